Background: an optimization exercise with open tools, aiming at small area, a short achievable clock period and few clock cycles. Do not read the settings as production practice. Only simulation tests tie the RTL to the original design; equivalence was not proved. The runs stand in the order in which they began. Some may have run side by side, so a run need not build on the results above it, and the first need not be the original design. The series may have gaps, and a smaller design here may also do less where the tests do not look. Power and IR drop assume default switching activity.

$ cat design/flow/config.mk
export PLATFORM = sky130hd
export DESIGN_NAME = rv5stage_top
export DESIGN_NICKNAME = rv5stage_top
export VERILOG_FILES = /design/flow/design.v
export SDC_FILE = /design/flow/constraint.sdc
export NUM_CORES = 8
export LEC_CHECK = 0
export CAP_MARGIN = 20
export CORE_MARGIN = 2
export CORE_UTILIZATION = 30
export SLEW_MARGIN = 20
$ cat design/flow/design.v
typedef struct packed {
  logic enable;
  logic [31:0] pc;
  logic [31:0] inst;
} FetchInfo;
typedef struct packed {
  logic enable;
  logic [31:0] pc;
  logic [6:0] opcode;
  logic [4:0] rd;
  logic [4:0] rs1;
  logic [4:0] rs2;
  logic [31:0] imm;
  logic rd_valid;
  logic rs1_valid;
  logic rs2_valid;
  logic [2:0] funct3;
  logic [6:0] funct7;
  logic reg_write;
  logic alu_src;       
  logic load_imm;      
  logic pc_rel;        
  logic branch;        
  logic uncond;        
  logic mem_read;      
  logic mem_write;     
  logic mem_to_reg;    
} DecodeInfo;
typedef struct packed {
  logic enable;
  logic [4:0] rd;
  logic [31:0] data;
} ForwardInfo;
typedef struct packed {
  logic stall_req;
  logic [3:0] flush_req;
} PipeRequest;
typedef struct packed {
  logic stall;
  logic flush;
} PipeControl;
module bram #(
  parameter WIDTH = 128,                 
  parameter DEPTH = 128,
  parameter ADDRW = $clog2(DEPTH),
  parameter MASKW = WIDTH / 8
) (
  input logic clk,
  input logic ena,
  input logic enb,
  input logic [MASKW-1:0] wea,
  input logic [ADDRW-1:0] addra,
  input logic [ADDRW-1:0] addrb,
  input logic [WIDTH-1:0] dia,
  output logic [WIDTH-1:0] dob
);
logic [WIDTH-1:0] mem [DEPTH-1:0];
always_ff @(posedge clk) begin
  if (ena) begin
    for (integer i = 0; i < MASKW; i = i + 1) begin
      if (wea[i]) begin
        mem[addra][i * 8 +: 8] <= dia[i * 8 +: 8];
      end
    end
  end
end
always_ff @(posedge clk) begin
  if (enb) begin
    dob <= mem[addrb];
  end
end
endmodule
module lutram #(
  parameter WIDTH = 128,                 
  parameter DEPTH = 128,
  parameter ADDRW = $clog2(DEPTH)
) (
  input logic clk,
  input logic we,
  input logic [ADDRW-1:0] a,
  input logic [ADDRW-1:0] dpra,
  input logic [WIDTH-1:0] di,
  output logic [WIDTH-1:0] spo,
  output logic [WIDTH-1:0] dpo
);
logic [WIDTH-1:0] mem [DEPTH-1:0];
always_ff @ (posedge clk) begin
  if (we) begin
    mem[a] <= di;
  end
end
assign spo = mem[a];
assign dpo = mem[dpra];
endmodule
module snoopy_rocache #(
  parameter WIDTH = 128,
  parameter MASKW = WIDTH / 8,
  parameter SIZE = 4 * 1024 * 8,     
  parameter DEPTH = SIZE / WIDTH,
  parameter ADDR_WIDTH = 32,
  parameter SPECULATE_BRAM_OPERATION = 1'b0
) (
  input   logic clk,
  input   logic rst,
  input   logic valid,
  output  logic ready,
  input   logic [ADDR_WIDTH-1:0] speculate_addr,
  input   logic [ADDR_WIDTH-1:0] addr,
  input   logic [MASKW-1:0] wmask,
  input   logic [WIDTH-1:0] wdata,
  output  logic [WIDTH-1:0] rdata,
  input   logic we,
  input   logic ce,
  output logic        bus_rw_valid,
  output logic [31:0] bus_rw_addr,
  output logic        bus_rw_we,
  input  logic        bus_rw_ready,
  input  logic [127:0] bus_r_data,
  output logic [15:0] bus_w_mask,
  output logic [127:0] bus_w_data,
  output logic        bus_w_ce,
  output logic        bus_inv_ready,
  input  logic        bus_inv_valid,
  input  logic [31:0] bus_inv_addr
);
parameter IDX_LSB_POS     = $clog2(WIDTH / 8);
parameter TAG_LSB_POS     = $clog2(SIZE / 8);
parameter TAG_WIDTH       = ADDR_WIDTH - TAG_LSB_POS;
parameter MEM_ADDR_WIDTH  = $clog2(DEPTH);
parameter DATA_LINE_WIDTH = WIDTH;
parameter TAG_LINE_WIDTH  = TAG_WIDTH;
logic [DEPTH-1:0]           valid_ram;
logic [MEM_ADDR_WIDTH-1:0]  valid_ram_r_addr;
logic                       valid_ram_r_data;
logic                       valid_ram_we1;
logic [MEM_ADDR_WIDTH-1:0]  valid_ram_w1_addr;
logic                       valid_ram_w1_data;
logic                       valid_ram_we2;
logic [MEM_ADDR_WIDTH-1:0]  valid_ram_w2_addr;
logic                       valid_ram_w2_data;
logic [MASKW-1:0]           data_ram_w_en;
logic data_ram_r_en;
logic [MEM_ADDR_WIDTH-1:0]  data_ram_w_addr;
logic [MEM_ADDR_WIDTH-1:0]  data_ram_r_addr;
logic [DATA_LINE_WIDTH-1:0] data_ram_w_data;
logic [DATA_LINE_WIDTH-1:0] data_ram_r_data;
logic tag_ram_rw_wen;
logic [MEM_ADDR_WIDTH-1:0]  tag_ram_rw_addr;
logic [MEM_ADDR_WIDTH-1:0]  tag_ram_r_addr;
logic [TAG_LINE_WIDTH-1:0]  tag_ram_rw_wdata;
logic [TAG_LINE_WIDTH-1:0]  tag_ram_rw_rdata;
logic [TAG_LINE_WIDTH-1:0]  tag_ram_r_data;
typedef enum {
  REFILL_IDLE = 0,
  REFILL_BUS,
  REFILL_OPER
} refill_stat_t;
refill_stat_t refill_stat, refill_stat_next;
typedef enum {
  WRITE_IDLE = 0,
  WRITE_BUS,
  WRITE_RESP
} write_stat_t;
write_stat_t write_stat, write_stat_next;
typedef enum {
  INV_IDLE = 0,
  INV_PENDING,
  INV_OPER
} inv_stat_t;
inv_stat_t inv_stat, inv_stat_next;
bram #(
  .WIDTH(DATA_LINE_WIDTH),
  .DEPTH(DEPTH)
) data_ram (
  .clk(clk),
  .ena(| data_ram_w_en),
  .enb(data_ram_r_en),
  .wea(data_ram_w_en),
  .addra(data_ram_w_addr),
  .addrb(data_ram_r_addr),
  .dia(data_ram_w_data),
  .dob(data_ram_r_data)
);
lutram #(
  .WIDTH(TAG_LINE_WIDTH),
  .DEPTH(DEPTH)
) tag_ram (
  .clk(clk),
  .we(tag_ram_rw_wen),
  .a(tag_ram_rw_addr),
  .dpra(tag_ram_r_addr),
  .di(tag_ram_rw_wdata),
  .spo(tag_ram_rw_rdata),
  .dpo(tag_ram_r_data)
);
assign valid_ram_r_data = valid_ram[valid_ram_r_addr];
always_ff @ (posedge clk) begin
  if (rst) begin
    valid_ram <= 0;
  end else begin
    if (valid_ram_we1) valid_ram[valid_ram_w1_addr] <= valid_ram_w1_data;
    if (valid_ram_we2) valid_ram[valid_ram_w2_addr] <= valid_ram_w2_data;
  end
end
logic read_hit;
logic [ADDR_WIDTH-1:0]  refill_addr;
logic [WIDTH-1:0]       refill_data;
generate
if (SPECULATE_BRAM_OPERATION == 1'b0) begin
always_comb begin
  tag_ram_rw_wen = 0;
  tag_ram_rw_addr = 0;
  tag_ram_rw_wdata = 0;
  data_ram_r_en = 0;
  data_ram_r_addr = 0;
  data_ram_w_en = 0;
  data_ram_w_addr = 0;
  data_ram_w_data = 0;
  valid_ram_r_addr = 0;
  valid_ram_we1 = 0;
  valid_ram_w1_addr = 0;
  valid_ram_w1_data = 1;
  if (valid && !we && refill_stat == REFILL_IDLE) begin
    tag_ram_rw_addr = addr[IDX_LSB_POS +: MEM_ADDR_WIDTH];
    data_ram_r_en = 1;
    data_ram_r_addr = addr[IDX_LSB_POS +: MEM_ADDR_WIDTH];
    valid_ram_r_addr = addr[IDX_LSB_POS +: MEM_ADDR_WIDTH];
  end else if (refill_stat == REFILL_OPER) begin
    tag_ram_rw_wen = 1;
    tag_ram_rw_addr = refill_addr[IDX_LSB_POS +: MEM_ADDR_WIDTH];
    tag_ram_rw_wdata = refill_addr[TAG_LSB_POS +: TAG_WIDTH];
    data_ram_w_en = {MASKW{1'b1}};
    data_ram_w_addr = refill_addr[IDX_LSB_POS +: MEM_ADDR_WIDTH];
    data_ram_w_data = refill_data;
    valid_ram_we1 = 1;
    valid_ram_w1_addr = refill_addr[IDX_LSB_POS +: MEM_ADDR_WIDTH];
    valid_ram_w1_data = 1;
  end
end
always_comb begin
  read_hit = (addr[TAG_LSB_POS +: TAG_WIDTH] == tag_ram_rw_rdata && valid_ram_r_data);
end
always_comb begin
  rdata = data_ram_r_data;
end
end else begin  
always_comb begin
  data_ram_r_en = 1;
  data_ram_r_addr = speculate_addr[IDX_LSB_POS +: MEM_ADDR_WIDTH];
end
always_comb begin
  tag_ram_rw_wen = 0;
  tag_ram_rw_addr = 0;
  tag_ram_rw_wdata = 0;
  data_ram_w_en = 0;
  data_ram_w_addr = 0;
  data_ram_w_data = 0;
  valid_ram_r_addr = 0;
  valid_ram_we1 = 0;
  valid_ram_w1_addr = 0;
  valid_ram_w1_data = 1;
  if (valid && !we && refill_stat == REFILL_IDLE) begin
    tag_ram_rw_addr = addr[IDX_LSB_POS +: MEM_ADDR_WIDTH];
    valid_ram_r_addr = addr[IDX_LSB_POS +: MEM_ADDR_WIDTH];
  end else if (refill_stat == REFILL_OPER) begin
    tag_ram_rw_wen = 1;
    tag_ram_rw_addr = refill_addr[IDX_LSB_POS +: MEM_ADDR_WIDTH];
    tag_ram_rw_wdata = refill_addr[TAG_LSB_POS +: TAG_WIDTH];
    data_ram_w_en = {MASKW{1'b1}};
    data_ram_w_addr = refill_addr[IDX_LSB_POS +: MEM_ADDR_WIDTH];
    data_ram_w_data = refill_data;
    valid_ram_we1 = 1;
    valid_ram_w1_addr = refill_addr[IDX_LSB_POS +: MEM_ADDR_WIDTH];
    valid_ram_w1_data = 1;
  end
end
always_comb begin
  read_hit = (addr[TAG_LSB_POS +: TAG_WIDTH] == tag_ram_rw_rdata && valid_ram_r_data);
end
refill_stat_t refill_stat_last;
always_ff @ (posedge clk) begin
  if (rst) begin
    refill_stat_last <= REFILL_IDLE;
  end else begin
    refill_stat_last <= refill_stat;
  end
end
always_ff @ (posedge clk) begin
  if (rst) begin
    rdata <= 0;
  end else if (refill_stat_last == REFILL_OPER) begin
    rdata <= refill_data;
  end else begin
    rdata <= data_ram_r_data;
  end
end
end
endgenerate
always_comb begin
  unique case (refill_stat)
  REFILL_IDLE: begin
    if (valid && !we && !read_hit && inv_stat == INV_IDLE) refill_stat_next = REFILL_BUS;
    else refill_stat_next = REFILL_IDLE;
  end
  REFILL_BUS: begin
    if (bus_rw_ready) refill_stat_next = REFILL_OPER;
    else refill_stat_next = REFILL_BUS;
  end
  REFILL_OPER: begin
    refill_stat_next = REFILL_IDLE;
  end
  default: refill_stat_next = REFILL_IDLE;
  endcase
end
always_ff @ (posedge clk) begin
  if (rst) begin
    refill_stat <= REFILL_IDLE;
  end else begin
    refill_stat <= refill_stat_next;
  end
end
always_ff @ (posedge clk) begin
  if (rst) begin
    refill_addr <= 0;
  end else if (refill_stat == REFILL_IDLE && refill_stat_next == REFILL_BUS) begin
    refill_addr <= addr;
  end
end
always_ff @ (posedge clk) begin
  if (rst) begin
    refill_data <= 0;
  end else if (refill_stat == REFILL_BUS && refill_stat_next == REFILL_OPER) begin
    refill_data <= bus_r_data;
  end
end
always_comb begin
  unique case (write_stat)
  WRITE_IDLE: begin
    if (valid && we) write_stat_next = WRITE_BUS;
    else write_stat_next = WRITE_IDLE;
  end
  WRITE_BUS: begin
    if (bus_rw_ready) write_stat_next = WRITE_RESP;
    else write_stat_next = WRITE_BUS;
  end
  WRITE_RESP: begin
    write_stat_next = WRITE_IDLE;
  end
  endcase
end
always_ff @ (posedge clk) begin
  if (rst) begin
    write_stat <= WRITE_IDLE;
  end else begin
    write_stat <= write_stat_next;
  end
end
always_comb begin
  ready = 0;
  if (valid && !we) begin
    if (refill_stat == REFILL_IDLE && read_hit) begin
      ready = 1;
    end
  end else if (valid && we) begin
    if (write_stat == WRITE_RESP) begin
      ready = 1;
    end
  end
end
always_comb begin
  bus_rw_valid = 0;
  bus_rw_addr = 0;
  bus_rw_we = 0;
  bus_w_mask = 0;
  bus_w_data = 0;
  bus_w_ce = 0;
  if (refill_stat == REFILL_BUS) begin
    bus_rw_valid = 1;
    bus_rw_addr = refill_addr;
    bus_rw_we = 0;
  end else if (write_stat == WRITE_BUS) begin
    bus_rw_valid = 1;
    bus_rw_addr = addr;
    bus_rw_we = 1;
    bus_w_mask = wmask;
    bus_w_data = wdata;
    bus_w_ce = 1;
  end
end
always_comb begin
  unique case (inv_stat)
  INV_IDLE: begin
    if (bus_inv_valid) inv_stat_next = INV_PENDING;
    else inv_stat_next = INV_IDLE;
  end
  INV_PENDING: begin
    if (refill_stat == REFILL_IDLE) inv_stat_next = INV_OPER;
    else inv_stat_next = INV_PENDING;
  end
  INV_OPER: begin
    inv_stat_next = INV_IDLE;
  end
  default: inv_stat_next = INV_IDLE;
  endcase
end
always_ff @ (posedge clk) begin
  if (rst) begin
    inv_stat <= INV_IDLE;
  end else begin
    inv_stat <= inv_stat_next;
  end
end
always_comb begin
  tag_ram_r_addr = 0;
  valid_ram_we2 = 0;
  valid_ram_w2_addr = 0;
  valid_ram_w2_data = 0;
  if (inv_stat == INV_OPER) begin
    tag_ram_r_addr = bus_inv_addr[IDX_LSB_POS +: MEM_ADDR_WIDTH];
    valid_ram_w2_addr = bus_inv_addr[IDX_LSB_POS +: MEM_ADDR_WIDTH];
    valid_ram_we2 = (tag_ram_r_data == bus_inv_addr[TAG_LSB_POS +: TAG_WIDTH]);
  end
end
always_comb begin
  bus_inv_ready = 0;
  if (inv_stat == INV_OPER) begin
    bus_inv_ready = 1;
  end
end
endmodule
module icache(
  input logic clk,
  input logic rst,
  output PipeRequest req,
  input PipeControl pc_pipe,
  input PipeControl if_id_pipe,
  input logic [31:0] addr,
  input logic [31:0] addr_ff,
  output logic [31:0] inst,
  output logic        bus_rw_valid,
  output logic [31:0] bus_rw_addr,
  output logic        bus_rw_we,
  input  logic        bus_rw_ready,
  input  logic [127:0] bus_r_data,
  output logic [15:0] bus_w_mask,
  output logic [127:0] bus_w_data,
  output logic        bus_w_ce,
  output logic        bus_inv_ready,
  input  logic        bus_inv_valid,
  input  logic [31:0] bus_inv_addr,
  output logic error
);
logic icache_ready;
logic [127:0] icache_rdata;
snoopy_rocache #(.SIZE(128 * 8), .SPECULATE_BRAM_OPERATION(1'b0)) icache (
  .clk(clk),
  .rst(rst),
  .valid(!error),
  .ready(icache_ready),
  .speculate_addr(0),
  .addr(addr),
  .rdata(icache_rdata),
  .wdata(0),
  .wmask(0),
  .we(0),
  .ce(0),
  .bus_rw_valid(bus_rw_valid), .bus_rw_addr(bus_rw_addr), .bus_rw_we(bus_rw_we),
    .bus_rw_ready(bus_rw_ready), .bus_r_data(bus_r_data), .bus_w_mask(bus_w_mask),
    .bus_w_data(bus_w_data), .bus_w_ce(bus_w_ce), .bus_inv_ready(bus_inv_ready),
    .bus_inv_valid(bus_inv_valid), .bus_inv_addr(bus_inv_addr)
);
assign error = addr[1:0] != 2'b00 || addr >= 32'h80040000 || addr < 32'h80000000;
logic stall_pending, stall_ff;
logic [127:0] icache_data_ff;
always_ff @(posedge clk) begin
  if (rst) begin
    icache_data_ff <= 0;
  end else if (pc_pipe.stall && !stall_ff) begin
    icache_data_ff <= icache_rdata;
  end else begin
    icache_data_ff <= icache_data_ff;
  end
end
always_ff @(posedge clk) begin
  if (rst) begin
    stall_ff <= 0;
  end else if (pc_pipe.stall) begin
    stall_ff <= 1;
  end else begin
    stall_ff <= 0;
  end
end
always_ff @(posedge clk) begin
  if (rst) begin
    inst <= 32'h00000000;
  end else if (if_id_pipe.flush) begin
    inst <= 32'h00000000;
  end else if (if_id_pipe.stall) begin
    inst <= inst;
  end else begin
    inst <= stall_ff ? icache_data_ff[addr_ff[3:2] * 32 +: 32] : icache_rdata[addr_ff[3:2] * 32 +: 32];
  end
end
assign req.stall_req = !icache_ready;
assign req.flush_req = 4'b0000;
endmodule
module l2cache #(
  parameter PORTS = 2,
  parameter PORT_WIDTH = $clog2(PORTS),
  parameter WIDTH = 128,
  parameter MASKW = WIDTH / 8,
  parameter SIZE = 256 * 1024 * 8,   
  parameter ADDR_WIDTH = 32,
  parameter BRAM_ADDR_WIDTH = $clog2(SIZE / WIDTH),
  parameter BRAM_ADDR_LSB   = $clog2(WIDTH / 8)
) (
  input logic clk,
  input logic rst,
  input  logic [PORTS-1:0]            bus_rw_valid,
  input  logic [PORTS*ADDR_WIDTH-1:0] bus_rw_addr_flat,
  input  logic [PORTS-1:0]            bus_rw_we,
  output logic [PORTS-1:0]            bus_rw_ready,
  output logic [WIDTH-1:0]            bus_r_data,
  input  logic [PORTS*MASKW-1:0]      bus_w_mask_flat,
  input  logic [PORTS*WIDTH-1:0]      bus_w_data_flat,
  input  logic [PORTS-1:0]            bus_w_ce,
  input  logic [PORTS-1:0]            bus_inv_ready,
  output logic [PORTS-1:0]            bus_inv_valid,
  output logic [ADDR_WIDTH-1:0]       bus_inv_addr,
  output logic                        mem_r_en,
  output logic [BRAM_ADDR_WIDTH-1:0]  mem_r_addr,
  input  logic [WIDTH-1:0]            mem_r_data,
  output logic [MASKW-1:0]            mem_w_en,
  output logic [BRAM_ADDR_WIDTH-1:0]  mem_w_addr,
  output logic [WIDTH-1:0]            mem_w_data
);
logic                   bram_r_en;
logic [ADDR_WIDTH-1:0]  bram_r_addr;
logic [WIDTH-1:0]       bram_r_data;
logic [MASKW-1:0]       bram_w_en;
logic [ADDR_WIDTH-1:0]  bram_w_addr;
logic [WIDTH-1:0]       bram_w_data;
assign mem_r_en    = bram_r_en;
assign mem_r_addr  = bram_r_addr[BRAM_ADDR_LSB +: BRAM_ADDR_WIDTH];
assign bram_r_data = mem_r_data;
assign mem_w_en    = bram_w_en;
assign mem_w_addr  = bram_w_addr[BRAM_ADDR_LSB +: BRAM_ADDR_WIDTH];
assign mem_w_data  = bram_w_data;
logic [PORTS-1:0] r_pri [PORTS-1:0];
logic [PORTS-1:0] r_valid;
logic [PORT_WIDTH-1:0] r_port_sel [PORTS:0];
logic [PORT_WIDTH-1:0] r_port_sel_ff;
generate
  for (genvar i = 0; i < PORTS; i = i + 1) begin
    assign r_valid[i] = bus_rw_valid[i] && (!bus_rw_we[i]);
  end
endgenerate
typedef enum {
  READ_IDLE = 0,
  READ_OPER,
  READ_RESP
} read_stat_t;
read_stat_t read_stat, read_stat_next;
always_ff @ (posedge clk) begin
  if (rst) begin
    for (integer i = 0; i < PORTS; i = i + 1)
      r_pri[i] <= ({{(PORTS-1){1'b0}}, {1'b1}} << i);
  end else if (read_stat == READ_OPER) begin
    for (integer i = 0; i < PORTS; i = i + 1)
      r_pri[i] <= ({{(PORTS-1){1'b0}}, {1'b1}} << (r_port_sel_ff - i[PORT_WIDTH-1:0]));
  end
end
logic [PORTS-1:0] current_r_pri [PORTS:0];
always_comb begin
  r_port_sel[0] = 0;
  current_r_pri[0] = 0;
  for (integer i = 0; i < PORTS; i = i + 1) begin
    r_port_sel[i+1] = (r_valid[i] && current_r_pri[i] < r_pri[i]) ? i[PORT_WIDTH-1:0] : r_port_sel[i];
    current_r_pri[i+1] = (r_valid[i] && current_r_pri[i] < r_pri[i]) ? r_pri[i] : current_r_pri[i];
  end
end
always_ff @ (posedge clk) begin
  if (rst) begin
    r_port_sel_ff <= 0;
  end else if (read_stat == READ_IDLE) begin
    r_port_sel_ff <= r_port_sel[PORTS];
  end
end
logic [ADDR_WIDTH-1:0] bus_rw_addr [PORTS-1:0];
generate
  for (genvar i = 0; i < PORTS; i = i + 1) begin
    assign bus_rw_addr[i] = bus_rw_addr_flat[i * ADDR_WIDTH +: ADDR_WIDTH];
  end
endgenerate
always_comb begin
  bram_r_en = 0;
  bram_r_addr = 0;
  if (read_stat == READ_OPER) begin
    bram_r_en = 1;
    bram_r_addr = bus_rw_addr[r_port_sel_ff];
  end
end
always_comb begin
  unique case (read_stat)
  READ_IDLE: begin
    if (| r_valid) read_stat_next = READ_OPER;
    else read_stat_next = READ_IDLE;
  end
  READ_OPER:
    read_stat_next = READ_RESP;
  READ_RESP:
    read_stat_next = READ_IDLE;
  default:
    read_stat_next = READ_IDLE;
  endcase
end
always_ff @ (posedge clk) begin
  if (rst) begin
    read_stat <= READ_IDLE;
  end else begin
    read_stat <= read_stat_next;
  end
end
logic [PORTS-1:0] w_pri [PORTS-1:0];
logic [PORTS-1:0] w_valid;
logic [PORT_WIDTH-1:0] w_port_sel [PORTS:0];
logic [PORT_WIDTH-1:0] w_port_sel_ff;
generate
  for (genvar i = 0; i < PORTS; i = i + 1) begin
    assign w_valid[i] = bus_rw_valid[i] && (bus_rw_we[i]);
  end
endgenerate
typedef enum {
  WRITE_IDLE = 0,
  WRITE_OPER,
  WRITE_BROADCAST,
  WRITE_RESP
} write_stat_t;
write_stat_t write_stat, write_stat_next;
always_ff @ (posedge clk) begin
  if (rst) begin
    for (integer i = 0; i < PORTS; i = i + 1)
      w_pri[i] <= ({{(PORTS-1){1'b0}}, {1'b1}} << i);
  end if (write_stat == WRITE_OPER) begin
    for (integer i = 0; i < PORTS; i = i + 1)
      w_pri[i] <= ({{(PORTS-1){1'b0}}, {1'b1}} << (w_port_sel_ff - i[PORT_WIDTH-1:0]));
  end
end
logic [PORTS-1:0] current_w_pri [PORTS:0];
always_comb begin
  w_port_sel[0] = 0;
  current_w_pri[0] = 0;
  for (integer i = 0; i < PORTS; i = i + 1) begin
    w_port_sel[i+1] = (w_valid[i] && current_w_pri[i] < w_pri[i]) ? i[PORT_WIDTH-1:0] : w_port_sel[i];
    current_w_pri[i+1] = (w_valid[i] && current_w_pri[i] < w_pri[i]) ? w_pri[i] : current_w_pri[i];
  end
end
always_ff @ (posedge clk) begin
  if (rst) begin
    w_port_sel_ff <= 0;
  end else if (write_stat == WRITE_IDLE) begin
    w_port_sel_ff <= w_port_sel[PORTS];
  end
end
logic [PORTS-1:0] broadcast_ready;
logic [PORTS-1:0] broadcast_board;
generate
  for (genvar i = 0; i < PORTS; i = i + 1) begin
    assign broadcast_ready[i] = bus_inv_ready[i];
  end
endgenerate
always_comb begin
  bus_inv_valid = 0;
  bus_inv_addr = 0;
  if (write_stat == WRITE_BROADCAST) begin
    bus_inv_valid = ~broadcast_board;
    bus_inv_addr = bus_rw_addr[w_port_sel_ff];
  end
end
always_ff @ (posedge clk) begin
  if (rst) begin
    broadcast_board <= 0;
  end else if (write_stat == WRITE_BROADCAST) begin
    broadcast_board <= broadcast_board | broadcast_ready;
  end else begin
    broadcast_board <= 0;
  end
end
logic [MASKW-1:0] bus_w_mask [PORTS-1:0];
logic [WIDTH-1:0] bus_w_data [PORTS-1:0];
generate
  for (genvar i = 0; i < PORTS; i = i + 1) begin
    assign bus_w_mask[i] = bus_w_mask_flat[i * MASKW +: MASKW];
    assign bus_w_data[i] = bus_w_data_flat[i * WIDTH +: WIDTH];
  end
endgenerate
always_comb begin
  bram_w_en = 0;
  bram_w_addr = 0;
  bram_w_data = 0;
  if (write_stat == WRITE_OPER) begin
    bram_w_en = bus_w_mask[w_port_sel_ff];
    bram_w_addr = bus_rw_addr[w_port_sel_ff];
    bram_w_data = bus_w_data[w_port_sel_ff];
  end
end
always_comb begin
  unique case (write_stat)
  WRITE_IDLE:
    if (| w_valid) write_stat_next = WRITE_OPER;
    else write_stat_next = WRITE_IDLE;
  WRITE_OPER:
    if (bus_w_ce[w_port_sel[PORTS]]) write_stat_next = WRITE_BROADCAST;
    else write_stat_next = WRITE_RESP;
  WRITE_BROADCAST:
    if (broadcast_board == {PORTS{1'b1}}) write_stat_next = WRITE_RESP;
    else write_stat_next = WRITE_BROADCAST;
  WRITE_RESP:
    write_stat_next = WRITE_IDLE;
  default:
    write_stat_next = WRITE_IDLE;
  endcase
end
always_ff @ (posedge clk) begin
  if (rst) begin
    write_stat <= WRITE_IDLE;
  end else begin
    write_stat <= write_stat_next;
  end
end
assign bus_r_data = bram_r_data;
always_comb begin
  bus_rw_ready = 0;
  if (read_stat == READ_RESP) begin
    bus_rw_ready[r_port_sel_ff] = 1;
  end
  if (write_stat == WRITE_RESP) begin
    bus_rw_ready[w_port_sel_ff] = 1;
  end
end
endmodule
module control(
  input PipeRequest if_req,
  input PipeRequest id_req,
  input PipeRequest ex_req,
  input PipeRequest ma_req,
  output PipeControl pc_ctrl,
  output PipeControl if_id_ctrl,
  output PipeControl id_ex_ctrl,
  output PipeControl ex_ma_ctrl
);
always_comb begin
  pc_ctrl.stall = if_req.stall_req || id_req.stall_req || ex_req.stall_req || ma_req.stall_req;
  pc_ctrl.flush = if_req.flush_req[0] || id_req.flush_req[0] || ex_req.flush_req[0] || ma_req.flush_req[0];
end
always_comb begin
  if_id_ctrl.stall = id_req.stall_req || ex_req.stall_req || ma_req.stall_req;
  if_id_ctrl.flush = id_req.flush_req[1] || ex_req.flush_req[1] || ma_req.flush_req[1];
end
always_comb begin
  id_ex_ctrl.stall = ex_req.stall_req || ma_req.stall_req;
  id_ex_ctrl.flush = ex_req.flush_req[2] || ma_req.flush_req[2];
end
always_comb begin
  ex_ma_ctrl.stall = ma_req.stall_req;
  ex_ma_ctrl.flush = ma_req.flush_req[3];
end
endmodule
module fetch(
  input logic clk,
  input logic rst,
  output PipeRequest req,
  input PipeControl pc_pipe,
  input PipeControl if_id_pipe,
  input logic pc_w_enable,
  input logic [31:0] pc_data,
  output FetchInfo info,
  output logic error,
  output logic        bus_rw_valid,
  output logic [31:0] bus_rw_addr,
  output logic        bus_rw_we,
  input  logic        bus_rw_ready,
  input  logic [127:0] bus_r_data,
  output logic [15:0] bus_w_mask,
  output logic [127:0] bus_w_data,
  output logic        bus_w_ce,
  output logic        bus_inv_ready,
  input  logic        bus_inv_valid,
  input  logic [31:0] bus_inv_addr
);
logic [31:0] pc, shadow_pc, to_icache_pc, inst, last_pc;
logic current_pc_drop;
logic shadow_pc_pending;
logic ic_error;
logic enable, last_enable;
icache icache(.clk(clk), .rst(rst), .req(req), .pc_pipe(pc_pipe), .if_id_pipe(if_id_pipe), .addr(to_icache_pc), .addr_ff(pc), .bus_rw_valid(bus_rw_valid), .bus_rw_addr(bus_rw_addr), .bus_rw_we(bus_rw_we),
    .bus_rw_ready(bus_rw_ready), .bus_r_data(bus_r_data), .bus_w_mask(bus_w_mask),
    .bus_w_data(bus_w_data), .bus_w_ce(bus_w_ce), .bus_inv_ready(bus_inv_ready),
    .bus_inv_valid(bus_inv_valid), .bus_inv_addr(bus_inv_addr), .inst(inst), .error(ic_error));
assign info = {last_enable, last_pc, inst};
assign error = 1'b0;
always_ff @ (posedge clk) begin
  if (rst) begin
    shadow_pc <= 32'h80000000;
  end else if (pc_w_enable && !shadow_pc_pending) begin
    shadow_pc <= pc_data;
  end
end
always_ff @ (posedge clk) begin
  if (rst) begin
    shadow_pc_pending <= 0;
  end else if (pc_w_enable) begin
    shadow_pc_pending <= 1;
  end else if (shadow_pc_pending && !current_pc_drop && !pc_pipe.stall) begin
    shadow_pc_pending <= 0;
  end else begin
    shadow_pc_pending <= shadow_pc_pending;
  end
end
always_ff @ (posedge clk) begin
  if (rst) begin
    current_pc_drop <= 0;
  end else if (pc_w_enable) begin
    current_pc_drop <= 1;
  end else if (current_pc_drop && !pc_pipe.stall) begin
    current_pc_drop <= 0;
  end else begin
    current_pc_drop <= current_pc_drop;
  end
end
always_comb begin
  if (rst) begin
    to_icache_pc = 32'h80000000;
  end else if (shadow_pc_pending && !current_pc_drop) begin
    to_icache_pc = shadow_pc;
  end else begin
    to_icache_pc = pc + 32'h4;
  end
end
always_ff @(posedge clk) begin
  if (rst) begin
    pc <= 32'h80000000 - 32'h4;
  end else if (pc_pipe.stall) begin
    pc <= pc;
  end else begin
    pc <= to_icache_pc;
  end
end
always_ff @(posedge clk) begin
  if (rst) begin
    enable <= 0;
  end else if (pc_pipe.flush) begin
    enable <= 0;
  end else if (pc_pipe.stall) begin
    enable <= enable;
  end else if (req.stall_req) begin
    enable <= 0;
  end else begin
    enable <= 1;
  end
end
always_ff @(posedge clk) begin
  if (rst) begin
    last_pc <= 32'h80000000;
  end else if (if_id_pipe.flush) begin
    last_pc <= 32'h80000000;
  end else if (if_id_pipe.stall) begin
    last_pc <= last_pc;
  end else begin
    last_pc <= pc;
  end
end
always_ff @(posedge clk) begin
  if (rst) begin
    last_enable <= 0;
  end else if (if_id_pipe.flush) begin
    last_enable <= 0;
  end else if (if_id_pipe.stall) begin
    last_enable <= last_enable;
  end else if (req.stall_req) begin
    last_enable <= 0;
  end else begin
    last_enable <= enable && (!shadow_pc_pending);
  end
end
endmodule
module decode(
  input logic clk,
  input logic rst,
  output PipeRequest req,
  input PipeControl pipe,
  input FetchInfo fetch_info,
  output logic error,
  output DecodeInfo info,
  output DecodeInfo info_ff
);
assign req.flush_req = 4'b0000;
logic [31:0] pc;
logic [31:0] inst;
assign pc = fetch_info.pc;
assign inst = fetch_info.inst;
logic [6:0] opcode;
logic [4:0] rd;
logic [4:0] rs1;
logic [4:0] rs2;
logic [2:0] funct3;
logic [6:0] funct7;
logic rd_valid, rs1_valid, rs2_valid;
logic reg_write;
logic alu_src;
logic branch;
logic mem_read;
logic mem_write;
logic mem_to_reg;
assign rd_valid = info.rd_valid;
assign rs1_valid = info.rs1_valid;
assign rs2_valid = info.rs2_valid;
assign reg_write = info.reg_write;
assign alu_src = info.alu_src;
assign branch = info.branch;
assign mem_read = info.mem_read;
assign mem_write = info.mem_write;
assign mem_to_reg = info.mem_to_reg;
assign opcode = inst[6:0];
assign rd = inst[11:7];
assign rs1 = inst[19:15];
assign rs2 = inst[24:20];
assign funct3 = inst[14:12];
assign funct7 = inst[31:25];
logic [31:0] imm_i, imm_s, imm_b, imm_u, imm_j;
assign imm_i = {{21{inst[31]}}, inst[30:20]};
assign imm_s = {{21{inst[31]}}, inst[30:25], inst[11:7]};
assign imm_b = {{20{inst[31]}}, inst[7], inst[30:25], inst[11:8], 1'b0};
assign imm_u = {inst[31:12], {12{1'b0}}};
assign imm_j = {{12{inst[31]}}, inst[19:12], inst[20], inst[30:21], 1'b0};
always_comb begin
  case (opcode)
    7'b0010011: begin  
      info = {1'b1, pc, opcode, rd, rs1, rs2, imm_i, 1'b1, 1'b1, 1'b0, funct3, funct7, 1'b1, 1'b1, 1'b0, 1'b0, 1'b0, 1'b0, 1'b0, 1'b0, 1'b0};
      error = 1'b0;
    end
    7'b0110011: begin  
      info = {1'b1, pc, opcode, rd, rs1, rs2, imm_i, 1'b1, 1'b1, 1'b1, funct3, funct7, 1'b1, 1'b0, 1'b0, 1'b0, 1'b0, 1'b0, 1'b0, 1'b0, 1'b0};
      error = 1'b0;
    end
    7'b0000011: begin  
      info = {1'b1, pc, opcode, rd, rs1, rs2, imm_i, 1'b1, 1'b1, 1'b0, funct3, funct7, 1'b1, 1'b1, 1'b0, 1'b0, 1'b0, 1'b0, 1'b1, 1'b0, 1'b1};
      error = 1'b0;
    end
    7'b0100011: begin  
      info = {1'b1, pc, opcode, rd, rs1, rs2, imm_s, 1'b0, 1'b1, 1'b1, funct3, funct7, 1'b0, 1'b1, 1'b0, 1'b0, 1'b0, 1'b0, 1'b0, 1'b1, 1'b0};
      error = 1'b0;
    end
    7'b1100011: begin  
      info = {1'b1, pc, opcode, rd, rs1, rs2, imm_b, 1'b0, 1'b1, 1'b1, funct3, funct7, 1'b0, 1'b0, 1'b0, 1'b1, 1'b1, 1'b0, 1'b0, 1'b0, 1'b0};
      error = 1'b0;
    end
    7'b0110111: begin  
      info = {1'b1, pc, opcode, rd, rs1, rs2, imm_u, 1'b1, 1'b0, 1'b0, funct3, funct7, 1'b1, 1'b1, 1'b1, 1'b0, 1'b0, 1'b0, 1'b0, 1'b0, 1'b0};
      error = 1'b0;
    end
    7'b0010111: begin  
      info = {1'b1, pc, opcode, rd, rs1, rs2, imm_u, 1'b1, 1'b0, 1'b0, funct3, funct7, 1'b1, 1'b1, 1'b1, 1'b1, 1'b0, 1'b0, 1'b0, 1'b0, 1'b0};
      error = 1'b0;
    end
    7'b1101111: begin  
      info = {1'b1, pc, opcode, rd, rs1, rs2, imm_j, 1'b1, 1'b0, 1'b0, funct3, funct7, 1'b1, 1'b1, 1'b0, 1'b1, 1'b1, 1'b1, 1'b0, 1'b0, 1'b0};
      error = 1'b0;
    end
    7'b1100111: begin  
      info = {1'b1, pc, opcode, rd, rs1, rs2, imm_i, 1'b1, 1'b1, 1'b0, funct3, funct7, 1'b1, 1'b1, 1'b0, 1'b0, 1'b1, 1'b1, 1'b0, 1'b0, 1'b0};
      error = 1'b0;
    end
    default: begin
      info = 0;
      error = 1'b1;
    end
  endcase
  if (!fetch_info.enable) begin
    info = 0;
    error = 0;
  end
end
logic ma_ex_hazard;
assign ma_ex_hazard = info.enable && info_ff.enable && info_ff.mem_to_reg && ((info.rs1_valid && info.rs1 != 5'b00000 && info.rs1 == info_ff.rd) || (info.rs2_valid && info.rs2 != 5'b00000 && info.rs2 == info_ff.rd));
assign req.stall_req = (!pipe.stall) && ma_ex_hazard;
always_ff @ (posedge clk) begin
  if (rst) begin
    info_ff <= 0;
  end else if (pipe.flush) begin
    info_ff <= 0;
  end else if (pipe.stall && (!req.stall_req)) begin
    info_ff <= info_ff;
  end else if (req.stall_req) begin
    info_ff <= 0;
  end else begin
    info_ff <= info;
  end
end
endmodule
module regfile(
  input logic clk,
  input logic rst,
  input PipeControl pipe,
  input logic [4:0] r1_addr,
  output logic [31:0] r1_data,
  input logic [4:0] r2_addr,
  output logic [31:0] r2_data,
  input logic w_enable,
  input logic [4:0] w_addr,
  input logic [31:0] w_data
);
logic [31:0] regs [0:31];
always_ff @ (posedge clk) begin
  if (rst) begin
    r1_data <= 32'h00000000;
  end else if (pipe.flush) begin
    r1_data <= 32'h00000000;
  end else if (pipe.stall) begin
    r1_data <= r1_data;
  end else if (r1_addr == 5'b00000) begin
    r1_data <= 32'h00000000;
  end else if (w_enable && r1_addr == w_addr) begin
    r1_data <= w_data;
  end else begin
    r1_data <= regs[r1_addr];
  end
end
always_ff @ (posedge clk) begin
  if (rst) begin
    r2_data <= 32'h00000000;
  end else if (pipe.flush) begin
    r2_data <= 32'h00000000;
  end else if (pipe.stall) begin
    r2_data <= r2_data;
  end else if (r2_addr == 5'b00000) begin
    r2_data <= 32'h00000000;
  end else if (w_enable && r2_addr == w_addr) begin
    r2_data <= w_data;
  end else begin
    r2_data <= regs[r2_addr];
  end
end
always_ff @ (posedge clk) begin
  if (rst) begin
    regs[0] <= 32'h00000000;
    regs[1] <= 32'h00000000;
    regs[2] <= 32'h00000000;
    regs[3] <= 32'h00000000;
    regs[4] <= 32'h00000000;
    regs[5] <= 32'h00000000;
    regs[6] <= 32'h00000000;
    regs[7] <= 32'h00000000;
    regs[8] <= 32'h00000000;
    regs[9] <= 32'h00000000;
    regs[10] <= 32'h00000000;
    regs[11] <= 32'h00000000;
    regs[12] <= 32'h00000000;
    regs[13] <= 32'h00000000;
    regs[14] <= 32'h00000000;
    regs[15] <= 32'h00000000;
    regs[16] <= 32'h00000000;
    regs[17] <= 32'h00000000;
    regs[18] <= 32'h00000000;
    regs[19] <= 32'h00000000;
    regs[20] <= 32'h00000000;
    regs[21] <= 32'h00000000;
    regs[22] <= 32'h00000000;
    regs[23] <= 32'h00000000;
    regs[24] <= 32'h00000000;
    regs[25] <= 32'h00000000;
    regs[26] <= 32'h00000000;
    regs[27] <= 32'h00000000;
    regs[28] <= 32'h00000000;
    regs[29] <= 32'h00000000;
    regs[30] <= 32'h00000000;
    regs[31] <= 32'h00000000;
  end else if (w_enable && w_addr != 5'b00000) begin
    regs[w_addr] <= w_data;
  end else begin
    regs[w_addr] <= regs[w_addr];
  end
end
endmodule
module execute(
  input logic clk,
  input logic rst,
  output PipeRequest req,
  input PipeControl pipe,
  input DecodeInfo info,
  input logic [31:0] rs1_data,
  input logic [31:0] rs2_data,
  input DecodeInfo mem_info,
  input logic [31:0] mem_out,
  output logic [31:0] addr_gen,
  output logic [31:0] alu_out,
  output logic [31:0] r2_out,
  output logic pc_w_enable,
  output logic [31:0] new_pc,
  output DecodeInfo info_ff
);
assign req.stall_req = 1'b0;
logic [31:0] exe_pc;
assign exe_pc = info.pc;
logic [31:0] opr1, forward_rs2, opr2;
logic [31:0] opr1_ff, forward_rs2_ff, opr2_ff;
logic stall_ff;
logic forward_rs1_from_exe;
assign forward_rs1_from_exe = info.enable && info_ff.enable && info_ff.rd_valid && info.rs1_valid && info.rs1 != 5'b00000 && info.rs1 == info_ff.rd;
logic forward_rs2_from_exe;
assign forward_rs2_from_exe = info.enable && info_ff.enable && info_ff.rd_valid && info.rs2_valid && info.rs2 != 5'b00000 && info.rs2 == info_ff.rd;
logic forward_rs1_from_mem;
assign forward_rs1_from_mem = info.enable && mem_info.enable && mem_info.rd_valid && info.rs1_valid && info.rs1 != 5'b00000 && info.rs1 == mem_info.rd;
logic forward_rs2_from_mem;
assign forward_rs2_from_mem = info.enable && mem_info.enable && mem_info.rd_valid && info.rs2_valid && info.rs2 != 5'b00000 && info.rs2 == mem_info.rd;
assign opr1 = stall_ff ? opr1_ff : forward_rs1_from_exe ? alu_out : forward_rs1_from_mem ? mem_out : rs1_data;
assign forward_rs2 = stall_ff ? forward_rs2_ff : forward_rs2_from_exe ? alu_out : forward_rs2_from_mem ? mem_out : rs2_data;
assign opr2 = stall_ff ? opr2_ff : info.alu_src ? info.imm : forward_rs2;
always_ff @ (posedge clk) begin
  if (rst) begin
    stall_ff <= 1'b0;
  end else if (pipe.stall) begin
    stall_ff <= 1'b1;
  end else begin
    stall_ff <= 1'b0;
  end
end
always_ff @ (posedge clk) begin
  if (rst) begin
    opr1_ff <= 0;
    forward_rs2_ff <= 0;
    opr2_ff <= 0;
  end if ((!stall_ff) && pipe.stall) begin
    opr1_ff <= opr1;
    forward_rs2_ff <= forward_rs2;
    opr2_ff <= opr2;
  end else begin
    opr1_ff <= opr1_ff;
    forward_rs2_ff <= forward_rs2_ff;
    opr2_ff <= opr2_ff;
  end
end
logic logic_out;
logic [31:0] u_out;
logic [31:0] out;
always_comb begin
  u_out = info.load_imm ? (info.pc_rel ? info.pc + info.imm : info.imm) : 32'h00000000;
end
always_comb begin
  case (info.funct3)
  3'b000: begin  
    logic_out = (opr1 == opr2);
  end
  3'b001: begin  
    logic_out = (opr1 != opr2);
  end
  3'b100: begin  
    logic_out = $signed(opr1) < $signed(opr2);
  end
  3'b101: begin  
    logic_out = $signed(opr1) >= $signed(opr2);
  end
  3'b110: begin  
    logic_out = opr1 < opr2;
  end
  3'b111: begin  
    logic_out = opr1 >= opr2;
  end
  default: begin
    logic_out = 1'b0;
  end
  endcase
end
logic [31:0] next_pc;
always_comb begin
  next_pc = info.pc + 32'h00000004;
  new_pc = info.pc_rel ? info.pc + info.imm : opr1 + info.imm;
end
always_comb begin
  pc_w_enable = (!pipe.stall) && (info.branch && (logic_out || info.uncond));
  req.flush_req = (!pipe.stall) && (info.branch && (logic_out || info.uncond)) ? 4'b0111 : 4'b0000;
end
always_comb begin
  casez ({info.alu_src, info.funct3, info.funct7[5]})
  5'b1_000_?, 5'b0_000_0: begin  
    out = opr1 + opr2;
  end
  5'b0_000_1: begin  
    out = opr1 - opr2;
  end
  5'b?_100_?: begin  
    out = opr1 ^ opr2;
  end
  5'b?_110_?: begin  
    out = opr1 | opr2;
  end
  5'b?_111_?: begin  
    out = opr1 & opr2;
  end
  5'b?_001_?: begin  
    out = opr1 << opr2[4:0];
  end
  5'b?_101_0: begin  
    out = opr1 >> opr2[4:0];
  end
  5'b?_101_1: begin  
    out = $signed(opr1) >>> opr2[4:0];
  end
  5'b?_010_?: begin  
    out = ($signed(opr1) < $signed(opr2)) ? 32'h00000001 : 32'h00000000;
  end
  5'b?_011_?: begin  
    out = (opr1 < opr2) ? 32'h00000001 : 32'h00000000;
  end
  default: begin
    out = 32'h00000000;
  end
  endcase
end
always_comb begin
  addr_gen = opr1 + info.imm;
end
always_ff @ (posedge clk) begin
  if (rst) begin
    alu_out <= 32'h00000000;
  end else if (pipe.flush) begin
    alu_out <= 32'h00000000;
  end else if (pipe.stall) begin
    alu_out <= alu_out;
  end else begin
    alu_out <= info.enable ? (info.load_imm ? u_out : (info.uncond ? next_pc : ((info.mem_read || info.mem_write) ? addr_gen : out))) : 32'h00000000;
  end
end
always_ff @(posedge clk) begin
  if (rst) begin
    r2_out <= 32'h00000000;
  end else if (pipe.flush) begin
    r2_out <= 32'h00000000;
  end else if (pipe.stall) begin
    r2_out <= r2_out;
  end else begin
    r2_out <= info.enable ? forward_rs2 : 32'h00000000;
  end
end
always_ff @ (posedge clk) begin
  if (rst) begin
    info_ff <= 0;
  end else if (pipe.flush) begin
    info_ff <= 0;
  end else if (pipe.stall) begin
    info_ff <= info_ff;
  end else begin
    info_ff <= info;
  end
end
endmodule
module memory(
  input logic clk,
  input logic rst,
  output PipeRequest req,
  input DecodeInfo info,
  input logic [31:0] speculate_addr,
  input logic [31:0] addr,
  input logic [31:0] data,
  output logic uart_valid,
  input logic uart_ready,
  output logic [7:0] uart_data,
  output logic [31:0] mem_out,
  output DecodeInfo info_ff,
  output logic        bus_rw_valid,
  output logic [31:0] bus_rw_addr,
  output logic        bus_rw_we,
  input  logic        bus_rw_ready,
  input  logic [127:0] bus_r_data,
  output logic [15:0] bus_w_mask,
  output logic [127:0] bus_w_data,
  output logic        bus_w_ce,
  output logic        bus_inv_ready,
  input  logic        bus_inv_valid,
  input  logic [31:0] bus_inv_addr
);
logic error;
assign error = addr[1:0] != 2'b00 || addr >= 32'h80040000 || addr < 32'h80000000;
logic [31:0] mem_pc;
assign mem_pc = info.pc;
logic dcache_valid;
logic dcache_ready;
logic dcache_we;
logic [127:0] dcache_rdata;
logic [15:0] dcache_wmask;
logic [127:0] dcache_wdata;
snoopy_rocache #(.SIZE(128 * 8), .SPECULATE_BRAM_OPERATION(1'b1)) dcache (
  .clk(clk),
  .rst(rst),
  .valid(dcache_valid),
  .ready(dcache_ready),
  .speculate_addr(speculate_addr),
  .addr(addr),
  .rdata(dcache_rdata),
  .wdata(dcache_wdata),
  .wmask(dcache_wmask),
  .we(dcache_we),
  .ce(1),
  .bus_rw_valid(bus_rw_valid), .bus_rw_addr(bus_rw_addr), .bus_rw_we(bus_rw_we),
    .bus_rw_ready(bus_rw_ready), .bus_r_data(bus_r_data), .bus_w_mask(bus_w_mask),
    .bus_w_data(bus_w_data), .bus_w_ce(bus_w_ce), .bus_inv_ready(bus_inv_ready),
    .bus_inv_valid(bus_inv_valid), .bus_inv_addr(bus_inv_addr)
);
logic [15:0] wmask;
always_comb begin
  unique case (info.funct3)
  3'b000: begin
    wmask = 16'h0001 << addr[3:0];
  end
  3'b001: begin
    wmask = 16'h0003 << addr[3:0];
  end
  3'b010: begin
    wmask = 16'h000f << addr[3:0];
  end
  default: begin
    wmask = 0;
  end
  endcase
end
always_comb begin
  dcache_valid = 0;
  dcache_we = 0;
  dcache_wmask = 0;
  dcache_wdata = 0;
  if (info.mem_read && addr < 32'he0000000) begin
    dcache_valid = 1;
    dcache_we = 0;
    dcache_wmask = 0;
    dcache_wdata = 0;
  end else if (info.mem_write && addr < 32'he0000000) begin
    dcache_valid = 1;
    dcache_we = 1;
    dcache_wmask = wmask;
    dcache_wdata = {{96{1'b0}}, data} << (addr[3:0] * 8);
  end
end
always_comb begin
  uart_valid = 0;
  uart_data = 0;
  if (info.mem_write && addr == 32'he0000000) begin
    uart_valid = 1;
    uart_data = data[7:0];
  end
end
logic [31:0] addr_ff;
logic [31:0] mem_rdata;
always_ff @ (posedge clk) begin
  if (rst) begin
    addr_ff <= 0;
  end else begin
    addr_ff <= addr;
  end
end
always_comb begin
  unique case (info_ff.funct3)
  3'b000: begin
    mem_rdata = {{24{dcache_rdata[addr_ff[3:0] * 8 + 7]}}, dcache_rdata[addr_ff[3:0] * 8 +: 8]};
  end
  3'b001: begin
    mem_rdata = {{16{dcache_rdata[addr_ff[3:1] * 16 + 15]}}, dcache_rdata[addr_ff[3:1] * 16 +: 16]};
  end
  3'b010: begin
    mem_rdata = dcache_rdata[addr_ff[3:2] * 32 +: 32];
  end
  3'b100: begin
    mem_rdata = {{24{1'b0}}, dcache_rdata[addr_ff[3:0] * 8 +: 8]};
  end
  3'b101: begin
    mem_rdata = {{16{1'b0}}, dcache_rdata[addr_ff[3:1] * 16 +: 16]};
  end
  default: begin
    mem_rdata = 0;
  end
  endcase
  mem_out = info_ff.mem_to_reg ? mem_rdata : addr_ff;
end
always_ff @ (posedge clk) begin
  if (rst) begin
    info_ff <= 0;
  end else if (req.stall_req) begin
    info_ff <= 0;
  end else begin
    info_ff <= info;
  end
end
logic mem_stall_req;
assign mem_stall_req = !dcache_ready && info.enable && (info.mem_read || info.mem_write) && addr < 32'he0000000;
logic uart_stall_req;
assign uart_stall_req = !uart_ready && info.enable && info.mem_write && addr == 32'he0000000;
assign req.stall_req = mem_stall_req || uart_stall_req;
assign req.flush_req = 4'b0000;
endmodule
module writeback(
  input logic clk,
  input logic rst,
  input DecodeInfo info,
  input logic [31:0] mem_in,
  output logic w_enable,
  output logic [4:0] w_addr,
  output logic [31:0] w_data
);
always_comb begin
  w_enable = info.enable && info.reg_write;
  w_addr = info.rd;
  w_data = mem_in;
end
endmodule
module rv5stage_top(
  input  logic         clk,
  input  logic         rst,
  output logic         error,
  output logic         mem_r_en,
  output logic [13:0]  mem_r_addr,
  input  logic [127:0] mem_r_data,
  output logic [15:0]  mem_w_en,
  output logic [13:0]  mem_w_addr,
  output logic [127:0] mem_w_data,
  output logic         io_valid,
  output logic [7:0]   io_data,
  input  logic         io_ready
);
logic [31:0] fetch_inst;
logic fetch_error, decode_error;
FetchInfo fetch_info;
DecodeInfo decode_info, decode_info_ff, execute_info_ff, memory_info_ff;
logic [31:0] regfile_r1_data, regfile_r2_data, regfile_w_data, regfile_r2_data_ff;
logic [4:0] regfile_w_addr;
logic regfile_w_enable;
logic [31:0] addr_gen;
logic [31:0] execute_out, execute_out_ff;
logic pc_w_enable;
logic [31:0] new_pc;
logic [31:0] mem_out;
logic uart_ready, uart_valid;
logic [7:0] uart_data;
PipeRequest if_req, id_req, ex_req, ma_req;
PipeControl pc_ctrl, if_id_ctrl, id_ex_ctrl, ex_ma_ctrl;
logic        ib_rw_valid, db_rw_valid;
logic [31:0] ib_rw_addr, db_rw_addr;
logic        ib_rw_we, db_rw_we;
logic        ib_rw_ready, db_rw_ready;
logic [127:0] b_r_data;
logic [15:0] ib_w_mask, db_w_mask;
logic [127:0] ib_w_data, db_w_data;
logic        ib_w_ce, db_w_ce;
logic        ib_inv_ready, db_inv_ready;
logic        ib_inv_valid, db_inv_valid;
logic [31:0] b_inv_addr;
l2cache l2cache (
  .clk(clk),
  .rst(rst),
  .bus_rw_valid({db_rw_valid, ib_rw_valid}),
  .bus_rw_addr_flat({db_rw_addr, ib_rw_addr}),
  .bus_rw_we({db_rw_we, ib_rw_we}),
  .bus_rw_ready({db_rw_ready, ib_rw_ready}),
  .bus_r_data(b_r_data),
  .bus_w_mask_flat({db_w_mask, ib_w_mask}),
  .bus_w_data_flat({db_w_data, ib_w_data}),
  .bus_w_ce({db_w_ce, ib_w_ce}),
  .bus_inv_ready({db_inv_ready, ib_inv_ready}),
  .bus_inv_valid({db_inv_valid, ib_inv_valid}),
  .bus_inv_addr(b_inv_addr),
  .mem_r_en(mem_r_en),
  .mem_r_addr(mem_r_addr),
  .mem_r_data(mem_r_data),
  .mem_w_en(mem_w_en),
  .mem_w_addr(mem_w_addr),
  .mem_w_data(mem_w_data)
);
assign io_valid = uart_valid;
assign io_data = uart_data;
assign uart_ready = io_ready;
control control(
  .if_req(if_req),
  .id_req(id_req),
  .ex_req(ex_req),
  .ma_req(ma_req),
  .pc_ctrl(pc_ctrl),
  .if_id_ctrl(if_id_ctrl),
  .id_ex_ctrl(id_ex_ctrl),
  .ex_ma_ctrl(ex_ma_ctrl)
);
fetch fetch(
  .clk(clk),
  .rst(rst),
  .req(if_req),
  .pc_pipe(pc_ctrl),
  .if_id_pipe(if_id_ctrl),
  .pc_w_enable(pc_w_enable),
  .pc_data(new_pc),
  .info(fetch_info),
  .error(fetch_error),
  .bus_rw_valid(ib_rw_valid), .bus_rw_addr(ib_rw_addr), .bus_rw_we(ib_rw_we),
  .bus_rw_ready(ib_rw_ready), .bus_r_data(b_r_data), .bus_w_mask(ib_w_mask),
  .bus_w_data(ib_w_data), .bus_w_ce(ib_w_ce), .bus_inv_ready(ib_inv_ready),
  .bus_inv_valid(ib_inv_valid), .bus_inv_addr(b_inv_addr)
);
decode decode(
  .clk(clk),
  .rst(rst),
  .req(id_req),
  .pipe(id_ex_ctrl),
  .fetch_info(fetch_info),
  .error(decode_error),
  .info(decode_info),
  .info_ff(decode_info_ff)
);
regfile regfile(
  .clk(clk),
  .rst(rst),
  .pipe(id_ex_ctrl),
  .r1_addr(decode_info.rs1),
  .r1_data(regfile_r1_data),
  .r2_addr(decode_info.rs2),
  .r2_data(regfile_r2_data),
  .w_enable(regfile_w_enable),
  .w_addr(regfile_w_addr),
  .w_data(regfile_w_data)
);
execute execute(
  .clk(clk),
  .rst(rst),
  .req(ex_req),
  .pipe(ex_ma_ctrl),
  .info(decode_info_ff),
  .rs1_data(regfile_r1_data),
  .rs2_data(regfile_r2_data),
  .mem_info(memory_info_ff),
  .mem_out(mem_out),
  .addr_gen(addr_gen),
  .alu_out(execute_out),
  .r2_out(regfile_r2_data_ff),
  .pc_w_enable(pc_w_enable),
  .new_pc(new_pc),
  .info_ff(execute_info_ff)
);
memory memory(
  .clk(clk),
  .rst(rst),
  .req(ma_req),
  .info(execute_info_ff),
  .speculate_addr(addr_gen),
  .addr(execute_out),
  .data(regfile_r2_data_ff),
  .uart_valid(uart_valid),
  .uart_ready(uart_ready),
  .uart_data(uart_data),
  .mem_out(mem_out),
  .info_ff(memory_info_ff),
  .bus_rw_valid(db_rw_valid), .bus_rw_addr(db_rw_addr), .bus_rw_we(db_rw_we),
  .bus_rw_ready(db_rw_ready), .bus_r_data(b_r_data), .bus_w_mask(db_w_mask),
  .bus_w_data(db_w_data), .bus_w_ce(db_w_ce), .bus_inv_ready(db_inv_ready),
  .bus_inv_valid(db_inv_valid), .bus_inv_addr(b_inv_addr)
);
writeback writeback(
  .clk(clk),
  .rst(rst),
  .info(memory_info_ff),
  .mem_in(mem_out),
  .w_enable(regfile_w_enable),
  .w_addr(regfile_w_addr),
  .w_data(regfile_w_data)
);
assign error = fetch_error || decode_error;
endmodule
$ cat design/flow/constraint.sdc
create_clock -name core_clock -period 11.0 [get_ports {clk}]
set_input_delay 2.2000 -clock core_clock [delete_from_list [all_inputs] [get_ports {clk}]]
set_output_delay 2.2000 -clock core_clock [all_outputs]
set_load 0.01 [all_outputs]
$ cat design/flow/run.sh
#!/bin/bash
# synth_recipe.tcl (not shown) runs the flow's synth.tcl, then flattens the netlist and writes it again
# the make line also repeats each setting of config.mk as NAME=value (left out here)
make -C /OpenROAD-flow-scripts/flow DESIGN_CONFIG=/design/flow/config.mk WORK_HOME=/design/flow/orfs CLKGATE_MAP_FILE= SYNTH_SCRIPT=/design/flow/synth_recipe.tcl finish
==> results.toml, run 1 <==
[setup_path]
arrival_ns = 10.86
crit_fanout = 62
worstSetupStartpointType = "register"
worstPathRequired_ns = 11.94
crit_path_end_kind = "register"
rr_worst_depth = 27
timing.rr.end = "fetch.last_pc[18]"
reg2reg_slack_ns = 1.08
timing.rr.start = "memory.addr_ff[3]"
worstSetupPathType = "register to register"

[grt]
track_usage_pct = 22.56
antenna_found_initial = 66
grt_start_max_net_pins = 189
grt_pass1_wl_um = 1282000
grt_pass1_vias = 169100
grt_overflow = 0

[cts]
cts-root-buf = "clkbuf_16"
htreeDepth = 6
cts_tree = "yes"
cts_sinks = 4845
numCtsBuffers = 530
clk_pin_slew_ns = 0.06
cts_repair_resize_count = 0
cts_setup_buffers = 0
hold_buffers = 0
clockBufferDepth = 4
clock_latency_ns = 1.13

[floorplan]
ios = 314
dieArea_um2 = 772600
coreArea_um2 = 763500
initial_core_util_pct = 30.08
die_x_um = 879.0
dieHeight_um = 879.0
rows = 321

[yosys]
syn_area_um2 = 229700
avgSynthCellArea_um2 = 10.52
async_flop_share_pct = 0
synth_cell_types = 105
synth-edff-count = 3698
synth_seq_cells = 4845
synth_seq_area_share_pct = 58.34
ys.flop_type = "edfxtp_1"
yosysWarnings = 27
syn_inst = 21840

[drt]
viasPerCell = 5.712
routed_wl_um = 919600
drc_errors = 0
ant_nets = 0
post_drt_wl_per_cell_um = 28.72
drt_pass1_iterations = 10
vias = 182900
drt_iter0_drc = 25920

[min_path]
hold-path-endpoint = "memory.dcache.rdata[114]"
hp-start = "memory.dcache.data_ram.dob[114]"
hold-path-cell-count = 2
hold_class = "register to register"

[timing]
final-setup-viol-count = 0
rsz0062_at_grt = "no"
worstMarginPinSlew_ns = 1.356
hold_viol = 0
fin_crit_sh_pct = 90.21
clock_skew_ns = 0.05943
max_freq_mhz = 100.8
slew_headroom_pct = 8.810
slew_viol_final = 0
final.min_clock_period_ns = 9.923
fin_tns_setup_ns = 0

[final_layout]
utilization_pct = 34.21
fin_nets = 21690
area_growth_pct = 13.72
drive_gt1_share_pct = 9.887

[pwr]
leakagePower_uw = 0.08641
power_uw = 38610
irDropWorstVdd_v = 0.0001559
p_per_area_nw_per_um2 = 147.8

[placement]
dp_hpwl_um = 582800
gp_congestion = 0.9783
port_buffers = 313

[run]
cap_violations = 0

[status]
status = "finished clean"
where the power goes:
part	switching (uW)	internal, uW
combinational	777	295
sequential	171	19800
clock	7640	9960
total	8590	30000
synth_stat cells, types with 21 or more instances:
library cell | count | area [um^2]
a2111oi_0 | 77 | 674.4
a211oi_1 | 313 | 2350
a21o_1 | 87 | 653.1
a21oi_1 | 1130 | 5655
a221oi_1 | 45 | 394.1
a22o_1 | 50 | 437.9
a22oi_1 | 89 | 668.1
a311oi_1 | 222 | 1944
a31oi_1 | 464 | 2903
a32oi_1 | 212 | 1857
and2_1 | 375 | 2346
and3_1 | 369 | 2308
and4_1 | 36 | 315.3
buf_1 | 178 | 668.1
buf_2 | 50 | 250.2
clkbuf_1 | 1607 | 6032
dfxtp_1 | 1147 | 22960
edfxtp_1 | 3698 | 111000
ha_1 | 182 | 2277
inv_1 | 167 | 626.9
mux2_2 | 233 | 2624
mux2i_1 | 464 | 4644
mux4_2 | 387 | 8716
nand2_1 | 4633 | 17390
nand2b_1 | 48 | 300.3
nand3_1 | 1052 | 5265
nand4_1 | 51 | 319.1
nor2_1 | 1970 | 7395
nor2b_1 | 205 | 1282
nor3_1 | 196 | 980.9
nor3b_1 | 145 | 1089
nor4_1 | 53 | 331.6
o211ai_1 | 121 | 908.4
o21a_1 | 29 | 217.7
o21ai_0 | 632 | 3163
o21bai_1 | 24 | 180.2
o221ai_1 | 22 | 192.7
o22ai_1 | 281 | 1758
o31a_1 | 21 | 183.9
o31ai_1 | 65 | 488.0
or2_2 | 22 | 137.6
or3_1 | 152 | 950.9
xnor2_1 | 159 | 1393
xor2_1 | 106 | 928.4
state kept, by name, summed over array words and instances (netlist names), 32 cells and up:
signal and flops:
execute.opr1_ff 32, fetch.pc 32, fetch.icache.icache.refill_data 128, fetch.last_pc 32, memory.addr_ff 32, execute.forward_rs2_ff 32
fetch.icache.icache.data_ram.dob 128, regfile.r1_data 32, regfile.regs 1024, decode.info_ff 94, fetch.icache.icache.data_ram.mem 1024, fetch.shadow_pc 32
execute.r2_out 32, memory.dcache.data_ram.dob 128, fetch.icache.icache_data_ff 128, fetch.icache.icache.tag_ram.mem 200, memory.dcache.refill_data 128, memory.dcache.rdata 128
execute.alu_out 32, fetch.icache.inst 32, execute.opr2_ff 32, memory.dcache.data_ram.mem 1024, regfile.r2_data 32, memory.dcache.tag_ram.mem 200
cells in the final DEF, fill, tap and decap left out, types with 86 or more instances in the layout:
| master | instances |
|---|---|
| nand3_1 | 1048 |
| o211ai_1 | 121 |
| xor2_1 | 105 |
| mux2i_1 | 462 |
| mux2_2 | 233 |
| a311oi_1 | 221 |
| clkbuf_1 | 150 |
| nor2_1 | 1942 |
| and2_1 | 361 |
| clkdlybuf4s50_1 | 312 |
| nand2_1 | 4594 |
| and3_1 | 365 |
| buf_4 | 468 |
| ha_1 | 182 |
| inv_1 | 163 |
| nor3b_1 | 138 |
| a21oi_1 | 1119 |
| a211oi_1 | 298 |
| nor3_1 | 176 |
| a21o_1 | 86 |
| dfxtp_1 | 1128 |
| o22ai_1 | 278 |
| clkbuf_16 | 539 |
| edfxtp_1 | 3698 |
| xnor2_1 | 158 |
| a32oi_1 | 212 |
| a31oi_1 | 462 |
| o21ai_0 | 627 |
| or3_1 | 150 |
| nor2b_1 | 200 |
| mux4_2 | 387 |
| a22oi_1 | 89 |
per-layer routing:
metal | vias up | GRT usage, % | routed length [um]
li1 | 78470 | - | -
met2 | 11300 | 34.11 | 398800
met5 | - | 0 | 163
met1 | 90950 | 29.51 | 352200
met4 | 26 | 13.05 | 64000
met3 | 2151 | 5.453 | 104500
cell type report:
type,count,area (um^2)
Timing Repair Buffer,823,7480
Fill cell,75360,502300
Clock buffer,715,14400
Clock inverter,245,2430
Tap cell,10170,12730
Sequential cell,4845,134100
Multi-Input combinational cell,14990,89320
Inverter,176,683.2
Antenna cell,48,120.1
kinds of logic after synthesis:
group	count (synthesis)	share of synthesized area, %
and+or+nand+nor	9377	17.87
DFF	4845	58.34
AOI/OAI and AO/OA	4047	11.38
buffers and inverters	2029	3.395
muxes	1086	6.970
xor gates and xnor gates	265	1.011
adders and majority gates	186	1.026
other	1	0.001633
worst max path at each step:
stage | start | endpoint | slack [ns] | cells past startpoint
2_1_floorplan | memory.dcache.refill_stat[0] | memory.dcache.data_ram.mem[1][0] | 0.61 | 5
3_3_place_gp | memory.addr_ff[1] | fetch.enable | 1.49 | 27
3_5_place_dp | memory.addr_ff[1] | decode.info_ff[53] | 1.43 | 27
4_1_cts | memory.addr_ff[1] | fetch.last_pc[18] | 1.34 | 27
5_1_grt | memory.addr_ff[1] | fetch.last_pc[18] | 0.48 | 27
6_report | memory.addr_ff[3] | fetch.last_pc[18] | 1.08 | 27
per-stage QoR:
step	setup WS [ns]	instances	area (um^2)	hold WS (ns)
after global placement	1.489	31010	244100	0.4289
after detailed placement	1.433	31010	244200	0.4298
after CTS	1.341	31970	261000	0.4410
final	1.077	32020	261200	0.4416
after global routing	0.4775	32000	261200	0.4651
after floorplan	0.6124	21870	229800	0.4218
critical path, stage by stage (launching register included):
cell and delay [ns]:
dfxtp_4 0.93, clkinv_1 0.61, mux2i_1 0.29, o22a_1 0.16
o211ai_1 0.37, a21oi_4 0.26, buf_4 0.46, nand2_1 0.10
o21ai_0 0.10, o21ai_0 0.18, mux2i_1 0.18, nor2_1 0.06
a21o_1 0.22, ha_1 0.52, or3b_2 0.48, o221ai_1 0.17
o2111ai_1 0.32, a311oi_1 0.85, o22a_1 0.30, nand3_1 0.10
a311oi_1 0.58, o21ai_0 0.29, nor3_1 0.16, or4_1 0.38
nand3_1 0.30, nand2_4 0.55, buf_4 0.64, a21oi_1 0.11
Testbench counts, summed over its fixed seeds: cycles 123,616.
==> run 2: changes to the inputs <==
--- a/design/flow/design.v
+++ b/design/flow/design.v
@@ -98,7 +98,8 @@
   parameter SIZE = 4 * 1024 * 8,     
   parameter DEPTH = SIZE / WIDTH,
   parameter ADDR_WIDTH = 32,
-  parameter SPECULATE_BRAM_OPERATION = 1'b0
+  parameter SPECULATE_BRAM_OPERATION = 1'b0,
+  parameter NO_DATA_RAM = 1'b0
 ) (
   input   logic clk,
   input   logic rst,
@@ -121,7 +122,9 @@
   output logic        bus_w_ce,
   output logic        bus_inv_ready,
   input  logic        bus_inv_valid,
-  input  logic [31:0] bus_inv_addr
+  input  logic [31:0] bus_inv_addr,
+  output logic        ext_ren,
+  input  logic [WIDTH-1:0] ext_rdata
 );
 parameter IDX_LSB_POS     = $clog2(WIDTH / 8);
 parameter TAG_LSB_POS     = $clog2(SIZE / 8);
@@ -168,6 +171,18 @@
   INV_OPER
 } inv_stat_t;
 inv_stat_t inv_stat, inv_stat_next;
+generate
+if (NO_DATA_RAM) begin : nodata
+  assign data_ram_r_data = ext_rdata;
+end else if (SPECULATE_BRAM_OPERATION) begin : data_spec
+logic [DATA_LINE_WIDTH-1:0] mem [DEPTH-1:0];
+logic [MEM_ADDR_WIDTH-1:0]  r_addr_ff;
+always_ff @(posedge clk) begin
+  if (| data_ram_w_en) mem[data_ram_w_addr] <= data_ram_w_data;
+  r_addr_ff <= data_ram_r_addr;
+end
+assign data_ram_r_data = mem[r_addr_ff];
+end else begin : data
 bram #(
   .WIDTH(DATA_LINE_WIDTH),
   .DEPTH(DEPTH)
@@ -181,6 +196,9 @@
   .dia(data_ram_w_data),
   .dob(data_ram_r_data)
 );
+end
+endgenerate
+assign ext_ren = data_ram_r_en;
 lutram #(
   .WIDTH(TAG_LINE_WIDTH),
   .DEPTH(DEPTH)
@@ -448,11 +466,13 @@
   output logic        bus_inv_ready,
   input  logic        bus_inv_valid,
   input  logic [31:0] bus_inv_addr,
-  output logic error
+  output logic error,
+  output logic ext_ren,
+  input  logic [127:0] ext_rdata
 );
 logic icache_ready;
 logic [127:0] icache_rdata;
-snoopy_rocache #(.SIZE(128 * 8), .SPECULATE_BRAM_OPERATION(1'b0)) icache (
+snoopy_rocache #(.SIZE(128 * 8), .ADDR_WIDTH(18), .SPECULATE_BRAM_OPERATION(1'b0), .NO_DATA_RAM(1'b1)) icache (
   .clk(clk),
   .rst(rst),
   .valid(!error),
@@ -467,16 +487,17 @@
   .bus_rw_valid(bus_rw_valid), .bus_rw_addr(bus_rw_addr), .bus_rw_we(bus_rw_we),
     .bus_rw_ready(bus_rw_ready), .bus_r_data(bus_r_data), .bus_w_mask(bus_w_mask),
     .bus_w_data(bus_w_data), .bus_w_ce(bus_w_ce), .bus_inv_ready(bus_inv_ready),
-    .bus_inv_valid(bus_inv_valid), .bus_inv_addr(bus_inv_addr)
+    .bus_inv_valid(bus_inv_valid), .bus_inv_addr(bus_inv_addr),
+    .ext_ren(ext_ren), .ext_rdata(ext_rdata)
 );
 assign error = addr[1:0] != 2'b00 || addr >= 32'h80040000 || addr < 32'h80000000;
 logic stall_pending, stall_ff;
-logic [127:0] icache_data_ff;
+logic [31:0] icache_data_ff;
 always_ff @(posedge clk) begin
   if (rst) begin
     icache_data_ff <= 0;
   end else if (pc_pipe.stall && !stall_ff) begin
-    icache_data_ff <= icache_rdata;
+    icache_data_ff <= icache_rdata[addr_ff[3:2] * 32 +: 32];
   end else begin
     icache_data_ff <= icache_data_ff;
   end
@@ -498,7 +519,7 @@
   end else if (if_id_pipe.stall) begin
     inst <= inst;
   end else begin
-    inst <= stall_ff ? icache_data_ff[addr_ff[3:2] * 32 +: 32] : icache_rdata[addr_ff[3:2] * 32 +: 32];
+    inst <= stall_ff ? icache_data_ff : icache_rdata[addr_ff[3:2] * 32 +: 32];
   end
 end
 assign req.stall_req = !icache_ready;
@@ -786,7 +807,10 @@
   output logic        bus_w_ce,
   output logic        bus_inv_ready,
   input  logic        bus_inv_valid,
-  input  logic [31:0] bus_inv_addr
+  input  logic [31:0] bus_inv_addr,
+  output logic        ic_ren,
+  output logic [31:0] ic_addr,
+  input  logic [127:0] ic_rdata
 );
 logic [31:0] pc, shadow_pc, to_icache_pc, inst, last_pc;
 logic current_pc_drop;
@@ -796,7 +820,9 @@
 icache icache(.clk(clk), .rst(rst), .req(req), .pc_pipe(pc_pipe), .if_id_pipe(if_id_pipe), .addr(to_icache_pc), .addr_ff(pc), .bus_rw_valid(bus_rw_valid), .bus_rw_addr(bus_rw_addr), .bus_rw_we(bus_rw_we),
     .bus_rw_ready(bus_rw_ready), .bus_r_data(bus_r_data), .bus_w_mask(bus_w_mask),
     .bus_w_data(bus_w_data), .bus_w_ce(bus_w_ce), .bus_inv_ready(bus_inv_ready),
-    .bus_inv_valid(bus_inv_valid), .bus_inv_addr(bus_inv_addr), .inst(inst), .error(ic_error));
+    .bus_inv_valid(bus_inv_valid), .bus_inv_addr(bus_inv_addr), .inst(inst), .error(ic_error),
+    .ext_ren(ic_ren), .ext_rdata(ic_rdata));
+assign ic_addr = to_icache_pc;
 assign info = {last_enable, last_pc, inst};
 assign error = 1'b0;
 always_ff @ (posedge clk) begin
@@ -1010,75 +1036,31 @@
   input logic [4:0] w_addr,
   input logic [31:0] w_data
 );
-logic [31:0] regs [0:31];
-always_ff @ (posedge clk) begin
-  if (rst) begin
-    r1_data <= 32'h00000000;
-  end else if (pipe.flush) begin
-    r1_data <= 32'h00000000;
-  end else if (pipe.stall) begin
-    r1_data <= r1_data;
-  end else if (r1_addr == 5'b00000) begin
-    r1_data <= 32'h00000000;
-  end else if (w_enable && r1_addr == w_addr) begin
-    r1_data <= w_data;
-  end else begin
-    r1_data <= regs[r1_addr];
+logic [32*32-1:0] flat;
+logic             we;
+assign flat[31:0] = 32'h0;
+assign we = w_enable && w_addr != 5'b00000;
+genvar g;
+generate
+  for (g = 1; g < 32; g = g + 1) begin : r
+    logic [31:0] q;
+    always_ff @(posedge clk) begin
+      if (rst) q <= 32'h0;
+      else if (we && w_addr == g) q <= w_data;
+    end
+    assign flat[g*32 +: 32] = q;
   end
-end
+endgenerate
+logic [31:0] r1_next, r2_next;
+assign r1_next = (we && r1_addr == w_addr) ? w_data : flat[r1_addr*32 +: 32];
+assign r2_next = (we && r2_addr == w_addr) ? w_data : flat[r2_addr*32 +: 32];
 always_ff @ (posedge clk) begin
-  if (rst) begin
-    r2_data <= 32'h00000000;
-  end else if (pipe.flush) begin
-    r2_data <= 32'h00000000;
-  end else if (pipe.stall) begin
-    r2_data <= r2_data;
-  end else if (r2_addr == 5'b00000) begin
+  if (rst || pipe.flush) begin
+    r1_data <= 32'h00000000;
     r2_data <= 32'h00000000;
-  end else if (w_enable && r2_addr == w_addr) begin
-    r2_data <= w_data;
-  end else begin
-    r2_data <= regs[r2_addr];
-  end
-end
-always_ff @ (posedge clk) begin
-  if (rst) begin
-    regs[0] <= 32'h00000000;
-    regs[1] <= 32'h00000000;
-    regs[2] <= 32'h00000000;
-    regs[3] <= 32'h00000000;
-    regs[4] <= 32'h00000000;
-    regs[5] <= 32'h00000000;
-    regs[6] <= 32'h00000000;
-    regs[7] <= 32'h00000000;
-    regs[8] <= 32'h00000000;
-    regs[9] <= 32'h00000000;
-    regs[10] <= 32'h00000000;
-    regs[11] <= 32'h00000000;
-    regs[12] <= 32'h00000000;
-    regs[13] <= 32'h00000000;
-    regs[14] <= 32'h00000000;
-    regs[15] <= 32'h00000000;
-    regs[16] <= 32'h00000000;
-    regs[17] <= 32'h00000000;
-    regs[18] <= 32'h00000000;
-    regs[19] <= 32'h00000000;
-    regs[20] <= 32'h00000000;
-    regs[21] <= 32'h00000000;
-    regs[22] <= 32'h00000000;
-    regs[23] <= 32'h00000000;
-    regs[24] <= 32'h00000000;
-    regs[25] <= 32'h00000000;
-    regs[26] <= 32'h00000000;
-    regs[27] <= 32'h00000000;
-    regs[28] <= 32'h00000000;
-    regs[29] <= 32'h00000000;
-    regs[30] <= 32'h00000000;
-    regs[31] <= 32'h00000000;
-  end else if (w_enable && w_addr != 5'b00000) begin
-    regs[w_addr] <= w_data;
-  end else begin
-    regs[w_addr] <= regs[w_addr];
+  end else if (!pipe.stall) begin
+    r1_data <= r1_next;
+    r2_data <= r2_next;
   end
 end
 endmodule
@@ -1146,29 +1128,19 @@
 always_comb begin
   u_out = info.load_imm ? (info.pc_rel ? info.pc + info.imm : info.imm) : 32'h00000000;
 end
+logic cmp_eq, cmp_ltu, cmp_lts;
+assign cmp_eq  = opr1 == opr2;
+assign cmp_ltu = opr1 < opr2;
+assign cmp_lts = (opr1[31] ^ opr2[31]) ? opr1[31] : cmp_ltu;
 always_comb begin
   case (info.funct3)
-  3'b000: begin  
-    logic_out = (opr1 == opr2);
-  end
-  3'b001: begin  
-    logic_out = (opr1 != opr2);
-  end
-  3'b100: begin  
-    logic_out = $signed(opr1) < $signed(opr2);
-  end
-  3'b101: begin  
-    logic_out = $signed(opr1) >= $signed(opr2);
-  end
-  3'b110: begin  
-    logic_out = opr1 < opr2;
-  end
-  3'b111: begin  
-    logic_out = opr1 >= opr2;
-  end
-  default: begin
-    logic_out = 1'b0;
-  end
+  3'b000: logic_out = cmp_eq;     
+  3'b001: logic_out = !cmp_eq;    
+  3'b100: logic_out = cmp_lts;    
+  3'b101: logic_out = !cmp_lts;   
+  3'b110: logic_out = cmp_ltu;    
+  3'b111: logic_out = !cmp_ltu;   
+  default: logic_out = 1'b0;
   endcase
 end
 logic [31:0] next_pc;
@@ -1180,6 +1152,15 @@
   pc_w_enable = (!pipe.stall) && (info.branch && (logic_out || info.uncond));
   req.flush_req = (!pipe.stall) && (info.branch && (logic_out || info.uncond)) ? 4'b0111 : 4'b0000;
 end
+function automatic [31:0] rev32(input [31:0] x);
+  for (int i = 0; i < 32; i++) rev32[i] = x[31 - i];
+endfunction
+logic        sh_left, sh_fill;
+logic [31:0] sh_in, sh_out;
+assign sh_left = info.funct3 == 3'b001;
+assign sh_fill = info.funct3[2] & info.funct7[5] & opr1[31];
+assign sh_in   = sh_left ? rev32(opr1) : opr1;
+assign sh_out  = 32'($signed({sh_fill, sh_in}) >>> opr2[4:0]);
 always_comb begin
   casez ({info.alu_src, info.funct3, info.funct7[5]})
   5'b1_000_?, 5'b0_000_0: begin  
@@ -1198,19 +1179,16 @@
     out = opr1 & opr2;
   end
   5'b?_001_?: begin  
-    out = opr1 << opr2[4:0];
-  end
-  5'b?_101_0: begin  
-    out = opr1 >> opr2[4:0];
+    out = rev32(sh_out);
   end
-  5'b?_101_1: begin  
-    out = $signed(opr1) >>> opr2[4:0];
+  5'b?_101_?: begin  
+    out = sh_out;
   end
   5'b?_010_?: begin  
-    out = ($signed(opr1) < $signed(opr2)) ? 32'h00000001 : 32'h00000000;
+    out = {31'b0, cmp_lts};
   end
   5'b?_011_?: begin  
-    out = (opr1 < opr2) ? 32'h00000001 : 32'h00000000;
+    out = {31'b0, cmp_ltu};
   end
   default: begin
     out = 32'h00000000;
@@ -1289,7 +1267,7 @@
 logic [127:0] dcache_rdata;
 logic [15:0] dcache_wmask;
 logic [127:0] dcache_wdata;
-snoopy_rocache #(.SIZE(128 * 8), .SPECULATE_BRAM_OPERATION(1'b1)) dcache (
+snoopy_rocache #(.SIZE(128 * 8), .ADDR_WIDTH(18), .SPECULATE_BRAM_OPERATION(1'b1)) dcache (
   .clk(clk),
   .rst(rst),
   .valid(dcache_valid),
@@ -1304,7 +1282,8 @@
   .bus_rw_valid(bus_rw_valid), .bus_rw_addr(bus_rw_addr), .bus_rw_we(bus_rw_we),
     .bus_rw_ready(bus_rw_ready), .bus_r_data(bus_r_data), .bus_w_mask(bus_w_mask),
     .bus_w_data(bus_w_data), .bus_w_ce(bus_w_ce), .bus_inv_ready(bus_inv_ready),
-    .bus_inv_valid(bus_inv_valid), .bus_inv_addr(bus_inv_addr)
+    .bus_inv_valid(bus_inv_valid), .bus_inv_addr(bus_inv_addr),
+    .ext_ren(), .ext_rdata(128'h0)
 );
 logic [15:0] wmask;
 always_comb begin
@@ -1337,7 +1316,11 @@
     dcache_valid = 1;
     dcache_we = 1;
     dcache_wmask = wmask;
-    dcache_wdata = {{96{1'b0}}, data} << (addr[3:0] * 8);
+    unique case (info.funct3[1:0])
+    2'b00:   dcache_wdata = {16{data[7:0]}};
+    2'b01:   dcache_wdata = {8{data[15:0]}};
+    default: dcache_wdata = {4{data}};
+    endcase
   end
 end
 always_comb begin
@@ -1441,6 +1424,11 @@
 logic [7:0] uart_data;
 PipeRequest if_req, id_req, ex_req, ma_req;
 PipeControl pc_ctrl, if_id_ctrl, id_ex_ctrl, ex_ma_ctrl;
+logic        l2_r_en, ic_ren;
+logic [13:0] l2_r_addr;
+logic [31:0] ic_addr;
+assign mem_r_en   = l2_r_en || ic_ren;
+assign mem_r_addr = l2_r_en ? l2_r_addr : ic_addr[17:4];
 logic        ib_rw_valid, db_rw_valid;
 logic [31:0] ib_rw_addr, db_rw_addr;
 logic        ib_rw_we, db_rw_we;
@@ -1466,8 +1454,8 @@
   .bus_inv_ready({db_inv_ready, ib_inv_ready}),
   .bus_inv_valid({db_inv_valid, ib_inv_valid}),
   .bus_inv_addr(b_inv_addr),
-  .mem_r_en(mem_r_en),
-  .mem_r_addr(mem_r_addr),
+  .mem_r_en(l2_r_en),
+  .mem_r_addr(l2_r_addr),
   .mem_r_data(mem_r_data),
   .mem_w_en(mem_w_en),
   .mem_w_addr(mem_w_addr),
@@ -1499,7 +1487,8 @@
   .bus_rw_valid(ib_rw_valid), .bus_rw_addr(ib_rw_addr), .bus_rw_we(ib_rw_we),
   .bus_rw_ready(ib_rw_ready), .bus_r_data(b_r_data), .bus_w_mask(ib_w_mask),
   .bus_w_data(ib_w_data), .bus_w_ce(ib_w_ce), .bus_inv_ready(ib_inv_ready),
-  .bus_inv_valid(ib_inv_valid), .bus_inv_addr(b_inv_addr)
+  .bus_inv_valid(ib_inv_valid), .bus_inv_addr(b_inv_addr),
+  .ic_ren(ic_ren), .ic_addr(ic_addr), .ic_rdata(mem_r_data)
 );
 decode decode(
   .clk(clk),
--- a/design/flow/config.mk
+++ b/design/flow/config.mk
@@ -8,4 +8,5 @@
 export CAP_MARGIN = 20
 export CORE_MARGIN = 2
 export CORE_UTILIZATION = 30
+export SETUP_SLACK_MARGIN = 5
 export SLEW_MARGIN = 20
==> run 2 against run 1 <==
Sequential power decreased by 41%. Core utilization grew 1.5 points. Worst setup slack gained 3.3 ns. Sequential share of layout area fell by 10 points. Final cell count fell by 31%. Die area fell by 33%. Highest routed layer unchanged. Total power decreased by 37%. Final area down 30%. Still clean. Critical path depth did not move. Via count shrank 28%. Synthesized area decreased by 33%.
==> results.toml, run 2 <==
[status]
status = "finished clean"

[yosys]
synth_seq_cells = 3060
synth_seq_area_share_pct = 48.57
yosysWarnings = 30
yosysTopAreaCell = "edfxtp_1"
synth_cell_types = 96
yosys-top-cells-count = "nor2_1 (1,949), dfxtp_1 (1,762), nand2_1 (1,601)"
avgSynthCellArea_um2 = 9.947
yosysTopAreaCellShare_pct = 25.50
async_flop_share_pct = 0
ys.flop_type = "dfxtp_1"
synth_most_common_cell = "nor2_1"
syn_inst = 15370
ys_top_cells_by_area = "edfxtp_1 (25%), dfxtp_1 (23%), a211oi_1 (6.6%), mux4_2 (6.0%), nor2_1 (4.8%)"
syn_area_um2 = 152900
synth-edff-count = 1298

[cts]
clk_pin_slew_ns = 0.06
clock_latency_ns = 1.04
numCtsBuffers = 339
htreeDepth = 5
cts-root-buf = "clkbuf_16"
clockBufferDepth = 4
cts_tree = "yes"
hold_buffers = 0
cts_sinks = 3060

[timing]
fin_tns_setup_ns = 0
fin_crit_sh_pct = 59.92
clock_skew_ns = 0.1003
worstMarginPinSlew_ns = 1.339
slew_viol_final = 0
hold_viol = 0
final-setup-viol-count = 0
slew_headroom_pct = 10.73
final.min_clock_period_ns = 6.591
max_freq_mhz = 151.7
rsz0062_at_grt = "yes"

[grt]
grt_start_max_net_pins = 186
antenna_found_initial = 53
grt_pass1_vias = 120500
grt_pass1_wl_um = 907400
track_usage_pct = 23.77
grt_overflow = 0

[floorplan]
dieArea_um2 = 515300
ios = 314
dieHeight_um = 717.9
rows = 262
initial_core_util_pct = 30.07
die_x_um = 717.9
coreArea_um2 = 508400

[drt]
ant_nets = 0
drc_errors = 0
viasPerCell = 5.907
drt_pass1_iterations = 8
vias = 131300
post_drt_wl_per_cell_um = 29.12
routed_wl_um = 647100
drt_iter0_drc = 19810

[setup_path]
worstPathRequired_ns = 11.90
worstSetupPathType = "register to register"
crit_path_end_kind = "register"
worstSetupStartpointType = "register"
slowest_stage = "o41ai_4"
arrival_ns = 7.49
critPathMaxStageDelay_ns = 0.54
cp_common_cell = "buf_12"
crit_fanout = 18

[placement]
place_inst = 21280
port_buffers = 313
gp_congestion = 1.009
dp_hpwl_um = 404700

[final_layout]
top_regs = "memory.dcache.genblk1.data_spec.mem: 1024 flops, regfile.r.q: 992 flops"
mostFrequentLayoutCells = "nor2_1 (1,830), dfxtp_1 (1,710), nand2_1 (1,570)"
largest_reg_flops = 1024
drive_gt1_share_pct = 17.19
layout_commonest_cell = "nor2_1"
largest-register = "memory.dcache.genblk1.data_spec.mem"
area_growth_pct = 18.79
fin_nets = 15490
fin_cells = 22220

[min_path]
hold_class = "register to register"

[pwr]
irDropWorstVdd_v = 0.0001378
leakagePower_uw = 0.06252
p_per_area_nw_per_um2 = 133.9

[run]
cap_violations = 0
==> run 2: cell families after synthesis <==
| kind of cell | count (synthesis) | synth area share (%) |
|---|---|---|
| buffers and inverters | 1697 | 4.439 |
| DFF | 3060 | 48.57 |
| adders and majority gates | 186 | 1.542 |
| and+or+nand+nor | 4899 | 13.94 |
| muxes | 1372 | 12.54 |
| xor gates and xnor gates | 204 | 1.169 |
| AOI/OAI and AO/OA | 3951 | 17.80 |
==> run 2: worst max-delay path: cells and delay by family (launching register included) <==
family,cells,cell delay (ns)
buf+inv,8,1.18
fa+ha+maj,1,0.40
simple gates,9,2.03
flops,1,0.39
compound gates,8,1.92
mux,1,0.49
==> run 2: path summary, 6_finish.rpt <==
kind | from | endpoint | slack, ns | cells past startpoint
max | memory.addr_ff[1] | fetch.last_enable | 4.41 | 27
min | fetch.enable | fetch.enable | 0.45 | 2
max reg2reg | memory.addr_ff[1] | fetch.last_enable | 4.41 | 27
min reg2reg | fetch.enable | fetch.enable | 0.45 | 2
==> run 2: metal layers <==
layer  GRT usage, %  vias to the layer above  routed length, um
met3          6.332                     1608              80700
met2          34.45                     8287             268300
met5         0.4531                        -                324
met4          11.21                       28              36900
met1          32.75                    64670             260900
li1               -                    56680                  -
==> run 2: power by group <==
part	switching (uW)	internal, uW
sequential	44.0	11800
combinational	461	223
clock	5000	6830
total	5500	18800
==> run 2: what timing repair did <==
item | CTS | global route
setup endpoints to repair | 661 | 414
resized for setup | 744 | 235
pin swaps | 163 | 85
setup buffers | 158 | 63
gates cloned | 56 | 7
==> run 2: final cells by class <==
class / instances / area [um^2]
fillers: 50250 / 326800
repair inverters: 1 / 8.758
repair buffers: 971 / 10250
flip-flops and latches: 3060 / 74370
diodes: 33 / 82.58
inverters: 174 / 701.9
clock buffers: 479 / 9821
multi-input cells: 10630 / 76310
clock inverters: 145 / 1635
well taps: 6732 / 8423
==> run 2: through the flow <==
step,worst slack [ns],instance area (um^2),hold WS (ns),power (uW),utilization [%]
floorplan,3.755,153100,0.4241,12360,-
global placement,2.201,162500,0.4330,12630,31.96
detailed placement,2.121,162500,0.4404,12630,31.96
CTS,4.606,179800,0.4476,24370,35.36
global route,4.329,181500,0.4638,24870,35.71
finish,4.409,181600,0.4494,24320,35.72
Testbench counts for the RTL of run 2, summed over its fixed seeds: cycles 123,616.
==> run 3: changes to the inputs <==
==> design/flow/design.v: back to that of run 1 <==
==> run 3 against run 2 <==
Still clean. Fmax down 2.0%. First-iteration DRC count up 40%. Sequential cell count up 1785. Count of clock-buffer cells in the layout up 249. Clock power up 52%. Non-clock buffer count up 407. Combinational power up 83%. Final area up 51%.
==> results.toml, run 3 <==
[status]
status = "finished clean"

[setup_path]
reg2reg_slack_ns = 4.27
critPathBufInv = 11
worstSetupStartpointType = "register"
worstSetupPathType = "register to register"
crit_fanout = 18
crit_path_end_kind = "register"
slowest_stage = "or4_4"
critPathMaxStageDelay_ns = 0.57
worstPathRequired_ns = 12.05
arrival_ns = 7.78
cp_common_cell = "buf_12"
cp_top_family = "simple AND/OR/NAND/NOR gates"

[drt]
ant_nets = 0
vias = 189700
routed_wl_um = 976600
drc_errors = 0
drt_pass1_iterations = 9
drt_iter0_drc = 27740
viasPerCell = 5.817
post_drt_wl_per_cell_um = 29.96

[cts]
htreeDepth = 6
cts_sinks = 4845
clockBufferDepth = 4
cts-root-buf = "clkbuf_16"
cts_tree = "yes"
hold_buffers = 0
clk_pin_slew_ns = 0.07
numCtsBuffers = 530
clock_latency_ns = 1.13

[final_layout]
regArea_um2 = 134100
fin_nets = 22270
fin_area_um2 = 274900
top_regs = "fetch.icache.icache.data_ram.mem: 1024 flops, memory.dcache.data_ram.mem: 1024 flops, regfile.regs: 1024 flops"
layout_commonest_cell = "nand2_1"
drive_gt1_share_pct = 15.79
multi_input_area_um2 = 94300
nFillCells = 73990
area_growth_pct = 19.69
mostFrequentLayoutCells = "nand2_1 (4,577), edfxtp_1 (3,698), nor2_1 (1,848)"

[timing]
final.min_clock_period_ns = 6.726
fin_crit_sh_pct = 61.14
max_freq_mhz = 148.7
slew_headroom_pct = 6.033
final-setup-viol-count = 0
slew_viol_final = 0
fin_tns_setup_ns = 0
clock_skew_ns = 0.08331
hold_viol = 0
worstMarginPinSlew_ns = 1.398
rsz0062_at_grt = "yes"

[placement]
dp_hpwl_um = 585500
gp_congestion = 0.9880
port_buffers = 313
placed_cell_area_um2 = 244300

[floorplan]
dieArea_um2 = 772600
ios = 314
dieHeight_um = 879.0
initial_core_util_pct = 30.08
coreArea_um2 = 763500
die_x_um = 879.0
rows = 321

[grt]
grt_start_max_net_pins = 177
antenna_found_initial = 59
grt_pass1_vias = 175300
grt_overflow = 0
track_usage_pct = 23.85
grt_pass1_wl_um = 1347000

[pwr]
p_per_area_nw_per_um2 = 142.1
irDropWorstVdd_v = 0.0001435
leakagePower_uw = 0.09266

[yosys]
yosys-top-cells-count = "nand2_1 (4,633), edfxtp_1 (3,698), nor2_1 (1,970)"
ys_top_cells_by_area = "edfxtp_1 (48%), dfxtp_1 (10%), nand2_1 (7.6%), mux4_2 (3.8%), nor2_1 (3.2%)"
synth_cell_types = 105
synth_seq_area_share_pct = 58.34
synth-edff-count = 3698
synth_seq_cells = 4845
syn_area_um2 = 229700
yosysWarnings = 27
async_flop_share_pct = 0
yosysTopAreaCellShare_pct = 48.35
avgSynthCellArea_um2 = 10.52
synth_most_common_cell = "nand2_1"
yosysTopAreaCell = "edfxtp_1"
ys.flop_type = "edfxtp_1"
syn_inst = 21840

[run]
cap_violations = 0

[min_path]
hold_class = "register to register"
run 3: cell families after synthesis:
| family | synth area share, % |
|---|---|
| compound gates | 11.38 |
| xor+xnor | 1.011 |
| fa+ha+maj | 1.026 |
| buf+inv | 3.395 |
| flops | 58.34 |
| mux | 6.970 |
| other cells | 0.001633 |
| simple gates | 17.87 |
run 3: cell type report:
cell class	count	area share (%)
Antenna cell	38	0.03459
Clock inverter	238	0.8743
Clock buffer	728	5.376
Inverter	176	0.2817
Sequential cell	4845	48.78
Timing Repair inverter	2	0.009102
Tap cell	10170	4.630
Timing Repair Buffer	1378	5.712
Multi-Input combinational cell	15020	34.30
run 3: path summary, 6_finish.rpt:
path | startpoint | endpoint | cells after the start
worst max-delay path | memory.addr_ff[2] | regfile.r2_data[6] | 33
worst min-delay path | memory.dcache.data_ram.dob[27] | memory.dcache.rdata[27] | 2
worst max register to register | memory.addr_ff[2] | regfile.r2_data[6] | 33
worst min register to register | memory.dcache.data_ram.dob[27] | memory.dcache.rdata[27] | 2
run 3: worst register-to-register path: cells and delay by family (launching register included):
family	cells	cell delay (ns)
AO/OA/AOI/OAI	10	1.71
adder cells (fa/ha/maj)	1	0.56
buffers and inverters	11	1.84
flip-flops	1	0.38
multiplexers	1	0.14
AND/OR/NAND/NOR	10	2.01
run 3: stage by stage:
stage | cells | hold WS, ns | total power [uW] | worst slack, ns | utilization, %
final | 32600 | 0.4386 | 39070 | 4.274 | 36.01
after global routing | 32570 | 0.4506 | 39890 | 4.191 | 36.00
after CTS | 32430 | 0.4382 | 39060 | 4.416 | 35.56
after detailed placement | 31020 | 0.4332 | 21350 | 1.090 | 32.00
after global placement | 31010 | 0.4314 | 21340 | 1.203 | 31.99
after floorplan | 21870 | 0.4218 | 20800 | 2.826 | -
run 3: what timing repair did:
item | 4_1_cts | 5_1_grt
hold endpoints to repair | 0 | 0
setup buffers | 316 | 115
gates resized for setup | 1190 | 485
pin swaps | 235 | 235
setup endpoints to repair | 1238 | 786
gates cloned | 128 | 21
run 3: report_power, final:
group / switching, uW / leakage (uW) / internal (uW)
logic: 877 / 0.0428 / 376
clock network: 7660 / 0.00838 / 10200
registers: 169 / 0.0415 / 19800
total: 8710 / 0.0927 / 30400
run 3: metal layers:
metal | wire length (um) | vias up | share of wire (%) | track usage [%]
li1 | - | 79740 | - | -
met1 | 361900 | 94310 | 37 | 30.71
met2 | 418000 | 12880 | 43 | 35.66
met3 | 122200 | 2708 | 13 | 6.578
met4 | 74200 | 36 | 7.6 | 14.60
met5 | 244 | - | 0.025 | 0
Testbench counts for the RTL of run 3, summed over its fixed seeds: cycles 123,616.

## static timing again, ports no longer ideal
Ports are ideal in the flow. The routed layouts listed here were re-timed in OpenROAD. Step 1, drivers: a clkbuf_16 drives clk and a buf_2 each remaining input, both assumed. Step 2 adds t to the input delays and takes it off the output delays; t is the mean of the earliest and latest rising clock arrival at the registers after step 1. Input paths then give back, and output paths get back, about the clock's delay inside the block. Slacks: ideal ports / drivers / drivers and shift; pairs: ideal ports / drivers.
run	t (ns)	slack for setup (ns)	hold WS [ns]	pins driven straight from the clock port
run 1	1.199	1.077 / 1.077 / 1.077	0.442 / 0.442 / 0.442	1
run 2	1.095	4.409 / 4.409 / 3.943	0.449 / 0.449 / 0.449	1
run 3	1.204	4.274 / 4.274 / 3.361	0.439 / 0.439 / 0.439	1
After both steps every run listed still meets setup and hold. For run 3, which loses most, drivers alone change the setup slack by 0.000 ns; drivers and shift together by -0.913 ns.
